Context: an optimization exercise on an open-source flow, tuned for small area, a short achievable clock period and few clock cycles. The choices shown serve that exercise and are no tape-out recipe.
RTL that was checked went through simulation tests only; none was proved equivalent to the original.
Order is by start time. A run may have started before the one above it ended, and the first run may already hold edits.
Not every run is shown, and edits may drop behaviour that the tests do not exercise.
No functional check of the RTL was part of runs 2 and 3.

[flow/run.sh]
#!/bin/bash
# synth_recipe.tcl (not shown) runs the flow's synth.tcl, then flattens the netlist and writes it again
# the make line also repeats each setting of config.mk as NAME=value (left out here)
make -C /OpenROAD-flow-scripts/flow DESIGN_CONFIG=/design/flow/config.mk WORK_HOME=/design/flow/orfs CLKGATE_MAP_FILE= SYNTH_SCRIPT=/design/flow/synth_recipe.tcl finish
[flow/config.mk]
export PLATFORM = sky130hd
export DESIGN_NAME = mips
export DESIGN_NICKNAME = mips
export VERILOG_FILES = /design/flow/design.v
export SDC_FILE = /design/flow/constraint.sdc
export NUM_CORES = 4
export LEC_CHECK = 0
export CAP_MARGIN = 20
export CORE_MARGIN = 2
export CORE_UTILIZATION = 40
export SLEW_MARGIN = 20
[flow/constraint.sdc]
create_clock -name core_clock -period 10.0 [get_ports {clk}]
set_input_delay 2.0000 -clock core_clock [delete_from_list [all_inputs] [get_ports {clk}]]
set_output_delay 2.0000 -clock core_clock [all_outputs]
set_load 0.01 [all_outputs]
[flow/design.v]
module A(clk, reset, busA_in, busA);
    input clk, reset;
    input [31:0] busA_in;
    output reg [31:0]busA;
    always @(posedge clk or posedge reset)
        if (reset)
            busA <= 32'b0;
        else
            busA <= busA_in;
endmodule
module ALU( A_in,B_in,ALUOp,zero,OV,ALUOut,opcode);
  	input [31:0]A_in,B_in;
 	input [2:0]ALUOp;
 	input [5:0]opcode;
  	output [31:0]ALUOut;
  	output zero,OV;
	reg [31:0] ALUOut;
  	assign zero = (ALUOut==0)? 1:0;
  	assign OV = (opcode == 6'b001000)?((A_in[31]==0&&B_in[31]==0&&ALUOut[31]==1) || (A_in[31]==1&&B_in[31]==1&&ALUOut[31]==0)):0;  
	always@( ALUOp or A_in or B_in )
	begin
		case(ALUOp)
			3'b000: ALUOut = A_in + B_in;
			3'b001: ALUOut = A_in - B_in;
			3'b010: ALUOut = A_in | B_in;
			3'b011: ALUOut = A_in & B_in;
			3'b100: begin
            if (A_in[31]> B_in[31])
                ALUOut = 1;
            else
              	begin
                if(A_in[31] == B_in[31])
                 	begin
                    if(((A_in[31] == 0) && ( A_in < B_in )) ||(( A_in[31]==1) && (A_in < B_in)))
                      	ALUOut = 1;
                    else
                      	ALUOut = 0;
                  	end
                else
                  ALUOut = 0;
              	end
            end
          	default: ALUOut = 0;			
		endcase		
	end
endmodule
module ALUOut(clk,reset,ALUOut_in,ALUOut);
   input clk,reset;
   input [31:0] ALUOut_in;
   output reg [31:0]ALUOut;
   always @(posedge clk or posedge reset)
       if (reset)
           ALUOut <= 32'b0;
       else
           ALUOut <= ALUOut_in;
endmodule
module B(clk,reset,busB_in,busB);
    input clk,reset;
    input [31:0] busB_in;
    output reg [31:0]busB;
    always @(posedge clk or posedge reset)
        if (reset)
            busB <= 32'b0;
        else
            busB <= busB_in;
endmodule
module DR(clk,reset,dout_DM_in,dout_DM);
    input clk,reset;
    input [31:0]dout_DM_in;
    output [31:0]dout_DM;
    reg [31:0] dout_DM;
    always@(posedge clk or posedge reset)
        if (reset)
            dout_DM <= 32'b0;
        else
            dout_DM <= dout_DM_in;
endmodule
module EXT(imm, EXTop, imm_extend);
    input [1:0]EXTop;
    input [15:0]imm;
    output [31:0]imm_extend;
    assign imm_extend=(EXTop == 2'b00)? {16'h0000,imm[15:0]}:
           (EXTop == 2'b01)? {{16{imm[15]}},imm[15:0]}:
           (EXTop == 2'b10)? {imm[15:0],16'h0000}:{{14{imm[15]}},imm[15:0],2'b00};
endmodule
module GPR(clk ,reset, RegWr, rs, rt, rd, busW, busA, busB, OV);
    input clk , reset , RegWr , OV ; 
    input [4:0]rs,rt,rd;   
    input [31:0] busW; 
    output [31:0] busA ,busB;
    reg [31:0] Regs[31:0];
    assign busA = Regs[rs];
    assign busB = Regs[rt];
    always@( posedge clk or posedge reset) begin
       	if (reset) begin
            Regs [1]<=0; Regs [2]<=0; Regs [3]<=0; Regs [4]<=0;
            Regs [5]<=0; Regs [6]<=0; Regs [7]<=0; Regs [8]<=0;
            Regs [9]<=0; Regs [10]<=0; Regs [11]<=0; Regs [12]<=0;
            Regs [13]<=0; Regs [14]<=0; Regs [15]<=0; Regs [16]<=0;
         	Regs [17]<=0; Regs [18]<=0; Regs [19]<=0; Regs [20]<=0;
         	Regs [21]<=0; Regs [22]<=0; Regs [23]<=0; Regs [24]<=0;
         	Regs [25]<=0; Regs [26]<=0; Regs [27]<=0; Regs [28]<=32'h00001800;
         	Regs [29]<=32'h00002ffc; Regs [30]<=0; Regs [31]<=0; Regs [0]<=0;
       	end
		else if (RegWr) begin
            if (!OV) begin
                if (rd != 5'd0)
                    Regs[rd] <= busW;
            end
            else
                Regs[30] <= (Regs[30] & ~1) | (OV & 1);   
        end
   	end
endmodule
module IR(clk,reset,instruction_in,IRWr,instruction);
    input clk,reset,IRWr;
    input [31:0]instruction_in;
    output reg [31:0] instruction;
    always @(posedge clk or posedge reset)
        if (reset)
            instruction <= 32'b0;
        else if(IRWr)
            instruction <= instruction_in;
endmodule
module NPC(PC, imm, jr_PC, NPC, PC_Add4, zero, NPCOp);
    input zero;
    input [1:0]NPCOp;
    input [31:0] PC,jr_PC;
    input [25:0] imm;
    output [31:0] NPC, PC_Add4;
    wire [31:0] t0, t1, t2, t3, t1_temp;
    assign PC_Add4 = PC;
    assign NPC = (NPCOp == 2'b11)? t3:
           ((NPCOp == 2'b01) && zero)? t1:
           (NPCOp == 2'b10)? t2:t0;
    assign t0 = PC + 4;  
    assign t1_temp = {{14{imm[15]}},imm[15:0],2'b00};  
    assign t1 = PC + t1_temp;  
    assign t2 = {PC_Add4[31:28],imm[25:0],2'b00};  
    assign t3 = jr_PC;  
endmodule
module PC(clk,reset,npc,pc,PCwr);
    input clk,reset,PCwr;
    input [31:0]npc;
    output [31:0]pc;
    reg [31:0]pc;
    always@(posedge clk or posedge reset) begin
        if(reset)
            pc <= 32'h0000_3000;
        else
            if(PCwr)
                pc <= npc;
    end
endmodule
module lb(DMin,LBout);
    input [31:0]DMin;
    output [31:0]LBout;
    assign LBout = {{24{DMin[7]}},DMin[7:0]};
endmodule
module sb(busB,dout_DM,SBout);
    input [31:0]busB,dout_DM;
    output [31:0]SBout;
    assign SBout={dout_DM[31:8],busB[7:0]};
endmodule
module controller(clk,reset,opcode,funct,PCWr,IRWr,GPRWr,DMWr,Bsel,EXTop,ALUOp,NPCop,WDsel,GPRsel,zero,sb_sel,lb_sel);
    input clk,reset,zero;
    input [5:0]opcode,funct;
    output PCWr,IRWr,GPRWr,DMWr,Bsel,sb_sel,lb_sel;
    output [1:0] EXTop,NPCop,WDsel,GPRsel;
    output [2:0]ALUOp;
    reg [3:0]FSM;
    wire addu,subu,ori,lw,sw,beq,j,lui,addi,addiu,slt,jal,jr,sb,lb;
    wire t0,t1,t2,t3,t4,t5,t6,t7,t8,t9;
    parameter s0=4'b0000,s1=4'b0001,s2=4'b0010,s3=4'b0011,s4=4'b0100,s5=4'b0101,s6=4'b0110,s7=4'b0111,s8=4'b1000,s9=4'b1001;
    assign addu=(opcode==6'b000000&&funct==6'b100001)?1:0;
    assign subu=(opcode==6'b000000&&funct==6'b100011)?1:0;
    assign slt =(opcode==6'b000000&&funct==6'b101010)?1:0;
    assign jr = (opcode==6'b000000&&funct==6'b001000)?1:0;
    assign addiu=(opcode==6'b001001)?1:0;
    assign addi=(opcode==6'b001000)?1:0;
    assign ori=(opcode==6'b001101)?1:0;
    assign beq=(opcode==6'b000100)?1:0;
    assign lui=(opcode==6'b001111)?1:0;
    assign jal=(opcode==6'b000011)?1:0;
    assign lw=(opcode==6'b100011)?1:0;  
    assign sw=(opcode==6'b101011)?1:0;
    assign lb=(opcode==6'b100000)?1:0;
    assign sb=(opcode==6'b101000)?1:0;
    assign j=(opcode==6'b000010)?1:0;
    always @(posedge clk or posedge reset) begin
        if(reset) 
            FSM<=s0;
        else begin
            case(FSM)
                s0:
                    FSM<=s1;
                s1:
                case(opcode)
                    6'b100011:
                        FSM<=s2; 
                    6'b100000:
                        FSM<=s2; 
                    6'b101000:
                        FSM<=s2; 
                    6'b101011:
                        FSM<=s2; 
                    6'b000000:
                        FSM<=s6; 
                    6'b001101:
                        FSM<=s6; 
                    6'b001111:
                        FSM<=s6; 
                    6'b001000:
                        FSM<=s6; 
                    6'b001001:
                        FSM<=s6; 
                    6'b000100:
                        FSM<=s8; 
                    6'b000010:
                        FSM<=s9; 
                    6'b000011:
                        FSM<=s9; 
                endcase
                s2:
                case(opcode)
                    6'b100011:
                        FSM<=s3; 
                    6'b100000:
                        FSM<=s3; 
                    6'b101000:
                        FSM<=s5; 
                    6'b101011:
                        FSM<=s5; 
                endcase
                s3:
                    FSM<=s4; 
                s4:
                    FSM<=s0; 
                s5:
                    FSM<=s0; 
                s6:
                    FSM<=s7; 
                s7:
                    FSM<=s0; 
                s8:
                    FSM<=s0; 
                s9:
                    FSM<=s0; 
            endcase
        end
    end
    assign t0=(~FSM[3])&&(~FSM[2])&&(~FSM[1])&&(~FSM[0]);  
    assign t1=(~FSM[3])&&(~FSM[2])&&(~FSM[1])&&( FSM[0]);  
    assign t2=(~FSM[3])&&(~FSM[2])&&( FSM[1])&&(~FSM[0]);  
    assign t3=(~FSM[3])&&(~FSM[2])&&( FSM[1])&&( FSM[0]);  
    assign t4=(~FSM[3])&&( FSM[2])&&(~FSM[1])&&(~FSM[0]);  
    assign t5=(~FSM[3])&&( FSM[2])&&(~FSM[1])&&( FSM[0]);  
    assign t6=(~FSM[3])&&( FSM[2])&&( FSM[1])&&(~FSM[0]);  
    assign t7=(~FSM[3])&&( FSM[2])&&( FSM[1])&&( FSM[0]);  
    assign t8=( FSM[3])&&(~FSM[2])&&(~FSM[1])&&(~FSM[0]);  
    assign t9=( FSM[3])&&(~FSM[2])&&(~FSM[1])&&( FSM[0]);  
    assign PCWr=t0||(t8&&zero)||t9||(jr&&t7);
    assign IRWr=t0;
    assign GPRWr=((lw||lb)&&t4)||((addu||subu||ori||lui||addi||addiu||slt)&&t7)||(jal&&t9);
    assign DMWr=(sw||sb)&&t5;
    assign EXTop[0]=((sw||sb)&&(t1||t2||t5))||((lw||lb)&&(t1||t2||t3||t4))||((addi||addiu)&&(t1||t6||t7));
    assign EXTop[1]=(lui&&(t1||t6||t7));
    assign Bsel=((addi||addiu||ori||lui)&&(t1||t6||t7))||((sw||sb)&&(t1||t2||t5))||((lw||lb)&&(t1||t2||t3||t4));
    assign ALUOp[0]=(subu&&(t1||t6||t7))||(beq&&(t1||t8));
    assign ALUOp[1]=((ori||lui)&&(t1||t6||t7));
    assign ALUOp[2]=(slt&&(t1||t6||t7));
    assign WDsel[0]=((lw||lb)&&(t1||t2||t3||t4));
    assign WDsel[1]=(jal&&(t1||t9));
    assign GPRsel[0]=((ori||addi||addiu||lui)&&(t1||t6||t7))||((lw||lb)&&(t1||t2||t3||t4));
    assign GPRsel[1]=(jal&&(t1||t9));
    assign NPCop[0]=(beq&&(t1||t8))||(jr&&(t1||t6||t7));
    assign NPCop[1]=((j||jal)&&(t1||t9))||(jr&&(t1||t6||t7));
    assign lb_sel=(lb&&(t1||t2||t3||t4));
    assign sb_sel=(sb&&(t1||t2||t5));
endmodule
module mips(clk,reset,imem_addr,imem_rdata,dmem_addr,dmem_wdata,dmem_we,dmem_rdata);
    input clk;
    input reset;
    output [9:0] imem_addr;
    input [31:0] imem_rdata;
    output [9:0] dmem_addr;
    output [31:0] dmem_wdata;
    output dmem_we;
    input [31:0] dmem_rdata;
    wire [31:0] busA, busA_in;
    wire [31:0] busB, busB_in;
    wire [31:0] imm_extend;
    wire [31:0] ALUout,ALUout_in;
    wire [31:0] dout;
    wire [31:0] instruction;
    wire [31:0] busW;
    wire [31:0] PC;
    wire [31:0] NPC;
    wire [31:0] PC_add4;
    wire PCwr, IRwr, DMwr, GPRwr, Bsel, zero, ov, sb_sel, lb_sel;
    wire [2:0] ALUOp;
    wire [1:0] NPCop,EXTop,WDsel,GPRsel;
    wire [4:0] rd;
    wire [31:0] B;
    wire [31:0] DM_RD, SBout, LBout;
    wire [31:0] dout_DM, dout_DM_in;
    wire [31:0] din;
    assign rd=(GPRsel==2'b00)?instruction[15:11]:(GPRsel==2'b01)?instruction[20:16]:(GPRsel==2'b10)?31:0;
    assign busW=(WDsel==2'b00)?ALUout:(WDsel==2'b01)?dout_DM:(WDsel==2'b10)?PC_add4:0;
    assign B=(Bsel==0)?busB:imm_extend;
    assign din=(sb_sel)?SBout:busB;
    assign dout_DM_in=(lb_sel)?LBout:DM_RD;
    PC PC1(clk,reset,NPC,PC,PCwr);
    assign imem_addr = PC[9:0];
    assign dout = imem_rdata;
    IR IR1(clk,reset,dout,IRwr,instruction);
    controller controller1(clk,reset,instruction[31:26],instruction[5:0],PCwr,IRwr,GPRwr,DMwr,Bsel,EXTop,ALUOp,NPCop,WDsel,GPRsel,zero,sb_sel,lb_sel);
    NPC NPC1(PC,instruction[25:0],busA,NPC,PC_add4,zero,NPCop);
    GPR GPR1(clk,reset,GPRwr,instruction[25:21],instruction[20:16],rd,busW,busA_in,busB_in,ov);
    A A1(clk,reset,busA_in,busA);
    B B1(clk,reset,busB_in,busB);
    EXT EXT1(instruction[15:0],EXTop,imm_extend);
    ALU ALU1(busA,B,ALUOp,zero,ov,ALUout_in,instruction[31:26]);
    ALUOut ALUout1(clk,reset,ALUout_in,ALUout);
    assign dmem_addr = ALUout[9:0];
    assign dmem_wdata = din;
    assign dmem_we = DMwr;
    assign DM_RD = dmem_rdata;
    sb sb1(busB,DM_RD,SBout);
    lb lb1(DM_RD,LBout);
    DR DR1(clk,reset,dout_DM_in,dout_DM);
endmodule
==> results of run 1 <==
cells in the final DEF, fill, tap and decap left out, types with 22 or more instances in the layout:
cell type,Yosys,layout
inv_1,117,116
a21oi_1,920,888
nor2_4,0,67
mux2i_1,38,38
clkinv_2,0,22
clkbuf_8,0,22
a22o_1,353,353
xor2_1,27,27
mux2_2,70,70
a22oi_1,330,330
clkbuf_16,0,140
o21ai_0,346,346
nor3_1,38,37
clkdlybuf4s50_1,0,118
clkbuf_1,559,34
ha_1,126,126
dfrtp_1,1205,1205
nand2_1,505,504
nand3_1,119,119
o32a_1,64,64
a21o_1,30,30
o21ai_1,37,37
or2_2,26,25
buf_4,31,167
a21oi_2,1,29
o21a_1,25,25
xnor2_1,39,39
a221oi_1,323,323
nand4_1,156,156
nor4_1,26,25
nor2_1,942,874
worst max-delay path: cells and delay by family, from the launching register on:
kind | cells | cell delay, ps
AO/OA/AOI/OAI | 10 | 3050
AND/OR/NAND/NOR | 10 | 2690
buffers and inverters | 5 | 1340
adder cells (fa/ha/maj) | 1 | 580
multiplexers | 2 | 500
flip-flops | 1 | 350
state kept, by name (all words and copies together) (netlist names):
signal / cells
IR1.instruction: 32
A1.busA: 32
DR1.dout_DM: 32
GPR1.Regs: 1024
controller1.FSM: 4
ALUout1.ALUOut: 32
B1.busB: 32
PC1.pc: 32
final cells by class:
type | count | share of cell area
Multi-Input combinational cell | 4888 | 0.4276
Sequential cell | 1220 | 0.4263
Clock buffer | 196 | 0.05490
Timing Repair Buffer | 307 | 0.04044
Tap cell | 2072 | 0.03618
Clock inverter | 44 | 0.007945
Inverter | 118 | 0.006234
Antenna cell | 11 | 0.0003842
per-layer routing:
layer,track usage,wire length [µm],vias up
li1,-,-,24970
met1,0.4818,117000,29980
met2,0.5448,130000,5417
met3,0.1812,50490,1856
met4,0.2764,30210,34
met5,0.02468,494,-
cell families (layout without fill, tap and decap cells):
group	count (synthesis)	after routing	share of synthesized area
other cells	0	11	0
compound gates	2609	2609	0.2759
xor+xnor	66	66	0.009090
mux	112	112	0.01932
fa+ha+maj	129	129	0.02574
flops	1220	1220	0.4804
simple gates	1972	1972	0.1389
buf+inv	797	665	0.05065
worst min path at each step:
stage | from | end | slack (ps) | depth (start not counted)
after floorplan | GPR1.Regs[0][0] | GPR1.Regs[0][0] | 450 | 1
after global placement | GPR1.Regs[0][11] | GPR1.Regs[0][11] | 390 | 0
after detailed placement | GPR1.Regs[0][27] | GPR1.Regs[0][27] | 390 | 0
after CTS | GPR1.Regs[0][2] | GPR1.Regs[0][2] | 410 | 0
after global routing | GPR1.Regs[0][19] | GPR1.Regs[0][19] | 420 | 0
final | GPR1.Regs[0][27] | GPR1.Regs[0][27] | 410 | 0
through the flow:
stage | utilization | hold WS, ps | worst slack (ps)
after detailed placement | 0.4238 | 392.1 | 1757
after global routing | 0.4529 | 415.6 | 994.0
after floorplan | - | 452.2 | -8843
final | 0.4529 | 406.5 | 1311
after global placement | 0.4236 | 388.1 | 1897
after CTS | 0.4523 | 405.9 | 1728
==> results.yml, run 1 <==
detailed_routing:
  avgViaCountPerCell: 7.030
  ant_nets: 0
  route.detailed.drc: 0
  dr.pass1.iters: 12
  drtIter0Drc: 10480
  avgRoutedWirePerCell_um: 37.06
  vias: 62260
  drt_wl_total_um: 328200
critical_path:
  cp_slowest_cell: "a311oi_1"
  start_kind: "register"
  crit_type: "register to register"
  cp_data_required_time_ps: 10660
  r2r_cells: 28
  worst-path-max-fanout: 25
  reg2reg_slack_ps: 1310
  critPathArrivalTime_ps: 9350
  rr_startpoint: "IR1.instruction[27]"
  cpPeakStageDelay_ps: 840
  reg2reg_to: "PC1.pc[6]"
  worstSetupStartpoint: "IR1.instruction[27]"
  end_kind: "register"
  cp-endpoint: "PC1.pc[6]"
floorplanning:
  die-area_mm2: 0.1622
  num_rows: 146
  die_x_um: 402.7
  die_h_um: 402.7
  start_util: 0.4020
  core_area_mm2: 0.1582
  ioPinCount: 119
timing:
  fin_tns_setup_ps: 0
  rsz0062_at_grt: "false"
  skew_ps: 42.89
  fmax_mhz: 115.1
  drv_slew: 0
  maxSlewHeadroom: 0.1518
  finalHoldViolations: 0
  min_period_over_period: 0.8689
  fin_crit_ps: 8689
  worst_pin_slew_ps: 1269
  final-setup-viol-count: 0
logic_synthesis:
  synth_area_per_cell_um2: 9.209
  post-synth-top-area-fraction: 0.4742
  ys_warn_count: 10
  ys.flop_type: "dfrtp_1"
  synth.area.top_cells: "dfrtp_1 (47%), a21oi_1 (7.2%), nor2_1 (5.6%)"
  synth.net_count: 7100
  synth_common_cells: "dfrtp_1 (1205), nor2_1 (942), a21oi_1 (920), clkbuf_1 (559), nand2_1 (505)"
  synth-async-reset-ratio: 1.000
  synth_top_area_cell: "dfrtp_1"
  syn_inst: 6905
  synth_seq_cells: 1220
  syn_area_mm2: 0.06359
  ys_seq_area_frac: 0.4804
  synth_edf_count: 0
  synth.distinct_cells: 92
  yosysMostFrequentCell: "dfrtp_1"
placement:
  portBuffers: 118
  dp_hpwl_um: 185700
  placed_area_mm2: 0.06705
  dp_cells: 8602
  gp_congestion: 0.9823
grt:
  grt_util_all_layers: 0.3939
  grt_pass1_wl_um: 453400
  grt_max_degree: 188
  grt_pass1_vias: 57900
  grt_overflow: 0
  antenna_found_initial: 20
outcome:
  status: "complete, no violations"
min_path:
  hold_path.class: "register to register"
cells_and_area:
  final_cell_area_mm2: 0.07165
  multi_input_comb_area_mm2: 0.03064
  drive_above_1_share: 0.09966
  area_growth_pct: 12.68
  layout.cells.non_filler: 8856
  ff_latch_area_mm2: 0.03055
  layout.nets: 6863
  nFillCells: 15170
clock_tree:
  cts_root_buffer: "clkbuf_16"
  ctsHoldBuffers: 0
  path_clk_slew_ps: 60
  cts_buffers: 133
  cts_resized: 0
  clock_path_buffers: 3
  clkLatencyLatePin_ps: 810
  cts_tree: "yes"
  clkSinkCount: 1220
  h-tree-depth: 4
  post_cts_buffers: 0
flow_run:
  max_cap_violations: 0
Testbench counts, summed over its fixed seeds: cycles 140,804.
Power of run 1 is not shown: the default activity estimate is doubtful for this run.
==> inputs of run 2 (changes only) <==
==> flow/design.v (replaced) <==
module GPR(clk, reset, we, waddr, wdata, ov_set, rs, rt, busA, busB);
    input clk, reset, we, ov_set;
    input [4:0] waddr, rs, rt;
    input [31:0] wdata;
    output [31:0] busA, busB;
    wire [1023:0] q;      
    wire [31:0] v;        
    assign q[31:0] = 32'b0;
    assign v[0] = 1'b1;
    genvar i;
    generate
        for (i = 1; i < 32; i = i + 1) begin : r
            if (i == 30) begin : rst
                reg [31:0] d;
                always @(posedge clk or posedge reset) begin
                    if (reset)
                        d <= 32'b0;
                    else begin
                        if (we && waddr == 5'd30)
                            d[31:1] <= wdata[31:1];
                        if ((we && waddr == 5'd30) || ov_set)
                            d[0] <= wdata[0] | ov_set;
                    end
                end
                assign q[32*i +: 32] = d;
                assign v[i] = 1'b1;
            end else begin : plain
                reg [31:0] d;
                reg val;
                always @(posedge clk)
                    if (we && waddr == i)
                        d <= wdata;
                always @(posedge clk or posedge reset)
                    if (reset)
                        val <= 1'b0;
                    else if (we && waddr == i)
                        val <= 1'b1;
                assign q[32*i +: 32] = d;
                assign v[i] = val;
            end
        end
    endgenerate
    function [31:0] init_val;
        input [4:0] a;
        init_val = (a == 5'd28) ? 32'h00001800 :
                   (a == 5'd29) ? 32'h00002ffc : 32'b0;
    endfunction
    wire [31:0] qa = q[32*rs +: 32];
    wire [31:0] qb = q[32*rt +: 32];
    wire va = v[rs];
    wire vb = v[rt];
    assign busA = va ? qa : init_val(rs);
    assign busB = vb ? qb : init_val(rt);
endmodule
module mips(clk,reset,imem_addr,imem_rdata,dmem_addr,dmem_wdata,dmem_we,dmem_rdata);
    input clk;
    input reset;
    output [9:0] imem_addr;
    input [31:0] imem_rdata;
    output [9:0] dmem_addr;
    output [31:0] dmem_wdata;
    output dmem_we;
    input [31:0] dmem_rdata;
    reg [31:0] pc;
    reg [31:0] ir;
    wire [5:0] op = ir[31:26];
    wire [4:0] rs = ir[25:21];
    wire [4:0] rt = ir[20:16];
    wire [4:0] rd = ir[15:11];
    wire [5:0] fn = ir[5:0];
    wire [15:0] imm = ir[15:0];
    wire [31:0] se = {{16{imm[15]}}, imm};
    wire mem    = op[5];
    wire store  = op[5] & op[3];
    wire load   = op[5] & ~op[3];
    wire word   = op[0];                         
    wire itype  = ~op[5] & op[3];                
    wire logic_i = op[2];                        
    wire is_lui = op[1];                         
    wire addi   = itype & ~op[2] & ~op[0];
    wire rtype  = ~op[5] & ~op[3] & ~op[2] & ~op[1];
    wire alu_r  = rtype & fn[5];                 
    wire jr     = rtype & ~fn[5] & fn[3];
    wire beq    = ~op[5] & ~op[3] & op[2];
    wire jmp    = ~op[5] & ~op[3] & ~op[2] & op[1];   
    wire jal    = jmp & op[0];
    wire sub    = fn[1];                         
    wire slt    = fn[3];                         
    wire [31:0] a, b;
    wire we;
    wire [4:0] waddr;
    wire [31:0] wdata;
    wire ov_set;
    GPR GPR1(.clk(clk), .reset(reset), .we(we), .waddr(waddr), .wdata(wdata),
             .ov_set(ov_set), .rs(rs), .rt(rt), .busA(a), .busB(b));
    wire [31:0] bop = alu_r ? (sub ? ~b : b) : se;
    wire [31:0] sum = a + bop + {31'b0, alu_r & sub};
    wire ov = (a[31] == se[31]) & (sum[31] != a[31]);
    wire lt = (a[31] != b[31]) ? a[31] : sum[31];
    wire [31:0] pc4 = pc + 32'd4;
    wire [31:0] load_val = word ? dmem_rdata : {{24{dmem_rdata[7]}}, dmem_rdata[7:0]};
    wire [31:0] logic_val = is_lui ? {imm, 16'b0} : (a | {16'b0, imm});
    wire [31:0] add_val = (addi & ov) ? b : sum;
    assign wdata = load   ? load_val :
                   jal    ? pc4 :
                   (itype & logic_i) ? logic_val :
                   (alu_r & slt) ? {31'b0, lt} :
                   add_val;
    assign we = load | jal | itype | alu_r;
    assign waddr = jal ? 5'd31 : rtype ? rd : rt;
    assign ov_set = addi & ov;
    wire [9:0] maddr = a[9:0] + imm[9:0];
    assign dmem_addr = maddr;
    assign dmem_we = store;
    assign dmem_wdata = {word ? b[31:8] : dmem_rdata[31:8], b[7:0]};
    wire taken = beq & (a == b);
    wire [31:0] btarget = pc4 + {se[29:0], 2'b00};
    wire [31:0] jtarget = {pc4[31:28], ir[25:0], 2'b00};
    wire [31:0] npc = jr ? a : taken ? btarget : jmp ? jtarget : pc4;
    assign imem_addr = npc[9:0];
    always @(posedge clk or posedge reset) begin
        if (reset) begin
            pc <= 32'h00002ffc;
            ir <= 32'b0;
        end else begin
            pc <= npc;
            ir <= imem_rdata;
        end
    end
endmodule
==> run 2 against run 1 <==
Against the previous run: global-route usage fell by 10 points; critical path depth fell by 15; fmax fell by 7.2%; count of clock-buffer cells in the layout fell by 52; non-clock buffer count did not move; synthesized cell count fell by 43%; clock skew rose by 31 ps; die area fell by 8.1%; highest routed layer unchanged.
==> results.yml, run 2 <==
cells_and_area:
  final_cell_mix: "edfxtp_1 (960), mux4_2 (427), nand2_1 (204)"
  multi_input_comb_area_mm2: 0.02484
  drive_above_1_share: 0.2599
  area_growth_pct: 13.31
  nFillCells: 12820
  layout.nets: 4252
  layout.cells.non_filler: 6122
  regMostFlops: "GPR1.r.plain.d"
  final_common_cell: "edfxtp_1"
  reg.largest.list: "GPR1.r.plain.d: 960 flops, GPR1.r.rst.d: 32 flops, pc: 32 flops"
  ff_latch_area_mm2: 0.03200
  largest_reg_flops: 960
floorplanning:
  start_util: 0.4017
  ioPinCount: 119
  core_area_mm2: 0.1454
  die_x_um: 386.1
  num_rows: 140
  die-area_mm2: 0.1491
  die_h_um: 386.1
critical_path:
  critPathBufInv: 2
  worst-path-stages: 13
  crit_path_cell_trace: "buf_4 -> or3_1 -> a221o_1 -> o21ai_0 -> nor4_2 -> mux2_2 -> xnor2_1 -> nand3_1 -> or4_4 -> and4bb_4 -> nor3_1 -> o32ai_1 -> clkdlybuf4s50_1"
  critPathTopFamily: "simple AND/OR/NAND/NOR gates"
  start_kind: "register"
  reg2reg_slack_ps: 1560
  crit_type: "register to output port"
  r2r_cells: 20
  reg2reg_to: "GPR1.r[30].rst.d[14]"
  critPathArrivalTime_ps: 7360
  worst-path-max-fanout: 35
  cp_slowest_cell: "dfrtp_2"
  cp_data_required_time_ps: 8000
  cp-endpoint: "imem_addr[4]"
  rr_startpoint: "ir[20]"
  end_kind: "output port"
  worstSetupStartpoint: "ir[20]"
  cpPeakStageDelay_ps: 950
detailed_routing:
  route.detailed.drc: 0
  avgRoutedWirePerCell_um: 36.03
  vias: 40950
  ant_nets: 0
  drt_wl_total_um: 220600
  avgViaCountPerCell: 6.689
  dr.pass1.iters: 7
  drtIter0Drc: 6240
logic_synthesis:
  ys_seq_area_frac: 0.5473
  synth_edf_count: 960
  synth.area.top_cells: "edfxtp_1 (49%), mux4_2 (16%), dfrtp_1 (4.9%)"
  synth_area_per_cell_um2: 14.74
  yosysMostFrequentCell: "edfxtp_1"
  post-synth-top-area-fraction: 0.4935
  synth_seq_cells: 1085
  ys_warn_count: 2
  synth_common_cells: "edfxtp_1 (960), mux4_2 (427), nor2_1 (217), nand2_1 (204), mux2i_1 (164)"
  synth.distinct_cells: 96
  syn_area_mm2: 0.05841
  synth.net_count: 4112
  ys.flop_type: "edfxtp_1"
  synth-async-reset-ratio: 0.1152
  syn_inst: 3963
  synth_top_area_cell: "edfxtp_1"
flow_run:
  max_cap_violations: 0
clock_tree:
  h-tree-depth: 3
  cts_root_buffer: "clkbuf_16"
  ctsHoldBuffers: 0
  clkSinkCount: 1085
  clock_path_buffers: 3
  cts_buffers: 112
  cts_tree: "yes"
  post_cts_buffers: 0
  clkLatencyLatePin_ps: 770
  path_clk_slew_ps: 60
  cts_resized: 0
min_path:
  hold_path.class: "register to register"
  hold_depth: 1
timing:
  min_period_over_period: 0.9364
  maxSlewHeadroom: 0.1493
  fin_crit_ps: 9364
  fin_tns_setup_ps: 0
  rsz0062_at_grt: "false"
  fmax_mhz: 106.8
  worst_pin_slew_ps: 1275
  drv_slew: 0
  finalHoldViolations: 0
  skew_ps: 74.23
  final-setup-viol-count: 0
grt:
  antenna_found_initial: 10
  grt_util_all_layers: 0.2938
  grt_pass1_vias: 40160
  grt_overflow: 0
  grt_pass1_wl_um: 308000
  grt_max_degree: 93
placement:
  dp_cells: 5905
  dp_hpwl_um: 142200
  portBuffers: 117
  gp_congestion: 0.9446
outcome:
  status: "complete, no violations"
-- run 2: cell types whose count changed in the layout (fill, tap and decap cells not counted), moves of 300 or more --
cell / previous run / this run
mux4_2: 0 / 427
a21oi_1: 888 / 149
nand2_1: 504 / 204
dfrtp_1: 1205 / 102
nor2_1: 874 / 182
edfxtp_1: 0 / 960
a22o_1: 353 / 6
-- run 2: logic make-up after synthesis --
logic type,share of synthesized area
AO/OA/AOI/OAI,0.09331
XOR/XNOR,0.02039
adder cells (fa/ha/maj),0.01829
buffers and inverters,0.03507
flip-flops,0.5473
multiplexers,0.2183
AND/OR/NAND/NOR,0.06735
-- run 2: worst reg2reg max path, stage by stage, from the launching register on --
cell and delay [ps]:
dfrtp_2 950, buf_4 650, or2_2 710, o32ai_1 290, nor3_1 780, mux2i_1 450
xnor2_1 220, o21ai_0 200, ha_1 330, nand2_1 80, o21ai_0 160, a221oi_1 570
o22ai_1 160, or2_2 320, nor4_1 370, o31ai_4 230, buf_12 240, nor4b_1 340
nor4_1 140, o22ai_4 830, mux2_2 360
-- run 2: through the flow --
step	util	instance area, µm²	hold WS (ps)	setup slack (ps)
4_1_cts	0.4550	66150	487.0	847.1
6_report	0.4552	66190	485.5	636.4
3_3_place_gp	0.4280	62230	467.9	1742
5_1_grt	0.4552	66180	506.2	645.7
3_5_place_dp	0.4280	62230	472.6	1660
2_1_floorplan	-	58410	448.6	2186
-- run 2: area by class of cell --
| cell class | instances | share of cell area |
|---|---|---|
| Timing Repair Buffer | 307 | 0.04114 |
| Inverter | 79 | 0.004556 |
| Clock inverter | 69 | 0.01261 |
| Tap cell | 1917 | 0.03624 |
| Multi-Input combinational cell | 2518 | 0.3753 |
| Sequential cell | 1085 | 0.4835 |
| Antenna cell | 3 | 0.0001134 |
| Clock buffer | 144 | 0.04662 |
-- run 2: routing by layer --
metal,track usage,up-vias,part of all wire
met5,0,-,0.00040
met4,0.1352,8,0.055
met3,0.08939,609,0.13
met2,0.4406,2758,0.44
met1,0.3921,21220,0.38
li1,-,16360,-
-- run 2: worst min-delay path by stage --
stage,start,end,slack [ps]
after CTS,GPR1.r[17].plain.val,GPR1.r[17].plain.val,490
after global routing,GPR1.r[7].plain.val,GPR1.r[7].plain.val,510
after floorplan,GPR1.r[20].plain.val,GPR1.r[20].plain.val,450
after detailed placement,GPR1.r[17].plain.val,GPR1.r[17].plain.val,470
final,GPR1.r[17].plain.val,GPR1.r[17].plain.val,490
after global placement,GPR1.r[19].plain.val,GPR1.r[19].plain.val,470
Power of run 2 is not shown: the default activity estimate is doubtful for this run.
==> inputs of run 3 (changes only) <==
==> flow/design.v (replaced) <==
module GPR(clk, reset, we, waddr, wdata, ov_set,
           sa, fa, ia28, ia29, sb, fb, ib28, ib29, fwd, busA, busB, valid);
    input clk, reset, we, ov_set;
    input [4:0] waddr;
    input [31:0] wdata;
    input [31:1] sa, sb;           
    input fa, fb;                  
    input ia28, ia29, ib28, ib29;  
    input [31:0] fwd;
    output [31:0] busA, busB;
    output [31:1] valid;           
    wire [31:0] q [1:31];
    genvar i;
    generate
        for (i = 1; i < 32; i = i + 1) begin : r
            if (i == 30) begin : rst
                reg [31:0] d;
                always @(posedge clk or posedge reset) begin
                    if (reset)
                        d <= 32'b0;
                    else begin
                        if (we && waddr == 5'd30)
                            d[31:1] <= wdata[31:1];
                        if ((we && waddr == 5'd30) || ov_set)
                            d[0] <= wdata[0] | ov_set;
                    end
                end
                assign q[i] = d;
                assign valid[i] = 1'b1;
            end else begin : plain
                reg [31:0] d;
                reg val;
                always @(posedge clk)
                    if (we && waddr == i)
                        d <= wdata;
                always @(posedge clk or posedge reset)
                    if (reset)
                        val <= 1'b0;
                    else if (we && waddr == i)
                        val <= 1'b1;
                assign q[i] = d;
                assign valid[i] = val;
            end
        end
    endgenerate
    reg [31:0] ra, rb;
    integer k;
    always @* begin
        ra = ({32{fa}} & fwd) | ({32{ia28}} & 32'h00001800) | ({32{ia29}} & 32'h00002ffc);
        rb = ({32{fb}} & fwd) | ({32{ib28}} & 32'h00001800) | ({32{ib29}} & 32'h00002ffc);
        for (k = 1; k < 32; k = k + 1) begin
            ra = ra | ({32{sa[k]}} & q[k]);
            rb = rb | ({32{sb[k]}} & q[k]);
        end
    end
    assign busA = ra;
    assign busB = rb;
endmodule
module mips(clk,reset,imem_addr,imem_rdata,dmem_addr,dmem_wdata,dmem_we,dmem_rdata);
    input clk;
    input reset;
    output [9:0] imem_addr;
    input [31:0] imem_rdata;
    output [9:0] dmem_addr;
    output [31:0] dmem_wdata;
    output dmem_we;
    input [31:0] dmem_rdata;
    reg [9:0]  fpc;            
    reg [9:0]  ras;            
    reg [31:0] ir;             
    reg        ir_v;           
    reg [31:0] pc_x;           
    reg [31:1] sa, sb;         
    reg        fa, fb;         
    reg        ia28, ia29, ib28, ib29;   
    reg        ldu;            
    reg        r30dep;         
    reg [9:0]  m_addr;
    reg [31:0] m_res;          
    reg        m_we;           
    reg        m_sb1;          
    reg        m_load, m_word, m_rwe, m_ov;
    reg [4:0]  m_waddr;
    wire [5:0] op = ir[31:26];
    wire [4:0] rs = ir[25:21];
    wire [4:0] rt = ir[20:16];
    wire [4:0] rd = ir[15:11];
    wire [5:0] fn = ir[5:0];
    wire [15:0] imm = ir[15:0];
    wire [31:0] se = {{16{imm[15]}}, imm};
    wire store  = op[5] & op[3];
    wire load   = op[5] & ~op[3];
    wire word   = op[0];                         
    wire itype  = ~op[5] & op[3];                
    wire logic_i = itype & op[2];                
    wire is_lui = op[1];
    wire addi   = itype & ~op[2] & ~op[0];
    wire rtype  = ~op[5] & ~op[3] & ~op[2] & ~op[1];
    wire alu_r  = rtype & fn[5];                 
    wire jr     = rtype & ~fn[5] & fn[3];
    wire beq    = ~op[5] & ~op[3] & op[2];
    wire jmp    = ~op[5] & ~op[3] & ~op[2] & op[1];   
    wire jal    = jmp & op[0];
    wire sub    = fn[1];                         
    wire slt    = fn[3];
    wire same   = (rs == rt);
    wire stall  = ldu | m_sb1 | (r30dep & m_ov);
    wire commit = ir_v & ~stall;
    wire x_rwe  = load | jal | itype | alu_r;
    wire [4:0] x_waddr = jal ? 5'd31 : rtype ? rd : rt;
    wire [31:0] a, b;
    wire [31:1] valid;
    wire [31:0] wdata;
    GPR GPR1(.clk(clk), .reset(reset), .we(m_rwe), .waddr(m_waddr), .wdata(wdata),
             .ov_set(m_ov), .sa(sa), .fa(fa), .ia28(ia28), .ia29(ia29),
             .sb(sb), .fb(fb), .ib28(ib28), .ib29(ib29), .fwd(m_res),
             .busA(a), .busB(b), .valid(valid));
    wire [31:0] bop = alu_r ? (sub ? ~b : b) : se;
    wire [31:0] sum = a + bop + {31'b0, alu_r & sub};
    wire ov = (a[31] == se[31]) & (sum[31] != a[31]);
    wire lt = (a[31] != b[31]) ? a[31] : sum[31];
    wire [31:0] pc4 = pc_x + 32'd4;
    wire [31:0] res = jal     ? pc4 :
                      logic_i ? (is_lui ? {imm, 16'b0} : (a | {16'b0, imm})) :
                      (alu_r & slt) ? {31'b0, lt} :
                      store   ? b :
                      (addi & ov) ? b : sum;
    wire [9:0] maddr = a[9:0] + imm[9:0];
    wire eq = (a == b);
    wire [31:0] btarget = pc4 + {se[29:0], 2'b00};
    wire [31:0] jtarget = {pc4[31:28], ir[25:0], 2'b00};
    wire [31:0] npc = jr ? a : (beq & eq) ? btarget : jmp ? jtarget : pc4;
    wire redirect = commit & ((jr & (a[9:0] != fpc)) | (beq & ~same & eq));
    wire [9:0] rtarget = jr ? a[9:0] : btarget[9:0];
    wire [5:0] f_op = imem_rdata[31:26];
    wire [4:0] f_rs = imem_rdata[25:21];
    wire [4:0] f_rt = imem_rdata[20:16];
    wire f_j    = ~f_op[5] & ~f_op[3] & ~f_op[2] & f_op[1];
    wire f_jal  = f_j & f_op[0];
    wire f_beqs = ~f_op[5] & ~f_op[3] & f_op[2] & (f_rs == f_rt);
    wire f_jr   = ~f_op[5] & ~f_op[3] & ~f_op[2] & ~f_op[1] & ~imem_rdata[5] & imem_rdata[3];
    wire [9:0] fpc4 = fpc + 10'd4;
    wire [9:0] fpred = f_j    ? {imem_rdata[7:0], 2'b00} :
                       f_beqs ? fpc4 + {imem_rdata[7:0], 2'b00} :
                       f_jr   ? ras : fpc4;
    wire [4:0] n_rs = stall ? rs : f_rs;
    wire [4:0] n_rt = stall ? rt : f_rt;
    wire x_fwd = commit & x_rwe & ~load & (x_waddr != 5'd0);
    wire n_fa = x_fwd & (x_waddr == n_rs);
    wire n_fb = x_fwd & (x_waddr == n_rt);
    wire n_ldu = commit & load & (rt != 5'd0) & ((rt == n_rs) | (rt == n_rt));
    wire n_r30 = commit & addi & ((n_rs == 5'd30) | (n_rt == 5'd30));
    wire [31:1] n_valid;
    wire [31:1] n_sa, n_sb;
    genvar i;
    generate
        for (i = 1; i < 32; i = i + 1) begin : sel
            assign n_valid[i] = valid[i] | (m_rwe & (m_waddr == i));
            assign n_sa[i] = (n_rs == i) & n_valid[i] & ~n_fa;
            assign n_sb[i] = (n_rt == i) & n_valid[i] & ~n_fb;
        end
    endgenerate
    assign wdata = m_load ? (m_word ? dmem_rdata : {{24{dmem_rdata[7]}}, dmem_rdata[7:0]}) : m_res;
    assign dmem_addr = m_addr;
    assign dmem_wdata = m_res;
    assign dmem_we = m_we;
    assign imem_addr = fpc;
    always @(posedge clk or posedge reset) begin
        if (reset) begin
            fpc <= 10'h000;
            ras <= 10'h000;
            ir <= 32'b0;
            ir_v <= 1'b0;
            pc_x <= 32'h00003000;
            sa <= 31'b0; sb <= 31'b0;
            fa <= 1'b0; fb <= 1'b0;
            ia28 <= 1'b0; ia29 <= 1'b0; ib28 <= 1'b0; ib29 <= 1'b0;
            ldu <= 1'b0; r30dep <= 1'b0;
        end else begin
            sa <= n_sa; sb <= n_sb;
            fa <= n_fa; fb <= n_fb;
            ia28 <= (n_rs == 5'd28) & ~n_valid[28] & ~n_fa;
            ia29 <= (n_rs == 5'd29) & ~n_valid[29] & ~n_fa;
            ib28 <= (n_rt == 5'd28) & ~n_valid[28] & ~n_fb;
            ib29 <= (n_rt == 5'd29) & ~n_valid[29] & ~n_fb;
            ldu <= n_ldu;
            r30dep <= n_r30;
            if (commit)
                pc_x <= npc;
            if (!stall) begin
                if (redirect) begin
                    fpc <= rtarget;
                    ir_v <= 1'b0;
                end else begin
                    fpc <= fpred;
                    ir_v <= 1'b1;
                    if (f_jal)
                        ras <= fpc4;
                end
                ir <= imem_rdata;
            end
        end
    end
    always @(posedge clk or posedge reset) begin
        if (reset) begin
            m_addr <= 10'b0;
            m_res <= 32'b0;
            m_we <= 1'b0;
            m_sb1 <= 1'b0;
            m_load <= 1'b0;
            m_word <= 1'b0;
            m_rwe <= 1'b0;
            m_ov <= 1'b0;
            m_waddr <= 5'b0;
        end else if (m_sb1) begin
            m_sb1 <= 1'b0;
            m_we <= 1'b1;
            m_res[31:8] <= dmem_rdata[31:8];
        end else if (commit) begin
            m_addr <= maddr;
            m_res <= res;
            m_we <= store & word;
            m_sb1 <= store & ~word;
            m_load <= load;
            m_word <= word;
            m_rwe <= x_rwe;
            m_ov <= addi & ov;
            m_waddr <= x_waddr;
        end else begin
            m_we <= 1'b0;
            m_sb1 <= 1'b0;
            m_load <= 1'b0;
            m_rwe <= 1'b0;
            m_ov <= 1'b0;
        end
    end
endmodule
--- a/flow/config.mk
+++ b/flow/config.mk
@@ -8,4 +8,5 @@
 export CAP_MARGIN = 20
 export CORE_MARGIN = 2
 export CORE_UTILIZATION = 40
+export SETUP_SLACK_MARGIN = 5
 export SLEW_MARGIN = 20
==> run 3 against run 2 <==
Against the previous run: still clean on timing, DRC and antenna; global-route usage is 9.4 points higher; cell area is 5.9% higher; cell count is 14% higher; sequential share of layout area is 2.7 points higher; routed wire length is 35% higher; critical endpoint is now m_res[19].
==> results.yml, run 3 <==
outcome:
  status: "complete, no violations"
logic_synthesis:
  synth_top_area_cell: "edfxtp_1"
  synth_common_cells: "edfxtp_1 (960), a22oi_1 (731), dfrtp_1 (267), nand2_1 (252), nor2_1 (221)"
  syn_area_mm2: 0.05814
  synth_xor_area_frac: 0.03164
  ys.flop_type: "edfxtp_1"
  synth_top_family_by_area: "compound AO/OA/AOI/OAI gates"
  syn_inst: 4692
  synth-async-reset-ratio: 0.2189
  synth.distinct_cells: 74
  synth_seq_cells: 1229
  ys_seq_area_frac: 0.6117
  synth_fa_ha_area_frac: 0.02045
  yosysMostFrequentCell: "edfxtp_1"
  synth_compound_area_frac: 0.2012
  synth.net_count: 4850
  synth.area.top_cells: "edfxtp_1 (50%), dfrtp_1 (11%), a22oi_1 (9.4%)"
  post-synth-top-area-fraction: 0.4959
  synthSimpleGateAreaFrac: 0.08775
  synth_area_per_cell_um2: 12.39
  synth_edf_count: 960
  synthMuxAreaShare: 0.01539
  ys_warn_count: 2
detailed_routing:
  route.detailed.drc: 0
  dr.pass1.iters: 13
  vias: 52520
  drtIter0Drc: 10850
  ant_nets: 0
  avgViaCountPerCell: 7.522
  avgRoutedWirePerCell_um: 42.54
  drt_wl_total_um: 297000
timing:
  drv_slew: 0
  rsz0062_at_grt: "true"
  min_period_over_period: 0.5249
  maxSlewHeadroom: 0.1896
  final-setup-viol-count: 0
  finalHoldViolations: 0
  skew_ps: 41.45
  fin_tns_setup_ps: 0
  fmax_mhz: 190.5
  fin_crit_ps: 5249
  worst_pin_slew_ps: 1216
min_path:
  hold_depth: 2
  hold_path.class: "register to register"
floorplanning:
  ioPinCount: 119
  die_x_um: 385.2
  core_area_mm2: 0.1440
  num_rows: 139
  start_util: 0.4037
  die_h_um: 385.2
  die-area_mm2: 0.1484
critical_path:
  worst-path-stages: 25
  worst_path_most_repeated_cell: "buf_4"
  end_kind: "register"
  r2r_cells: 25
  crit_type: "register to register"
  cp_data_required_time_ps: 10720
  cpPeakStageDelay_ps: 540
  critPathBufInv: 8
  start_kind: "register"
  critPathTopFamily: "compound AO/OA/AOI/OAI gates"
  critPathArrivalTime_ps: 5960
  cp_slowest_cell: "or3_4"
  worst-path-max-fanout: 32
clock_tree:
  cts_tree: "yes"
  path_clk_slew_ps: 60
  clkLatencyLatePin_ps: 810
  clkSinkCount: 1229
  h-tree-depth: 4
  clock_path_buffers: 3
  ctsHoldBuffers: 0
  cts_buffers: 135
  cts_root_buffer: "clkbuf_16"
cells_and_area:
  area_growth_pct: 20.51
  regMostFlops: "GPR1.r.plain.d"
  nFillCells: 12560
  drive_above_1_share: 0.1733
  ff_latch_area_mm2: 0.03576
  final_cell_mix: "edfxtp_1 (960), a22oi_1 (725), nand2_1 (242)"
  final_common_cell: "edfxtp_1"
  largest_reg_flops: 960
  multi_input_comb_area_mm2: 0.02202
  layout.nets: 5113
grt:
  grt_util_all_layers: 0.3880
  grt_pass1_vias: 48300
  grt_pass1_wl_um: 396300
  antenna_found_initial: 14
  grt_overflow: 0
  grt_max_degree: 159
placement:
  gp_congestion: 0.9644
  dp_hpwl_um: 160600
  portBuffers: 117
flow_run:
  max_cap_violations: 0
-- run 3: cell count changes after synthesis, sizes merged, moves of 57 or more --
cell and change:
a221oi +87, a22o +122, a22oi +687, buf -57, clkbuf +105, dfrtp +153
mux2 -70, mux2i -138, mux4 -431, nand4 +190, o21ai +64
-- run 3: cell families after synthesis --
kind of cell | count (synthesis)
simple gates | 1022
mux | 79
fa+ha+maj | 92
buf+inv | 434
flops | 1229
xor+xnor | 210
compound gates | 1626
-- run 3: tightest hold or removal path: stages (launching register included) --
cell	delay (ps)
dfrtp_1	330
nor2_1	60
inv_1	50
-- run 3: metrics by stage --
stage | utilization | instances | setup slack [ps] | hold WS [ps] | cell area (µm²)
6_report | 0.4865 | 6982 | 4751 | 459.6 | 70060
4_1_cts | 0.4786 | 6931 | 4983 | 455.8 | 68920
3_3_place_gp | 0.4303 | 6547 | 3248 | 436.9 | 61970
3_5_place_dp | 0.4304 | 6547 | 3249 | 442.1 | 61980
2_1_floorplan | - | 4692 | 4448 | 426.8 | 58140
5_1_grt | 0.4863 | 6972 | 4572 | 478.8 | 70030
-- run 3: worst paths after layout --
path                                         to                  from  slack (ps)
setup / recovery                      m_res[19]                sb[25]        4750
hold / removal             GPR1.r[19].plain.val  GPR1.r[19].plain.val         460
setup reg to reg                      m_res[19]                sb[25]        4750
hold reg to reg            GPR1.r[19].plain.val  GPR1.r[19].plain.val         460
max in group asynchronous  GPR1.r[30].rst.d[30]                 reset        7130
min in group asynchronous                ras[2]                 reset        1520
-- run 3: final cells by class --
| cell class | instances | area share |
|---|---|---|
| sequential | 1229 | 0.5104 |
| multi-input combinational | 3030 | 0.3142 |
| timing repair buffer | 454 | 0.06874 |
| clock buffer | 191 | 0.05724 |
| tap | 1903 | 0.03399 |
| clock inverter | 58 | 0.009233 |
| inverter | 105 | 0.005679 |
| antenna | 12 | 0.0004286 |
-- run 3: routing by layer --
layer  vias up  GRT usage  wire [µm]
met4        20     0.2897      30120
met3      1891     0.2053      55580
li1      19350          -          -
met1     25290     0.4583      95170
met5         -    0.01787        542
met2      5970     0.5288     115600
-- run 3: timing repair --
action	CTS	global route
buffers inserted	131	35
pin swaps	40	70
cloned	4	2
endpoints found under the setup margin	55	44
gates resized for setup	245	138
endpoints found under the hold margin	0	0
Power of run 3 is not shown: the default activity estimate is doubtful for this run.
==> inputs of run 4 (changes only) <==
==> flow/design.v (replaced) <==
module ALU(a, b, cin, sum);
    input [31:0] a, b;
    input cin;
    output [31:0] sum;
    wire [31:0] g0 = a & b;
    wire [31:0] p0 = a ^ b;
    wire [31:0] g1, p1, g2, p2, g3, p3, g4, p4, g5;
    wire [31:0] gi = {g0[31:1], g0[0] | (p0[0] & cin)};
    genvar i;
    generate
        for (i = 0; i < 32; i = i + 1) begin : l1
            if (i >= 1) begin : c
                assign g1[i] = gi[i] | (p0[i] & gi[i-1]);
                assign p1[i] = p0[i] & p0[i-1];
            end else begin : n
                assign g1[i] = gi[i];
                assign p1[i] = p0[i];
            end
        end
        for (i = 0; i < 32; i = i + 1) begin : l2
            if (i >= 2) begin : c
                assign g2[i] = g1[i] | (p1[i] & g1[i-2]);
                assign p2[i] = p1[i] & p1[i-2];
            end else begin : n
                assign g2[i] = g1[i];
                assign p2[i] = p1[i];
            end
        end
        for (i = 0; i < 32; i = i + 1) begin : l3
            if (i >= 4) begin : c
                assign g3[i] = g2[i] | (p2[i] & g2[i-4]);
                assign p3[i] = p2[i] & p2[i-4];
            end else begin : n
                assign g3[i] = g2[i];
                assign p3[i] = p2[i];
            end
        end
        for (i = 0; i < 32; i = i + 1) begin : l4
            if (i >= 8) begin : c
                assign g4[i] = g3[i] | (p3[i] & g3[i-8]);
                assign p4[i] = p3[i] & p3[i-8];
            end else begin : n
                assign g4[i] = g3[i];
                assign p4[i] = p3[i];
            end
        end
        for (i = 0; i < 32; i = i + 1) begin : l5
            if (i >= 16) begin : c
                assign g5[i] = g4[i] | (p4[i] & g4[i-16]);
            end else begin : n
                assign g5[i] = g4[i];
            end
        end
    endgenerate
    assign sum = p0 ^ {g5[30:0], cin};
endmodule
module GPR(clk, reset, we, waddr, wdata, ov_set,
           sa, fa, ia28, ia29, sb, fb, ib28, ib29, fwd, busA, busB, valid);
    input clk, reset, we, ov_set;
    input [4:0] waddr;
    input [31:0] wdata;
    input [31:1] sa, sb;           
    input fa, fb;                  
    input ia28, ia29, ib28, ib29;  
    input [31:0] fwd;
    output [31:0] busA, busB;
    output [31:1] valid;           
    wire [31:0] q [1:31];
    genvar i;
    generate
        for (i = 1; i < 32; i = i + 1) begin : r
            if (i == 30) begin : rst
                reg [31:0] d;
                always @(posedge clk or posedge reset) begin
                    if (reset)
                        d <= 32'b0;
                    else begin
                        if (we && waddr == 5'd30)
                            d[31:1] <= wdata[31:1];
                        if ((we && waddr == 5'd30) || ov_set)
                            d[0] <= wdata[0] | ov_set;
                    end
                end
                assign q[i] = d;
                assign valid[i] = 1'b1;
            end else begin : plain
                reg [31:0] d;
                reg val;
                always @(posedge clk)
                    if (we && waddr == i)
                        d <= wdata;
                always @(posedge clk or posedge reset)
                    if (reset)
                        val <= 1'b0;
                    else if (we && waddr == i)
                        val <= 1'b1;
                assign q[i] = d;
                assign valid[i] = val;
            end
        end
    endgenerate
    reg [31:0] ra, rb;
    integer k;
    always @* begin
        ra = ({32{fa}} & fwd) | ({32{ia28}} & 32'h00001800) | ({32{ia29}} & 32'h00002ffc);
        rb = ({32{fb}} & fwd) | ({32{ib28}} & 32'h00001800) | ({32{ib29}} & 32'h00002ffc);
        for (k = 1; k < 32; k = k + 1) begin
            ra = ra | ({32{sa[k]}} & q[k]);
            rb = rb | ({32{sb[k]}} & q[k]);
        end
    end
    assign busA = ra;
    assign busB = rb;
endmodule
module mips(clk,reset,imem_addr,imem_rdata,dmem_addr,dmem_wdata,dmem_we,dmem_rdata);
    input clk;
    input reset;
    output [9:0] imem_addr;
    input [31:0] imem_rdata;
    output [9:0] dmem_addr;
    output [31:0] dmem_wdata;
    output dmem_we;
    input [31:0] dmem_rdata;
    reg [9:0]  fpc;            
    reg [9:0]  ras;            
    reg        r_v;            
    reg [31:0] r_ir;
    reg [9:0]  r_pc;           
    reg [31:1] sa, sb;         
    reg        fa, fb;         
    reg        ia28, ia29, ib28, ib29;   
    reg        x_v;            
    reg [31:0] x_ir;
    reg [31:0] xa, xb;         
    reg [31:0] xbop;           
    reg        xfa, xfb;       
    reg        xfbop;          
    reg [31:0] pc_x;
    reg [9:0]  m_addr;
    reg [31:0] m_res;          
    reg        m_we;           
    reg        m_sb1;          
    reg        m_load, m_word, m_rwe, m_ov;
    reg [4:0]  m_waddr;
    function [22:0] decode;
        input [31:0] w;
        reg [5:0] op, fn;
        reg store, load, itype, logic_i, addi, rtype, alur, jr, beq, same, j, jal, sub, slt, rwe;
        reg [4:0] waddr;
        begin
            op = w[31:26];
            fn = w[5:0];
            store = op[5] & op[3];
            load = op[5] & ~op[3];
            itype = ~op[5] & op[3];
            logic_i = itype & op[2];
            addi = itype & ~op[2] & ~op[0];
            rtype = ~op[5] & ~op[3] & ~op[2] & ~op[1];
            alur = rtype & fn[5];
            jr = rtype & ~fn[5] & fn[3];
            beq = ~op[5] & ~op[3] & op[2];
            same = (w[25:21] == w[20:16]);
            j = ~op[5] & ~op[3] & ~op[2] & op[1];
            jal = j & op[0];
            sub = fn[1];
            slt = alur & fn[3];
            rwe = load | jal | itype | alur;
            waddr = jal ? 5'd31 : rtype ? w[15:11] : w[20:16];
            decode = {store, load, op[0], addi, jr, beq, beq & ~same, j,
                      rwe & (waddr != 5'd0), alur & ~sub, alur & sub, ~alur,
                      jal, logic_i, op[1], slt, store,
                      ~(jal | logic_i | slt | store), waddr};
        end
    endfunction
    reg [22:0] r_c, x_c;
    wire x_store  = x_c[22];
    wire x_load   = x_c[21];
    wire x_word   = x_c[20];
    wire x_addi   = x_c[19];
    wire x_jr     = x_c[18];
    wire x_beq    = x_c[17];
    wire x_beqd   = x_c[16];
    wire x_jmp    = x_c[15];
    wire x_rwe    = x_c[14];
    wire x_bb     = x_c[13];
    wire x_bnb    = x_c[12];
    wire x_bse    = x_c[11];
    wire x_rpc4   = x_c[10];
    wire x_rlogic = x_c[9];
    wire x_rlui   = x_c[8];
    wire x_rslt   = x_c[7];
    wire x_rb     = x_c[6];
    wire x_rsum   = x_c[5];
    wire [4:0] x_waddr = x_c[4:0];
    wire r_rwe    = r_c[14];
    wire r_load   = r_c[21];
    wire [4:0] r_waddr = r_c[4:0];
    wire [4:0] r_rs = r_ir[25:21];
    wire [4:0] r_rt = r_ir[20:16];
    wire ldu = r_v & x_v & x_load & x_rwe & ((x_waddr == r_rs) | (x_waddr == r_rt));
    wire flush = m_ov;                        
    wire x_commit = x_v & ~m_sb1 & ~flush;
    wire hold_r = m_sb1 | ldu;                
    wire [31:0] wdata = m_load ? (m_word ? dmem_rdata : {{24{dmem_rdata[7]}}, dmem_rdata[7:0]}) : m_res;
    wire m_wen = m_rwe & ~m_ov;
    wire [31:0] ra, rb;
    wire [31:1] valid;
    GPR GPR1(.clk(clk), .reset(reset), .we(m_wen), .waddr(m_waddr), .wdata(wdata),
             .ov_set(m_ov), .sa(sa), .fa(fa), .ia28(ia28), .ia29(ia29),
             .sb(sb), .fb(fb), .ib28(ib28), .ib29(ib29), .fwd(wdata),
             .busA(ra), .busB(rb), .valid(valid));
    wire x_byp = x_v & x_rwe & ~x_load;
    wire n_xfa = x_byp & (x_waddr == r_rs);
    wire n_xfb = x_byp & (x_waddr == r_rt);
    wire r_bb  = r_c[13];
    wire r_bnb = r_c[12];
    wire [31:0] r_se = {{16{r_ir[15]}}, r_ir[15:0]};
    wire [31:0] n_bop = r_bb ? rb : r_bnb ? ~rb : r_se;
    wire [31:0] a = xfa ? m_res : xa;
    wire [31:0] b = xfb ? m_res : xb;
    wire [15:0] imm = x_ir[15:0];
    wire [31:0] se = {{16{imm[15]}}, imm};
    wire [31:0] bop = xfbop ? (m_res ^ {32{x_bnb}}) : xbop;
    wire [31:0] sum;
    ALU ALU1(.a(a), .b(bop), .cin(x_bnb), .sum(sum));
    wire ov = (a[31] == se[31]) & (sum[31] != a[31]);
    wire lt = (a[31] != b[31]) ? a[31] : sum[31];
    wire [31:0] pc4 = pc_x + 32'd4;
    wire [31:0] logic_val = x_rlui ? {imm, 16'b0} : (a | {16'b0, imm});
    wire [31:0] res = ({32{x_rpc4}} & pc4) | ({32{x_rlogic}} & logic_val) |
                      {31'b0, x_rslt & lt} | ({32{x_rb}} & b) | ({32{x_rsum}} & sum);
    wire [9:0] maddr = a[9:0] + imm[9:0];
    wire eq = (a == b);
    wire [31:0] btarget = pc4 + {se[29:0], 2'b00};
    wire [31:0] jtarget = {pc4[31:28], x_ir[25:0], 2'b00};
    wire [31:0] npc = x_jr ? a : (x_beq & eq) ? btarget : x_jmp ? jtarget : pc4;
    wire redirect = x_commit & ((x_jr & (~r_v | (a[9:0] != r_pc))) | (x_beqd & eq));
    wire [9:0] rtarget = x_jr ? a[9:0] : btarget[9:0];
    wire [31:0] w = imem_rdata;
    wire f_j    = ~w[31] & ~w[29] & ~w[28] & w[27];
    wire f_jal  = f_j & w[26];
    wire f_beqs = ~w[31] & ~w[29] & w[28] & (w[25:21] == w[20:16]);
    wire f_jr   = ~w[31] & ~w[29] & ~w[28] & ~w[27] & ~w[5] & w[3];
    wire [9:0] fpc4 = fpc + 10'd4;
    wire [9:0] fpred = f_j  ? {w[7:0], 2'b00} :
                       f_beqs ? fpc4 + {w[7:0], 2'b00} :
                       f_jr ? ras : fpc4;
    wire [4:0] n_rs = hold_r ? r_rs : w[25:21];
    wire [4:0] n_rt = hold_r ? r_rt : w[20:16];
    wire n_mw = x_commit & x_rwe;
    wire n_fa = n_mw & (x_waddr == n_rs);
    wire n_fb = n_mw & (x_waddr == n_rt);
    wire [31:1] n_valid;
    wire [31:1] n_sa, n_sb;
    genvar i;
    generate
        for (i = 1; i < 32; i = i + 1) begin : sel
            assign n_valid[i] = valid[i] | (m_wen & (m_waddr == i));
            assign n_sa[i] = (n_rs == i) & n_valid[i] & ~n_fa;
            assign n_sb[i] = (n_rt == i) & n_valid[i] & ~n_fb;
        end
    endgenerate
    assign dmem_addr = m_addr;
    assign dmem_wdata = m_res;
    assign dmem_we = m_we;
    assign imem_addr = fpc;
    always @(posedge clk or posedge reset) begin
        if (reset) begin
            fpc <= 10'h000;
            r_v <= 1'b0;
            x_v <= 1'b0;
            pc_x <= 32'h00003000;
        end else begin
            if (x_commit)
                pc_x <= npc;
            if (flush) begin
                fpc <= pc_x[9:0];
                r_v <= 1'b0;
                x_v <= 1'b0;
            end else if (m_sb1) begin
            end else if (redirect) begin
                fpc <= rtarget;
                r_v <= 1'b0;
                x_v <= 1'b0;
            end else if (ldu) begin
                x_v <= 1'b0;
            end else begin
                fpc <= fpred;
                r_v <= 1'b1;
                x_v <= r_v;
            end
        end
    end
    always @(posedge clk) begin
        sa <= n_sa; sb <= n_sb;
        fa <= n_fa; fb <= n_fb;
        ia28 <= (n_rs == 5'd28) & ~n_valid[28] & ~n_fa;
        ia29 <= (n_rs == 5'd29) & ~n_valid[29] & ~n_fa;
        ib28 <= (n_rt == 5'd28) & ~n_valid[28] & ~n_fb;
        ib29 <= (n_rt == 5'd29) & ~n_valid[29] & ~n_fb;
        if (!hold_r) begin
            r_ir <= w;
            r_c <= decode(w);
            r_pc <= fpc;
            if (!redirect && !flush && f_jal)
                ras <= fpc4;
        end
        if (!m_sb1) begin
            x_ir <= r_ir;
            x_c <= r_c;
            xa <= ra;
            xb <= rb;
            xbop <= n_bop;
            xfa <= n_xfa;
            xfb <= n_xfb;
            xfbop <= n_xfb & (r_bb | r_bnb);
        end
    end
    always @(posedge clk or posedge reset) begin
        if (reset) begin
            m_we <= 1'b0;
            m_sb1 <= 1'b0;
            m_rwe <= 1'b0;
            m_ov <= 1'b0;
        end else if (m_sb1) begin
            m_sb1 <= 1'b0;
            m_we <= 1'b1;
        end else if (x_commit) begin
            m_we <= x_store & x_word;
            m_sb1 <= x_store & ~x_word;
            m_rwe <= x_rwe;
            m_ov <= x_addi & ov;
        end else begin
            m_we <= 1'b0;
            m_sb1 <= 1'b0;
            m_rwe <= 1'b0;
            m_ov <= 1'b0;
        end
    end
    always @(posedge clk) begin
        if (m_sb1)
            m_res[31:8] <= dmem_rdata[31:8];
        else begin
            m_addr <= maddr;
            m_res <= res;
            m_load <= x_load;
            m_word <= x_word;
            m_waddr <= x_waddr;
        end
    end
endmodule
==> flow/flow/run.sh (new file) <==
#!/bin/bash
set -euo pipefail
bash standard.sh SETUP_SLACK_MARGIN=6.5 "BUFFER_PORTS_ARGS=-buffer_cell sky130_fd_sc_hd__buf_4" finish > standard_flow.log 2>&1
==> flow/standard.sh (new file) <==
#!/bin/bash
# synth_recipe.tcl (not shown) runs the flow's synth.tcl, then flattens the netlist and writes it again
# the make line also repeats each setting of config.mk as NAME=value (left out here)
make -C /OpenROAD-flow-scripts/flow DESIGN_CONFIG=/design/flow/config.mk WORK_HOME=/design/flow/orfs CLKGATE_MAP_FILE= SYNTH_SCRIPT=/design/flow/synth_recipe.tcl "${@:-finish}"
--- a/flow/config.mk
+++ b/flow/config.mk
@@ -8,5 +8,4 @@
 export CAP_MARGIN = 20
 export CORE_MARGIN = 2
 export CORE_UTILIZATION = 40
-export SETUP_SLACK_MARGIN = 5
 export SLEW_MARGIN = 20
removed: flow/run.sh
==> run 4 against run 3 <==
Against the previous run: register-to-register slack better by 1300 ps; worst hold slack worse by 41 ps; critical endpoint is now m_res[0]; still clean on timing, DRC and antenna; utilization about the same; setup slack gained 1300 ps.
==> results.yml, run 4 <==
grt:
  antenna_found_initial: 11
  grt_util_all_layers: 0.3672
  grt_pass1_vias: 51050
  grt_overflow: 0
  grt_pass1_wl_um: 416900
  grt_max_degree: 91
clock_tree:
  path_clk_slew_ps: 60
  cts_tree: "yes"
  clkSinkCount: 1399
  ctsHoldBuffers: 0
  clock_path_buffers: 3
  h-tree-depth: 4
  cts_buffers: 149
  cts_root_buffer: "clkbuf_16"
  clkLatencyLatePin_ps: 830
critical_path:
  critPathArrivalTime_ps: 4560
  start_kind: "register"
  end_kind: "register"
  crit_type: "register to register"
  cp_data_required_time_ps: 10660
  worst-path-max-fanout: 8
logic_synthesis:
  synth_area_per_cell_um2: 13.21
  ys_warn_count: 2
  synth_edf_count: 1197
  synth_seq_cells: 1399
  synth.distinct_cells: 87
  synth_fa_ha_area_frac: 0.01854
  ys_seq_area_frac: 0.6271
  synth-async-reset-ratio: 0.07863
  syn_area_mm2: 0.06465
  yosysMostFrequentCell: "edfxtp_1"
  synth_common_cells: "edfxtp_1 (1197), a221oi_1 (401), a22o_1 (377), clkbuf_1 (263), a21oi_1 (229)"
  synth_xor_area_frac: 0.02682
  post-synth-top-area-fraction: 0.5560
  synth_compound_area_frac: 0.2062
  ys.flop_type: "edfxtp_1"
  synth.net_count: 5053
  synth_top_area_cell: "edfxtp_1"
  synthSimpleGateAreaFrac: 0.06644
  syn_inst: 4895
  synth.area.top_cells: "edfxtp_1 (56%), a221oi_1 (5.4%), a22o_1 (5.1%)"
  synthMuxAreaShare: 0.02590
  synth_top_family_by_area: "compound AO/OA/AOI/OAI gates"
detailed_routing:
  drtIter0Drc: 11220
  ant_nets: 0
  avgViaCountPerCell: 7.393
  vias: 55390
  route.detailed.drc: 0
  dr.pass1.iters: 12
  drt_wl_total_um: 314100
  avgRoutedWirePerCell_um: 41.92
timing:
  final-setup-viol-count: 0
  fin_crit_ps: 3905
  finalHoldViolations: 0
  min_period_over_period: 0.3905
  maxSlewHeadroom: 0.1812
  drv_slew: 0
  rsz0062_at_grt: "true"
  worst_pin_slew_ps: 1228
  setup_slack_ps: 6095
  fin_tns_setup_ps: 0
  skew_ps: 31.06
  fmax_mhz: 256.1
floorplanning:
  die_h_um: 406.0
  core_area_mm2: 0.1606
  die-area_mm2: 0.1649
  num_rows: 147
  die_x_um: 406.0
  start_util: 0.4026
  ioPinCount: 119
placement:
  portBuffers: 117
  dp_hpwl_um: 159100
  gp_congestion: 0.9277
  post-place-ws_ps: 4792
min_path:
  hold_path.class: "register to register"
cells_and_area:
  regMostFlops: "GPR1.r.plain.d"
  final_common_cell: "edfxtp_1"
  final_util: 0.4863
  largest_reg_flops: 960
  area_growth_pct: 20.78
  drive_above_1_share: 0.2308
  final_cell_mix: "edfxtp_1 (1197), a221oi_1 (390), buf_4 (378)"
  layout.nets: 5353
outcome:
  status: "complete, no violations"
flow_run:
  max_cap_violations: 0
## run 4: changes by cell type in the layout (fill, tap and decap cells not counted), sizes merged, moves of 92 or more
| cell | change |
|---|---|
| clkdlybuf4s50 | -117 |
| dfrtp | -159 |
| a22o | +249 |
| a221oi | +254 |
| a22oi | -543 |
| edfxtp | +237 |
| dfxtp | +92 |
| buf | +111 |
## run 4: worst paths after layout
check | start | to | slack [ps] | depth (start not counted)
min reg2reg | r_c[2] | x_c[2] | 420 | 0
max | xfa | m_res[0] | 6100 | 15
max reg2reg | xfa | m_res[0] | 6100 | 15
min in group asynchronous | reset | GPR1.r[30].rst.d[4] | 1350 | 2
max in group asynchronous | reset | pc_x[14] | 6780 | 4
min | r_c[2] | x_c[2] | 420 | 0
## run 4: metal layers
layer / global-route usage / vias up / share of wire / wire length [µm]
met5: 0.02557 / - / 0.0016 / 506
met4: 0.2538 / 26 / 0.095 / 29710
met3: 0.1813 / 1811 / 0.18 / 55260
met2: 0.5090 / 5883 / 0.40 / 124400
met1: 0.4418 / 26890 / 0.33 / 104300
li1: - / 20790 / - / -
## run 4: repair_timing
| item | in CTS | in global routing |
|---|---|---|
| gates resized for setup | 260 | 166 |
| setup endpoints to repair | 198 | 212 |
| buffers inserted | 136 | 74 |
| gates cloned | 25 | 9 |
| pin swaps | 111 | 118 |
## run 4: kinds of logic (layout without fill, tap and decap cells)
group / Yosys count / in the layout
xor+xnor: 198 / 198
mux: 157 / 157
flops: 1399 / 1399
simple gates: 856 / 857
other cells: 0 / 12
fa+ha+maj: 93 / 93
buf+inv: 484 / 885
compound gates: 1708 / 1732
## run 4: critical path, cell delays in order, from the launching register on
cell and delay [ps]:
edfxtp_1 490, buf_6 210, buf_16 160, nand2_2 60, a21boi_4 230, inv_2 80, ha_4 160, or3_4 380
o221a_4 240, o311a_4 350, o31ai_4 310, a21oi_4 120, a31oi_4 230, xnor2_2 120, maj3_2 410, o21ai_2 190
## run 4: layout make-up
type                       instances  area [µm²]
antenna                           12       30.03
clock buffer                     198        4078
clock inverter                    79       920.9
fill                           13710       82490
inverter                         158       616.8
multi-input combinational       3037       25010
sequential                      1399       40750
tap                             2160        2703
timing repair buffer             450        3974
## run 4: metrics by stage
stage,instance area (µm²),hold slack (ps),instances
floorplan,65500,400.3,4895
global placement,68920,401.1,6958
detailed placement,68990,404.5,6960
CTS,76580,418.7,7398
global route,78060,423.7,7486
finish,78080,418.2,7493
Testbench counts for the RTL of run 4, summed over its fixed seeds: cycles 40,750.
Power of run 4 is not shown: the default activity estimate is doubtful for this run.
==> inputs of run 5 (changes only) <==
==> flow/design.v (replaced) <==
module ALU(a, b, cin, sum);
    input [31:0] a, b;
    input cin;
    output [31:0] sum;
    wire [31:0] g0 = a & b;
    wire [31:0] p0 = a ^ b;
    wire [31:0] g1, p1, g2, p2, g3, p3, g4, p4, g5;
    wire [31:0] gi = {g0[31:1], g0[0] | (p0[0] & cin)};
    genvar i;
    generate
        for (i = 0; i < 32; i = i + 1) begin : l1
            if (i >= 1) begin : c
                assign g1[i] = gi[i] | (p0[i] & gi[i-1]);
                assign p1[i] = p0[i] & p0[i-1];
            end else begin : n
                assign g1[i] = gi[i];
                assign p1[i] = p0[i];
            end
        end
        for (i = 0; i < 32; i = i + 1) begin : l2
            if (i >= 2) begin : c
                assign g2[i] = g1[i] | (p1[i] & g1[i-2]);
                assign p2[i] = p1[i] & p1[i-2];
            end else begin : n
                assign g2[i] = g1[i];
                assign p2[i] = p1[i];
            end
        end
        for (i = 0; i < 32; i = i + 1) begin : l3
            if (i >= 4) begin : c
                assign g3[i] = g2[i] | (p2[i] & g2[i-4]);
                assign p3[i] = p2[i] & p2[i-4];
            end else begin : n
                assign g3[i] = g2[i];
                assign p3[i] = p2[i];
            end
        end
        for (i = 0; i < 32; i = i + 1) begin : l4
            if (i >= 8) begin : c
                assign g4[i] = g3[i] | (p3[i] & g3[i-8]);
                assign p4[i] = p3[i] & p3[i-8];
            end else begin : n
                assign g4[i] = g3[i];
                assign p4[i] = p3[i];
            end
        end
        for (i = 0; i < 32; i = i + 1) begin : l5
            if (i >= 16) begin : c
                assign g5[i] = g4[i] | (p4[i] & g4[i-16]);
            end else begin : n
                assign g5[i] = g4[i];
            end
        end
    endgenerate
    assign sum = p0 ^ {g5[30:0], cin};
endmodule
module GPR(clk, reset, we, waddr, wdata, ov_set,
           sa, fa, ia28, ia29, sb, fb, ib28, ib29, fwd, busA, busB, valid);
    input clk, reset, we, ov_set;
    input [4:0] waddr;
    input [31:0] wdata;
    input [31:1] sa, sb;           
    input fa, fb;                  
    input ia28, ia29, ib28, ib29;  
    input [31:0] fwd;
    output [31:0] busA, busB;
    output [31:1] valid;           
    wire [31:0] q [1:31];
    genvar i;
    generate
        for (i = 1; i < 32; i = i + 1) begin : r
            if (i == 30) begin : rst
                reg [31:0] d;
                always @(posedge clk or posedge reset) begin
                    if (reset)
                        d <= 32'b0;
                    else begin
                        if (we && waddr == 5'd30)
                            d[31:1] <= wdata[31:1];
                        if ((we && waddr == 5'd30) || ov_set)
                            d[0] <= wdata[0] | ov_set;
                    end
                end
                assign q[i] = d;
                assign valid[i] = 1'b1;
            end else begin : plain
                reg [31:0] d;
                reg val;
                always @(posedge clk)
                    if (we && waddr == i)
                        d <= wdata;
                always @(posedge clk or posedge reset)
                    if (reset)
                        val <= 1'b0;
                    else if (we && waddr == i)
                        val <= 1'b1;
                assign q[i] = d;
                assign valid[i] = val;
            end
        end
    endgenerate
    reg [31:0] ra, rb;
    integer k;
    always @* begin
        ra = ({32{fa}} & fwd) | ({32{ia28}} & 32'h00001800) | ({32{ia29}} & 32'h00002ffc);
        rb = ({32{fb}} & fwd) | ({32{ib28}} & 32'h00001800) | ({32{ib29}} & 32'h00002ffc);
        for (k = 1; k < 32; k = k + 1) begin
            ra = ra | ({32{sa[k]}} & q[k]);
            rb = rb | ({32{sb[k]}} & q[k]);
        end
    end
    assign busA = ra;
    assign busB = rb;
endmodule
module mips(clk,reset,imem_addr,imem_rdata,dmem_addr,dmem_wdata,dmem_we,dmem_rdata);
    input clk;
    input reset;
    output [9:0] imem_addr;
    input [31:0] imem_rdata;
    output [9:0] dmem_addr;
    output [31:0] dmem_wdata;
    output dmem_we;
    input [31:0] dmem_rdata;
    reg [9:0]  fpc;            
    reg [9:0]  ras;            
    reg [31:0] ir;             
    reg        ir_v;           
    reg [31:0] pc_x;           
    reg [31:1] sa, sb;         
    reg        fa, fb;         
    reg        ia28, ia29, ib28, ib29;   
    reg        ldu;            
    reg        adep;           
    reg [9:0]  m_addr;
    reg [31:0] m_res;          
    reg        m_we;           
    reg        m_sb1;          
    reg        m_load, m_word, m_rwe, m_ov;
    reg [4:0]  m_waddr;
    wire [5:0] f_op = imem_rdata[31:26];
    wire [4:0] f_rs = imem_rdata[25:21];
    wire [4:0] f_rt = imem_rdata[20:16];
    wire [4:0] f_rd = imem_rdata[15:11];
    wire [5:0] f_fn = imem_rdata[5:0];
    wire f_store  = f_op[5] & f_op[3];
    wire f_load   = f_op[5] & ~f_op[3];
    wire f_itype  = ~f_op[5] & f_op[3];                  
    wire f_logic  = f_itype & f_op[2];                   
    wire f_addi   = f_itype & ~f_op[2] & ~f_op[0];
    wire f_rtype  = ~f_op[5] & ~f_op[3] & ~f_op[2] & ~f_op[1];
    wire f_alur   = f_rtype & f_fn[5];                   
    wire f_jr     = f_rtype & ~f_fn[5] & f_fn[3];
    wire f_beq    = ~f_op[5] & ~f_op[3] & f_op[2];
    wire f_same   = (f_rs == f_rt);
    wire f_j      = ~f_op[5] & ~f_op[3] & ~f_op[2] & f_op[1];   
    wire f_jal    = f_j & f_op[0];
    wire f_sub    = f_fn[1];                             
    wire f_slt    = f_alur & f_fn[3];
    wire f_rwe    = f_load | f_jal | f_itype | f_alur;
    wire [4:0] f_waddr = f_jal ? 5'd31 : f_rtype ? f_rd : f_rt;
    reg c_store, c_load, c_word, c_addi, c_jr, c_beq, c_beqd, c_jmp;
    reg c_rwe, c_fwd, c_ldu;
    reg [4:0] c_waddr;
    reg c_bb, c_bnb, c_bse;                  
    reg c_rpc4, c_rlogic, c_rlui, c_rslt, c_rb, c_rsum;   
    always @(posedge clk) begin
        if (!stall) begin
            c_store <= f_store;
            c_load <= f_load;
            c_word <= f_op[0];
            c_addi <= f_addi;
            c_jr <= f_jr;
            c_beq <= f_beq;
            c_beqd <= f_beq & ~f_same;
            c_jmp <= f_j;
            c_rwe <= f_rwe;
            c_fwd <= f_rwe & ~f_load & (f_waddr != 5'd0);
            c_ldu <= f_load & (f_rt != 5'd0);
            c_waddr <= f_waddr;
            c_bb <= f_alur & ~f_sub;
            c_bnb <= f_alur & f_sub;
            c_bse <= ~f_alur;
            c_rpc4 <= f_jal;
            c_rlogic <= f_logic;
            c_rlui <= f_op[1];
            c_rslt <= f_slt;
            c_rb <= f_store;
            c_rsum <= ~(f_jal | f_logic | f_slt | f_store);
        end
    end
    wire [4:0] rs = ir[25:21];
    wire [4:0] rt = ir[20:16];
    wire [15:0] imm = ir[15:0];
    wire [31:0] se = {{16{imm[15]}}, imm};
    wire stall  = ldu | m_sb1 | (adep & m_ov);
    wire commit = ir_v & ~stall;
    wire [31:0] a, b;
    wire [31:1] valid;
    wire [31:0] wdata;
    wire m_wen = m_rwe & ~m_ov;
    GPR GPR1(.clk(clk), .reset(reset), .we(m_wen), .waddr(m_waddr), .wdata(wdata),
             .ov_set(m_ov), .sa(sa), .fa(fa), .ia28(ia28), .ia29(ia29),
             .sb(sb), .fb(fb), .ib28(ib28), .ib29(ib29), .fwd(m_res),
             .busA(a), .busB(b), .valid(valid));
    wire [31:0] bop = ({32{c_bb}} & b) | ({32{c_bnb}} & ~b) | ({32{c_bse}} & se);
    wire [31:0] sum;
    ALU ALU1(.a(a), .b(bop), .cin(c_bnb), .sum(sum));
    wire ov = (a[31] == se[31]) & (sum[31] != a[31]);
    wire lt = (a[31] != b[31]) ? a[31] : sum[31];
    wire [31:0] pc4 = pc_x + 32'd4;
    wire [31:0] logic_val = c_rlui ? {imm, 16'b0} : (a | {16'b0, imm});
    wire [31:0] res = ({32{c_rpc4}} & pc4) | ({32{c_rlogic}} & logic_val) |
                      {31'b0, c_rslt & lt} | ({32{c_rb}} & b) | ({32{c_rsum}} & sum);
    wire [9:0] maddr = a[9:0] + imm[9:0];
    wire eq = (a == b);
    wire [31:0] btarget = pc4 + {se[29:0], 2'b00};
    wire [31:0] jtarget = {pc4[31:28], ir[25:0], 2'b00};
    wire [31:0] npc = c_jr ? a : (c_beq & eq) ? btarget : c_jmp ? jtarget : pc4;
    wire redirect = commit & ((c_jr & (a[9:0] != fpc)) | (c_beqd & eq));
    wire [9:0] rtarget = c_jr ? a[9:0] : btarget[9:0];
    wire [9:0] fpc4 = fpc + 10'd4;
    wire [9:0] fpred = f_j                ? {imem_rdata[7:0], 2'b00} :
                       (f_beq & f_same)   ? fpc4 + {imem_rdata[7:0], 2'b00} :
                       f_jr               ? ras : fpc4;
    wire [4:0] n_rs = stall ? rs : f_rs;
    wire [4:0] n_rt = stall ? rt : f_rt;
    wire x_fwd = commit & c_fwd;
    wire n_fa = x_fwd & (c_waddr == n_rs);
    wire n_fb = x_fwd & (c_waddr == n_rt);
    wire n_ldu = commit & c_ldu & ((c_waddr == n_rs) | (c_waddr == n_rt));
    wire n_adep = commit & c_addi & ((n_rs == 5'd30) | (n_rt == 5'd30) |
                                     (c_waddr == n_rs) | (c_waddr == n_rt));
    wire [31:1] n_valid;
    wire [31:1] n_sa, n_sb;
    genvar i;
    generate
        for (i = 1; i < 32; i = i + 1) begin : sel
            assign n_valid[i] = valid[i] | (m_wen & (m_waddr == i));
            assign n_sa[i] = (n_rs == i) & n_valid[i] & ~n_fa;
            assign n_sb[i] = (n_rt == i) & n_valid[i] & ~n_fb;
        end
    endgenerate
    assign wdata = m_load ? (m_word ? dmem_rdata : {{24{dmem_rdata[7]}}, dmem_rdata[7:0]}) : m_res;
    assign dmem_addr = m_addr;
    assign dmem_wdata = m_res;
    assign dmem_we = m_we;
    assign imem_addr = fpc;
    always @(posedge clk or posedge reset) begin
        if (reset) begin
            fpc <= 10'h000;
            ir_v <= 1'b0;
            pc_x <= 32'h00003000;
            ldu <= 1'b0;
            adep <= 1'b0;
        end else begin
            ldu <= n_ldu;
            adep <= n_adep;
            if (commit)
                pc_x <= npc;
            if (!stall) begin
                if (redirect) begin
                    fpc <= rtarget;
                    ir_v <= 1'b0;
                end else begin
                    fpc <= fpred;
                    ir_v <= 1'b1;
                end
            end
        end
    end
    always @(posedge clk) begin
        sa <= n_sa; sb <= n_sb;
        fa <= n_fa; fb <= n_fb;
        ia28 <= (n_rs == 5'd28) & ~n_valid[28] & ~n_fa;
        ia29 <= (n_rs == 5'd29) & ~n_valid[29] & ~n_fa;
        ib28 <= (n_rt == 5'd28) & ~n_valid[28] & ~n_fb;
        ib29 <= (n_rt == 5'd29) & ~n_valid[29] & ~n_fb;
        if (!stall) begin
            ir <= imem_rdata;
            if (!redirect && f_jal)
                ras <= fpc4;
        end
    end
    always @(posedge clk or posedge reset) begin
        if (reset) begin
            m_we <= 1'b0;
            m_sb1 <= 1'b0;
            m_rwe <= 1'b0;
            m_ov <= 1'b0;
        end else if (m_sb1) begin
            m_sb1 <= 1'b0;
            m_we <= 1'b1;
        end else if (commit) begin
            m_we <= c_store & c_word;
            m_sb1 <= c_store & ~c_word;
            m_rwe <= c_rwe;
            m_ov <= c_addi & ov;
        end else begin
            m_we <= 1'b0;
            m_sb1 <= 1'b0;
            m_rwe <= 1'b0;
            m_ov <= 1'b0;
        end
    end
    always @(posedge clk) begin
        if (m_sb1)
            m_res[31:8] <= dmem_rdata[31:8];
        else begin
            m_addr <= maddr;
            m_res <= res;
            m_load <= c_load;
            m_word <= c_word;
            m_waddr <= c_waddr;
        end
    end
endmodule
==> flow/run.sh (new file) <==
#!/bin/bash
# synth_recipe.tcl (not shown) runs the flow's synth.tcl, then flattens the netlist and writes it again
# the make line also repeats each setting of config.mk as NAME=value (left out here)
make -C /OpenROAD-flow-scripts/flow DESIGN_CONFIG=/design/flow/config.mk WORK_HOME=/design/flow/orfs CLKGATE_MAP_FILE= SYNTH_SCRIPT=/design/flow/synth_recipe.tcl finish
--- a/flow/config.mk
+++ b/flow/config.mk
@@ -8,4 +8,5 @@
 export CAP_MARGIN = 20
 export CORE_MARGIN = 2
 export CORE_UTILIZATION = 40
+export SETUP_SLACK_MARGIN = 5
 export SLEW_MARGIN = 20
removed: flow/flow/run.sh
removed: flow/standard.sh
==> run 5 against run 4 <==
Against the previous run: via count shrank 8.3%; utilization shrank 0.53 points; first-iteration DRC count is essentially flat; register-to-register slack lost 1200 ps; synthesized cell count shrank 8.5%; non-clock buffer count shrank 54; setup slack lost 1200 ps; highest routed layer unchanged.
==> results.yml, run 5 <==
logic_synthesis:
  synth_seq_cells: 1248
  syn_area_mm2: 0.05754
  synth.distinct_cells: 85
  synth_edf_count: 1045
  syn_inst: 4478
  synth.area.top_cells: "edfxtp_1 (55%), a22oi_1 (10%), dfrtp_1 (4.7%)"
  synth.net_count: 4636
  synth_area_per_cell_um2: 12.85
  ys.flop_type: "edfxtp_1"
  yosysMostFrequentCell: "edfxtp_1"
  ys_seq_area_frac: 0.6256
  post-synth-top-area-fraction: 0.5453
  synth_common_cells: "edfxtp_1 (1045), a22oi_1 (797), nand4_1 (225), nand2_1 (218), a21oi_1 (181)"
  ys_warn_count: 2
  synth_top_area_cell: "edfxtp_1"
  synth-async-reset-ratio: 0.08894
timing:
  final-setup-viol-count: 0
  fmax_mhz: 197.0
  fin_crit_ps: 5076
  fin_tns_setup_ps: 0
  finalHoldViolations: 0
  min_period_over_period: 0.5076
  maxSlewHeadroom: 0.1694
  rsz0062_at_grt: "true"
  fin_hold_ws_ps: 446.2
  drv_slew: 0
  skew_ps: 49.45
  worst_pin_slew_ps: 1243
cells_and_area:
  layout.nets: 4877
  nFillCells: 12480
  ff_latch_area_mm2: 0.03619
  final_common_cell: "edfxtp_1"
  largest_reg_flops: 960
  regMostFlops: "GPR1.r.plain.d"
  final_cell_mix: "edfxtp_1 (1045), a22oi_1 (789), nand4_1 (225)"
  area_growth_pct: 19.65
  drive_above_1_share: 0.1660
  multi_input_comb_area_mm2: 0.02109
grt:
  antenna_found_initial: 12
  grt_max_degree: 76
  grt_pass1_wl_um: 389400
  grt_overflow: 0
  grt_pass1_vias: 46420
  grt_util_all_layers: 0.3872
clock_tree:
  path_clk_slew_ps: 60
  h-tree-depth: 4
  cts_tree: "yes"
  cts_buffers: 133
  clkLatencyLatePin_ps: 820
  clkSinkCount: 1248
  cts_root_buffer: "clkbuf_16"
  clock_path_buffers: 3
critical_path:
  end_kind: "register"
  critPathArrivalTime_ps: 5620
  reg2reg_to: "m_res[0]"
  worst-path-max-fanout: 27
  r2r_cells: 20
  rr_startpoint: "sb[11]"
  crit_type: "register to register"
  start_kind: "register"
  reg2reg_slack_ps: 4920
  cp_data_required_time_ps: 10540
floorplanning:
  num_rows: 139
  ioPinCount: 119
  die_h_um: 383.3
  start_util: 0.4020
  die-area_mm2: 0.1469
  core_area_mm2: 0.1431
  die_x_um: 383.3
placement:
  gp_congestion: 0.9900
  portBuffers: 117
  dp_hpwl_um: 166600
min_path:
  hold_start: "c_load"
  holdPathEnd: "m_load"
  hold_depth: 0
  hold_path.class: "register to register"
detailed_routing:
  drt_wl_total_um: 294600
  avgViaCountPerCell: 7.527
  dr.pass1.iters: 13
  vias: 50780
  ant_nets: 0
  drtIter0Drc: 11230
  avgRoutedWirePerCell_um: 43.67
  route.detailed.drc: 0
outcome:
  status: "complete, no violations"
flow_run:
  max_cap_violations: 0
[run 5: stage by stage]
step	instance area, µm²	utilization	cells	setup slack (ps)
after detailed placement	61720	0.4312	6384	3695
after global placement	61710	0.4311	6383	3702
after floorplan	57540	-	4478	5073
after CTS	67380	0.4707	6676	4931
after global routing	68830	0.4809	6736	4919
final	68850	0.4810	6746	4924
[run 5: logic make-up (layout without fill, tap and decap cells)]
logic type | after synthesis | in the layout | share of synthesized area
flip-flops | 1248 | 1248 | 0.6256
buffers and inverters | 420 | 773 | 0.03116
multiplexers | 126 | 126 | 0.02285
adder cells (fa/ha/maj) | 92 | 92 | 0.02066
AO/OA/AOI/OAI | 1495 | 1495 | 0.1909
other | 0 | 12 | 0
AND/OR/NAND/NOR | 942 | 942 | 0.08523
XOR/XNOR | 155 | 155 | 0.02359
[run 5: layout make-up]
type | instances | area share
Multi-Input combinational cell | 2810 | 0.3062
Clock inverter | 65 | 0.01069
Tap cell | 1903 | 0.03458
Timing Repair Buffer | 396 | 0.06030
Antenna cell | 12 | 0.0004361
Clock buffer | 182 | 0.05501
Inverter | 130 | 0.007160
Sequential cell | 1248 | 0.5256
[run 5: what timing repair did]
item | CTS | global route
buffers inserted | 44 | 54
gates resized for setup | 173 | 163
pin swaps | 21 | 54
endpoints found under the setup margin | 28 | 30
cloned | 1 | 3
hold buffers | 0 | 0
[run 5: worst max path at each step]
stage / to / from / depth (start not counted) / slack [ps]
floorplan: GPR1.r[10].plain.val / reset / 1 / 5070
global placement: m_res[0] / sb[25] / 19 / 3700
detailed placement: m_res[0] / sb[25] / 19 / 3690
CTS: m_res[0] / sb[5] / 21 / 4930
global route: m_res[0] / sb[13] / 21 / 4920
finish: m_res[0] / sb[11] / 20 / 4920
[run 5: metal layers]
metal,wire length (µm),part of all wire,up-vias,global-route usage
li1,-,-,18680,-
met4,29240,0.099,16,0.2724
met3,54460,0.18,1704,0.1914
met5,415,0.0014,-,0.007937
met1,97670,0.33,24600,0.4789
met2,112800,0.38,5770,0.5211
[run 5: worst max-delay path, cell delays in order, from the launching register on]
cell and delay (ps):
dfxtp_2 520, buf_12 300, a22oi_1 290, nand4_1 130, nor4_1 360, buf_4 240
nor2b_1 50, a221o_1 260, ha_1 430, o211ai_1 130, nor2_1 120, o21a_1 230
o221ai_2 180, o21ai_2 170, a21oi_2 80, buf_6 140, o311a_4 380, a211oi_4 210
buf_6 170, nor2_1 50, a311o_1 300
Testbench counts for the RTL of run 5, summed over its fixed seeds: cycles 39,464.
Power of run 5 is not shown: the default activity estimate is doubtful for this run.
==> inputs of run 6 (changes only) <==
==> flow/design.v (replaced) <==
module ALU(a, b, cin, sum);
    input [31:0] a, b;
    input cin;
    output [31:0] sum;
    wire [31:0] g0 = a & b;
    wire [31:0] p0 = a ^ b;
    wire [31:0] g1, p1, g2, p2, g3, p3, g4, p4, g5;
    wire [31:0] gi = {g0[31:1], g0[0] | (p0[0] & cin)};
    genvar i;
    generate
        for (i = 0; i < 32; i = i + 1) begin : l1
            if (i >= 1) begin : c
                assign g1[i] = gi[i] | (p0[i] & gi[i-1]);
                assign p1[i] = p0[i] & p0[i-1];
            end else begin : n
                assign g1[i] = gi[i];
                assign p1[i] = p0[i];
            end
        end
        for (i = 0; i < 32; i = i + 1) begin : l2
            if (i >= 2) begin : c
                assign g2[i] = g1[i] | (p1[i] & g1[i-2]);
                assign p2[i] = p1[i] & p1[i-2];
            end else begin : n
                assign g2[i] = g1[i];
                assign p2[i] = p1[i];
            end
        end
        for (i = 0; i < 32; i = i + 1) begin : l3
            if (i >= 4) begin : c
                assign g3[i] = g2[i] | (p2[i] & g2[i-4]);
                assign p3[i] = p2[i] & p2[i-4];
            end else begin : n
                assign g3[i] = g2[i];
                assign p3[i] = p2[i];
            end
        end
        for (i = 0; i < 32; i = i + 1) begin : l4
            if (i >= 8) begin : c
                assign g4[i] = g3[i] | (p3[i] & g3[i-8]);
                assign p4[i] = p3[i] & p3[i-8];
            end else begin : n
                assign g4[i] = g3[i];
                assign p4[i] = p3[i];
            end
        end
        for (i = 0; i < 32; i = i + 1) begin : l5
            if (i >= 16) begin : c
                assign g5[i] = g4[i] | (p4[i] & g4[i-16]);
            end else begin : n
                assign g5[i] = g4[i];
            end
        end
    endgenerate
    assign sum = p0 ^ {g5[30:0], cin};
endmodule
module GPR(clk, reset, we, waddr, wdata, ov_set,
           sa, fa, ia28, ia29, sb, fb, ib28, ib29, fwd, busA, busB, valid);
    input clk, reset, we, ov_set;
    input [4:0] waddr;
    input [31:0] wdata;
    input [31:1] sa, sb;           
    input fa, fb;                  
    input ia28, ia29, ib28, ib29;  
    input [31:0] fwd;
    output [31:0] busA, busB;
    output [31:1] valid;           
    wire [31:0] q [1:31];
    genvar i;
    generate
        for (i = 1; i < 32; i = i + 1) begin : r
            if (i == 30) begin : rst
                reg [31:0] d;
                always @(posedge clk or posedge reset) begin
                    if (reset)
                        d <= 32'b0;
                    else begin
                        if (we && waddr == 5'd30)
                            d[31:1] <= wdata[31:1];
                        if ((we && waddr == 5'd30) || ov_set)
                            d[0] <= wdata[0] | ov_set;
                    end
                end
                assign q[i] = d;
                assign valid[i] = 1'b1;
            end else begin : plain
                reg [31:0] d;
                reg val;
                always @(posedge clk)
                    if (we && waddr == i)
                        d <= wdata;
                always @(posedge clk or posedge reset)
                    if (reset)
                        val <= 1'b0;
                    else if (we && waddr == i)
                        val <= 1'b1;
                assign q[i] = d;
                assign valid[i] = val;
            end
        end
    endgenerate
    reg [31:0] ra, rb;
    integer k;
    always @* begin
        ra = ({32{fa}} & fwd) | ({32{ia28}} & 32'h00001800) | ({32{ia29}} & 32'h00002ffc);
        rb = ({32{fb}} & fwd) | ({32{ib28}} & 32'h00001800) | ({32{ib29}} & 32'h00002ffc);
        for (k = 1; k < 32; k = k + 1) begin
            ra = ra | ({32{sa[k]}} & q[k]);
            rb = rb | ({32{sb[k]}} & q[k]);
        end
    end
    assign busA = ra;
    assign busB = rb;
endmodule
module mips(clk,reset,imem_addr,imem_rdata,dmem_addr,dmem_wdata,dmem_we,dmem_rdata);
    input clk;
    input reset;
    output [9:0] imem_addr;
    input [31:0] imem_rdata;
    output [9:0] dmem_addr;
    output [31:0] dmem_wdata;
    output dmem_we;
    input [31:0] dmem_rdata;
    reg [9:0]  fpc;            
    reg [9:0]  ras;            
    reg        r_v;            
    reg [31:0] r_ir;
    reg [9:0]  r_pc;           
    reg [31:1] sa, sb;         
    reg        fa, fb;         
    reg        ia28, ia29, ib28, ib29;   
    reg        x_v;            
    reg [31:0] x_ir;
    reg [31:0] xa;             
    reg [31:0] xbop;           
    reg        xfa;            
    reg        xfbop;          
    reg [31:0] pc_x;
    reg [9:0]  m_addr;
    reg [31:0] m_res;          
    reg        m_we;           
    reg        m_sb1;          
    reg        m_load, m_word, m_rwe, m_ov;
    reg [4:0]  m_waddr;
    function [22:0] decode;
        input [31:0] w;
        reg [5:0] op, fn;
        reg store, load, itype, logic_i, addi, rtype, alur, jr, beq, same, j, jal, sub, slt, rwe, bb, bnb;
        reg [4:0] waddr;
        begin
            op = w[31:26];
            fn = w[5:0];
            store = op[5] & op[3];
            load = op[5] & ~op[3];
            itype = ~op[5] & op[3];
            logic_i = itype & op[2];
            addi = itype & ~op[2] & ~op[0];
            rtype = ~op[5] & ~op[3] & ~op[2] & ~op[1];
            alur = rtype & fn[5];
            jr = rtype & ~fn[5] & fn[3];
            beq = ~op[5] & ~op[3] & op[2];
            same = (w[25:21] == w[20:16]);
            j = ~op[5] & ~op[3] & ~op[2] & op[1];
            jal = j & op[0];
            sub = fn[1];
            slt = alur & fn[3];
            bb = (alur & ~sub) | store;
            bnb = (alur & sub) | beq;
            rwe = load | jal | itype | alur;
            waddr = jal ? 5'd31 : rtype ? w[15:11] : w[20:16];
            decode = {store, load, op[0], addi, jr, beq, beq & ~same, j,
                      rwe & (waddr != 5'd0), bb, bnb, ~(bb | bnb),
                      jal, logic_i, op[1], slt, store,
                      ~(jal | logic_i | slt | store), waddr};
        end
    endfunction
    reg [22:0] r_c, x_c;
    wire x_store  = x_c[22];
    wire x_load   = x_c[21];
    wire x_word   = x_c[20];
    wire x_addi   = x_c[19];
    wire x_jr     = x_c[18];
    wire x_beq    = x_c[17];
    wire x_beqd   = x_c[16];
    wire x_jmp    = x_c[15];
    wire x_rwe    = x_c[14];
    wire x_bb     = x_c[13];
    wire x_bnb    = x_c[12];
    wire x_bse    = x_c[11];
    wire x_rpc4   = x_c[10];
    wire x_rlogic = x_c[9];
    wire x_rlui   = x_c[8];
    wire x_rslt   = x_c[7];
    wire x_rb     = x_c[6];
    wire x_rsum   = x_c[5];
    wire [4:0] x_waddr = x_c[4:0];
    wire r_rwe    = r_c[14];
    wire r_load   = r_c[21];
    wire [4:0] r_waddr = r_c[4:0];
    wire [4:0] r_rs = r_ir[25:21];
    wire [4:0] r_rt = r_ir[20:16];
    wire ldu = r_v & x_v & x_load & x_rwe & ((x_waddr == r_rs) | (x_waddr == r_rt));
    wire flush = m_ov;                        
    wire x_commit = x_v & ~m_sb1 & ~flush;
    wire hold_r = m_sb1 | ldu;                
    wire [31:0] wdata = m_load ? (m_word ? dmem_rdata : {{24{dmem_rdata[7]}}, dmem_rdata[7:0]}) : m_res;
    wire m_wen = m_rwe & ~m_ov;
    wire [31:0] ra, rb;
    wire [31:1] valid;
    GPR GPR1(.clk(clk), .reset(reset), .we(m_wen), .waddr(m_waddr), .wdata(wdata),
             .ov_set(m_ov), .sa(sa), .fa(fa), .ia28(ia28), .ia29(ia29),
             .sb(sb), .fb(fb), .ib28(ib28), .ib29(ib29), .fwd(wdata),
             .busA(ra), .busB(rb), .valid(valid));
    wire x_byp = x_v & x_rwe & ~x_load;
    wire n_xfa = x_byp & (x_waddr == r_rs);
    wire n_xfb = x_byp & (x_waddr == r_rt);
    wire r_bb  = r_c[13];
    wire r_bnb = r_c[12];
    wire [31:0] r_se = {{16{r_ir[15]}}, r_ir[15:0]};
    wire [31:0] n_bop = r_bb ? rb : r_bnb ? ~rb : r_se;
    wire [31:0] a = xfa ? m_res : xa;
    wire [15:0] imm = x_ir[15:0];
    wire [31:0] se = {{16{imm[15]}}, imm};
    wire [31:0] bop = xfbop ? (m_res ^ {32{x_bnb}}) : xbop;
    wire [31:0] b = bop ^ {32{x_bnb}};     
    wire [31:0] sum;
    ALU ALU1(.a(a), .b(bop), .cin(x_bnb), .sum(sum));
    wire ov = (a[31] == se[31]) & (sum[31] != a[31]);
    wire lt = (a[31] != b[31]) ? a[31] : sum[31];
    wire [31:0] pc4 = pc_x + 32'd4;
    wire [31:0] logic_val = x_rlui ? {imm, 16'b0} : (a | {16'b0, imm});
    wire [31:0] res = ({32{x_rpc4}} & pc4) | ({32{x_rlogic}} & logic_val) |
                      {31'b0, x_rslt & lt} | ({32{x_rb}} & b) | ({32{x_rsum}} & sum);
    wire [9:0] maddr = a[9:0] + imm[9:0];
    wire eq = (a == b);
    wire [31:0] btarget = pc4 + {se[29:0], 2'b00};
    wire [31:0] jtarget = {pc4[31:28], x_ir[25:0], 2'b00};
    wire [31:0] npc = x_jr ? a : (x_beq & eq) ? btarget : x_jmp ? jtarget : pc4;
    wire redirect = x_commit & ((x_jr & (~r_v | (a[9:0] != r_pc))) | (x_beqd & eq));
    wire [9:0] rtarget = x_jr ? a[9:0] : btarget[9:0];
    wire [31:0] w = imem_rdata;
    wire f_j    = ~w[31] & ~w[29] & ~w[28] & w[27];
    wire f_jal  = f_j & w[26];
    wire f_beqs = ~w[31] & ~w[29] & w[28] & (w[25:21] == w[20:16]);
    wire f_jr   = ~w[31] & ~w[29] & ~w[28] & ~w[27] & ~w[5] & w[3];
    wire [9:0] fpc4 = fpc + 10'd4;
    wire [9:0] fpred = f_j  ? {w[7:0], 2'b00} :
                       f_beqs ? fpc4 + {w[7:0], 2'b00} :
                       f_jr ? ras : fpc4;
    wire [4:0] n_rs = hold_r ? r_rs : w[25:21];
    wire [4:0] n_rt = hold_r ? r_rt : w[20:16];
    wire n_mw = x_commit & x_rwe;
    wire n_fa = n_mw & (x_waddr == n_rs);
    wire n_fb = n_mw & (x_waddr == n_rt);
    wire [31:1] n_valid;
    wire [31:1] n_sa, n_sb;
    genvar i;
    generate
        for (i = 1; i < 32; i = i + 1) begin : sel
            assign n_valid[i] = valid[i] | (m_wen & (m_waddr == i));
            assign n_sa[i] = (n_rs == i) & n_valid[i] & ~n_fa;
            assign n_sb[i] = (n_rt == i) & n_valid[i] & ~n_fb;
        end
    endgenerate
    assign dmem_addr = m_addr;
    assign dmem_wdata = m_res;
    assign dmem_we = m_we;
    assign imem_addr = fpc;
    always @(posedge clk or posedge reset) begin
        if (reset) begin
            fpc <= 10'h000;
            r_v <= 1'b0;
            x_v <= 1'b0;
            pc_x <= 32'h00003000;
        end else begin
            if (x_commit)
                pc_x <= npc;
            if (flush) begin
                fpc <= pc_x[9:0];
                r_v <= 1'b0;
                x_v <= 1'b0;
            end else if (m_sb1) begin
            end else if (redirect) begin
                fpc <= rtarget;
                r_v <= 1'b0;
                x_v <= 1'b0;
            end else if (ldu) begin
                x_v <= 1'b0;
            end else begin
                fpc <= fpred;
                r_v <= 1'b1;
                x_v <= r_v;
            end
        end
    end
    always @(posedge clk) begin
        sa <= n_sa; sb <= n_sb;
        fa <= n_fa; fb <= n_fb;
        ia28 <= (n_rs == 5'd28) & ~n_valid[28] & ~n_fa;
        ia29 <= (n_rs == 5'd29) & ~n_valid[29] & ~n_fa;
        ib28 <= (n_rt == 5'd28) & ~n_valid[28] & ~n_fb;
        ib29 <= (n_rt == 5'd29) & ~n_valid[29] & ~n_fb;
        if (!hold_r) begin
            r_ir <= w;
            r_c <= decode(w);
            r_pc <= fpc;
            if (!redirect && !flush && f_jal)
                ras <= fpc4;
        end
        if (!m_sb1) begin
            x_ir <= r_ir;
            x_c <= r_c;
            xa <= ra;
            xbop <= n_bop;
            xfa <= n_xfa;
            xfbop <= n_xfb & (r_bb | r_bnb);
        end
    end
    always @(posedge clk or posedge reset) begin
        if (reset) begin
            m_we <= 1'b0;
            m_sb1 <= 1'b0;
            m_rwe <= 1'b0;
            m_ov <= 1'b0;
        end else if (m_sb1) begin
            m_sb1 <= 1'b0;
            m_we <= 1'b1;
        end else if (x_commit) begin
            m_we <= x_store & x_word;
            m_sb1 <= x_store & ~x_word;
            m_rwe <= x_rwe;
            m_ov <= x_addi & ov;
        end else begin
            m_we <= 1'b0;
            m_sb1 <= 1'b0;
            m_rwe <= 1'b0;
            m_ov <= 1'b0;
        end
    end
    always @(posedge clk) begin
        if (m_sb1)
            m_res[31:8] <= dmem_rdata[31:8];
        else begin
            m_addr <= maddr;
            m_res <= res;
            m_load <= x_load;
            m_word <= x_word;
            m_waddr <= x_waddr;
        end
    end
endmodule
==> flow/flow/run.sh (new file) <==
#!/bin/bash
set -euo pipefail
bash standard.sh SETUP_SLACK_MARGIN=6.5 "BUFFER_PORTS_ARGS=-buffer_cell sky130_fd_sc_hd__buf_4" finish > standard_flow.log 2>&1
==> flow/standard.sh (new file) <==
#!/bin/bash
# synth_recipe.tcl (not shown) runs the flow's synth.tcl, then flattens the netlist and writes it again
# the make line also repeats each setting of config.mk as NAME=value (left out here)
make -C /OpenROAD-flow-scripts/flow DESIGN_CONFIG=/design/flow/config.mk WORK_HOME=/design/flow/orfs CLKGATE_MAP_FILE= SYNTH_SCRIPT=/design/flow/synth_recipe.tcl "${@:-finish}"
--- a/flow/config.mk
+++ b/flow/config.mk
@@ -8,5 +8,4 @@
 export CAP_MARGIN = 20
 export CORE_MARGIN = 2
 export CORE_UTILIZATION = 40
-export SETUP_SLACK_MARGIN = 5
 export SLEW_MARGIN = 20
removed: flow/run.sh
==> run 6 against run 5 <==
Against the previous run: worst hold slack got worse by 29 ps; clock skew fell by 3.2 ps; cell count is 9.4% higher; setup slack improved by 1300 ps; still clean; non-clock buffer count up 37; routed wire length up 4.2%; first-iteration DRC count grew 0.90%; die area rose by 11%; synthesized area up 11%.
==> results.yml, run 6 <==
critical_path:
  r2r_cells: 18
  start_kind: "register"
  rr_startpoint: "x_c[12]"
  critPathTopFamily: "compound AO/OA/AOI/OAI gates"
  cp_data_required_time_ps: 10680
  critPathBufInv: 2
  cp_slowest_cell: "edfxtp_1"
  reg2reg_slack_ps: 6180
  crit_path_cell_trace: "buf_12 -> xnor2_4 -> nor2_2 -> a21oi_2 -> fa_2 -> inv_2 -> fa_2 -> a21o_1 -> a21oi_2 -> o21bai_2 -> a41o_4 -> a21oi_4 -> nor3_4 -> o31a_1 -> or4_4 -> a21o_1 -> nand3_1 -> a2bb2oi_1"
  worst-path-max-fanout: 4
  cpPeakStageDelay_ps: 440
  reg2reg_to: "m_res[30]"
  critPathArrivalTime_ps: 4500
  crit_type: "register to register"
  worst-path-stages: 18
  end_kind: "register"
placement:
  dp_cells: 6857
  gp_congestion: 0.9396
  portBuffers: 117
  dp_hpwl_um: 151700
  placed_area_mm2: 0.06764
cells_and_area:
  final_cell_mix: "edfxtp_1 (1164), a221oi_1 (394), a22o_1 (384)"
  largest_reg_flops: 960
  final_common_cell: "edfxtp_1"
  area_growth_pct: 20.70
  layout.nets: 5329
  multi_input_comb_area_mm2: 0.02537
  final_util: 0.4860
  regMostFlops: "GPR1.r.plain.d"
  final_cell_area_mm2: 0.07698
  nFillCells: 13490
  layout.cells.non_filler: 7382
  drive_above_1_share: 0.2286
  ff_latch_area_mm2: 0.03974
clock_tree:
  cts_buffers: 142
  path_clk_slew_ps: 60
  cts_root_buffer: "clkbuf_16"
  cts_tree: "yes"
  h-tree-depth: 4
  clkLatencyLatePin_ps: 830
  clock_path_buffers: 3
  clkSinkCount: 1366
logic_synthesis:
  synth_top_area_cell: "edfxtp_1"
  synth-async-reset-ratio: 0.08053
  yosysMostFrequentCell: "edfxtp_1"
  synth_common_cells: "edfxtp_1 (1164), a221oi_1 (407), a22o_1 (384), clkbuf_1 (265), a21oi_1 (248)"
  ys_seq_area_frac: 0.6201
  synth_seq_cells: 1366
  synth_area_per_cell_um2: 13.01
  post-synth-top-area-fraction: 0.5480
  syn_inst: 4901
  synth.area.top_cells: "edfxtp_1 (55%), a221oi_1 (5.6%), a22o_1 (5.3%)"
  ys.flop_type: "edfxtp_1"
  synth_edf_count: 1164
  ys_warn_count: 2
  syn_area_mm2: 0.06378
  synth.distinct_cells: 100
  synth.net_count: 5059
detailed_routing:
  avgViaCountPerCell: 7.444
  avgRoutedWirePerCell_um: 41.58
  top_layer_used: "met5"
  wl_met3_um: 52090
  vias: 54950
  drtIter0Drc: 11330
  m1WireLength_um: 103500
  ant_nets: 0
  met2_length_um: 124800
  dr.pass1.iters: 11
  drt_wl_total_um: 306900
  route.detailed.drc: 0
timing:
  final-setup-viol-count: 0
  drv_slew: 0
  fin_crit_ps: 3820
  rsz0062_at_grt: "true"
  finalHoldViolations: 0
  skew_ps: 46.26
  fmax_mhz: 261.8
  min_period_over_period: 0.3820
  maxSlewHeadroom: 0.1408
  worst_pin_slew_ps: 1289
  fin_tns_setup_ps: 0
flow_run:
  max_cap_violations: 0
outcome:
  status: "complete, no violations"
grt:
  grt_pass1_vias: 50220
  grt_max_degree: 111
  grt_pass1_wl_um: 407400
  grt_overflow: 0
  antenna_found_initial: 9
  grt_util_all_layers: 0.3605
floorplanning:
  start_util: 0.4027
  num_rows: 146
  die_x_um: 403.3
  ioPinCount: 119
  die_h_um: 403.3
  core_area_mm2: 0.1584
  die-area_mm2: 0.1627
min_path:
  hold_path.class: "register to register"
  holdPathEnd: "x_c[3]"
  hold_depth: 0
  hold_start: "r_c[3]"
[run 6: changes by cell type after synthesis, moves of 67 or more]
cell | previous run | this run
a22oi_1 | 797 | 159
a221oi_1 | 108 | 407
a22o_1 | 96 | 384
clkbuf_1 | 140 | 265
edfxtp_1 | 1045 | 1164
nand4_1 | 225 | 146
xnor2_1 | 87 | 159
buf_2 | 92 | 24
a21oi_1 | 181 | 248
[run 6: per-layer routing]
metal	up-vias	GRT usage
li1	20660	-
met1	26960	0.4373
met2	5660	0.5119
met3	1654	0.1743
met4	17	0.2249
met5	-	0.007136
[run 6: through the flow]
stage / setup slack [ps] / hold slack (ps)
floorplan: 6061 / 400.3
global placement: 4242 / 403.1
detailed placement: 4238 / 405.4
CTS: 6157 / 417.1
global route: 6017 / 423.5
finish: 6180 / 416.9
[run 6: worst max path at each step]
stage / to / slack (ps) / from
floorplan: fpc[8] / 6060 / imem_rdata[0]
global placement: m_res[31] / 4240 / xfa
detailed placement: m_res[31] / 4240 / xfa
CTS: m_res[30] / 6160 / x_c[12]
global route: pc_x[30] / 6020 / pc_x[3]
finish: m_res[30] / 6180 / x_c[12]
[run 6: cell type report]
class / count / share of cell area
Antenna cell: 17 / 0.0005526
Clock buffer: 181 / 0.04912
Clock inverter: 85 / 0.01408
Inverter: 142 / 0.007590
Multi-Input combinational cell: 3085 / 0.3296
Sequential cell: 1366 / 0.5163
Tap cell: 2072 / 0.03368
Timing Repair Buffer: 433 / 0.04899
Timing Repair inverter: 1 / 0.0001138
[run 6: timing repair]
item / 4_1_cts / 5_1_grt
hold buffers: 0 / 0
hold endpoints to repair: 0 / 0
resized for setup: 252 / 225
gates cloned: 27 / 8
pin swaps: 107 / 138
endpoints found under the setup margin: 261 / 177
buffers inserted: 106 / 100
[run 6: logic make-up after synthesis]
family / Yosys count / share of synthesized area
muxes: 115 / 0.01923
DFF: 1366 / 0.6201
buffers and inverters: 475 / 0.03033
and+or+nand+nor: 881 / 0.06892
AOI/OAI and AO/OA: 1746 / 0.2115
xor gates and xnor gates: 226 / 0.03125
adders and majority gates: 92 / 0.01864
Testbench counts for the RTL of run 6, summed over its fixed seeds: cycles 40,750.
Power of run 6 is not shown: the default activity estimate is doubtful for this run.
==> inputs of run 7 (changes only) <==
--- a/flow/design.v
+++ b/flow/design.v
@@ -128,6 +128,7 @@
     reg [9:0]  r_pc;           
     reg [31:1] sa, sb;         
     reg        fa, fb;         
+    reg        ldm;            
     reg        ia28, ia29, ib28, ib29;   
     reg        x_v;            
     reg [31:0] x_ir;
@@ -202,14 +203,15 @@
     wire ldu = r_v & x_v & x_load & x_rwe & ((x_waddr == r_rs) | (x_waddr == r_rt));
     wire flush = m_ov;                        
     wire x_commit = x_v & ~m_sb1 & ~flush;
-    wire hold_r = m_sb1 | ldu;                
+    wire hold_r = m_sb1 | ldu | (ldm & r_v);  
+    wire r_wait = ldu | (ldm & r_v);
     wire [31:0] wdata = m_load ? (m_word ? dmem_rdata : {{24{dmem_rdata[7]}}, dmem_rdata[7:0]}) : m_res;
     wire m_wen = m_rwe & ~m_ov;
     wire [31:0] ra, rb;
     wire [31:1] valid;
     GPR GPR1(.clk(clk), .reset(reset), .we(m_wen), .waddr(m_waddr), .wdata(wdata),
              .ov_set(m_ov), .sa(sa), .fa(fa), .ia28(ia28), .ia29(ia29),
-             .sb(sb), .fb(fb), .ib28(ib28), .ib29(ib29), .fwd(wdata),
+             .sb(sb), .fb(fb), .ib28(ib28), .ib29(ib29), .fwd(m_res),
              .busA(ra), .busB(rb), .valid(valid));
     wire x_byp = x_v & x_rwe & ~x_load;
     wire n_xfa = x_byp & (x_waddr == r_rs);
@@ -249,7 +251,8 @@
                        f_jr ? ras : fpc4;
     wire [4:0] n_rs = hold_r ? r_rs : w[25:21];
     wire [4:0] n_rt = hold_r ? r_rt : w[20:16];
-    wire n_mw = x_commit & x_rwe;
+    wire n_mw = x_commit & x_rwe & ~x_load;
+    wire n_ldm = x_commit & x_rwe & x_load & ((x_waddr == n_rs) | (x_waddr == n_rt));
     wire n_fa = n_mw & (x_waddr == n_rs);
     wire n_fb = n_mw & (x_waddr == n_rt);
     wire [31:1] n_valid;
@@ -284,7 +287,7 @@
                 fpc <= rtarget;
                 r_v <= 1'b0;
                 x_v <= 1'b0;
-            end else if (ldu) begin
+            end else if (r_wait) begin
                 x_v <= 1'b0;
             end else begin
                 fpc <= fpred;
@@ -296,6 +299,7 @@
     always @(posedge clk) begin
         sa <= n_sa; sb <= n_sb;
         fa <= n_fa; fb <= n_fb;
+        ldm <= n_ldm;
         ia28 <= (n_rs == 5'd28) & ~n_valid[28] & ~n_fa;
         ia29 <= (n_rs == 5'd29) & ~n_valid[29] & ~n_fa;
         ib28 <= (n_rt == 5'd28) & ~n_valid[28] & ~n_fb;
==> run 7 against run 6 <==
Against the previous run: critical path depth unchanged; sequential share of layout area down 0.37 points; clock skew down 17 ps; global-route usage up 2.0 points; register-to-register slack worse by 90 ps; routed wire length up 4.9%; synthesized cell count up 4.2%; setup slack worse by 86 ps; via count up 2.7%; cell count up 3.9%; count of clock-buffer cells in the layout up 7; critical path type unchanged.
==> results.yml, run 7 <==
outcome:
  status: "complete, no violations"
detailed_routing:
  avgViaCountPerCell: 7.362
  dr.pass1.iters: 9
  route.detailed.drc: 0
  drtIter0Drc: 10710
  m1WireLength_um: 104600
  top_layer_used: "met5"
  met2_length_um: 130300
  wl_met3_um: 54660
  avgRoutedWirePerCell_um: 41.99
  vias: 56450
  drt_wl_total_um: 321900
  ant_nets: 0
timing:
  maxSlewHeadroom: 0.09507
  fin_hold_ws_ps: 413.7
  rsz0062_at_grt: "true"
  drv_slew: 0
  min_period_over_period: 0.3906
  finalHoldViolations: 0
  fmax_mhz: 256.0
  worst_pin_slew_ps: 1347
  skew_ps: 28.81
  final-setup-viol-count: 0
  fin_crit_ps: 3906
  fin_tns_setup_ps: 0
floorplanning:
  start_util: 0.4015
  num_rows: 147
  die_h_um: 405.0
  die_x_um: 405.0
  die-area_mm2: 0.1640
  ioPinCount: 119
  core_area_mm2: 0.1602
critical_path:
  crit_type: "register to register"
  end_kind: "register"
  worst-path-max-fanout: 5
  cp_data_required_time_ps: 10560
  start_kind: "register"
  reg2reg_slack_ps: 6090
  critPathArrivalTime_ps: 4470
  rr_startpoint: "xfa"
  reg2reg_to: "m_res[0]"
  r2r_cells: 18
logic_synthesis:
  synth_seq_cells: 1367
  ys_warn_count: 2
  syn_area_mm2: 0.06433
  ys_seq_area_frac: 0.6152
  synth.distinct_cells: 89
  yosysMostFrequentCell: "edfxtp_1"
  synth.area.top_cells: "edfxtp_1 (54%), a22oi_1 (6.7%), dfrtp_1 (4.2%)"
  post-synth-top-area-fraction: 0.5434
  synth.net_count: 5264
  syn_inst: 5106
  synth_area_per_cell_um2: 12.60
  synth_common_cells: "edfxtp_1 (1164), a22oi_1 (574), clkbuf_1 (289), nor2_1 (237), a21oi_1 (229)"
  synth_edf_count: 1164
  ys.flop_type: "edfxtp_1"
  synth_top_area_cell: "edfxtp_1"
  synth-async-reset-ratio: 0.08047
grt:
  grt_util_all_layers: 0.3806
  antenna_found_initial: 7
  grt_overflow: 0
  grt_max_degree: 98
  grt_pass1_vias: 52140
  grt_pass1_wl_um: 429400
placement:
  dp_cells: 7181
  dp_hpwl_um: 177800
  gp_congestion: 0.9762
  portBuffers: 117
clock_tree:
  cts_buffers: 144
  path_clk_slew_ps: 60
  cts_root_buffer: "clkbuf_16"
  clkSinkCount: 1367
  clock_path_buffers: 3
  clkLatencyLatePin_ps: 820
  ctsHoldBuffers: 0
  h-tree-depth: 4
  cts_tree: "yes"
cells_and_area:
  final_util: 0.4843
  layout.cells.non_filler: 7667
  regMostFlops: "GPR1.r.plain.d"
  final_common_cell: "edfxtp_1"
  nFillCells: 13990
  drive_above_1_share: 0.2210
  final_cell_mix: "edfxtp_1 (1164), a22oi_1 (573), buf_4 (418)"
  largest_reg_flops: 960
  area_growth_pct: 20.60
  layout.nets: 5533
flow_run:
  max_cap_violations: 0
min_path:
  hold_start: "r_c[7]"
  hold_path.class: "register to register"
  hold_depth: 0
  holdPathEnd: "x_c[7]"
[run 7: cell types whose count changed after synthesis, moves of 25 or more]
cell	previous run	this run
a211o_1	44	1
a221oi_1	407	225
a22o_1	384	213
a22oi_1	159	574
nand3_1	76	158
nor3_1	35	60
nor4_1	46	74
o211ai_1	41	73
or4_1	9	40
[run 7: through the flow]
| step | setup WS, ps | cell area [µm²] |
|---|---|---|
| 6_report | 6094 | 77580 |
| 4_1_cts | 6113 | 76130 |
| 3_5_place_dp | 3996 | 68550 |
| 5_1_grt | 6031 | 77560 |
| 2_1_floorplan | 5887 | 65010 |
| 3_3_place_gp | 4013 | 68530 |
[run 7: worst max-delay path, cell delays in order, from the launching register on]
cell        delay [ps]
edfxtp_1           420
buf_12             180
buf_12             120
buf_16             140
nand2_4             70
a21boi_4           170
buf_6              120
clkinvlp_4         100
ha_4               220
o211a_1            210
o31a_1             130
o41a_1             400
o211ai_1           200
buf_4              190
a31o_4             180
a31oi_4            120
xnor2_2            190
mux2i_2            200
a221o_1            300
[run 7: per-layer routing]
layer / up-vias / track usage
li1: 21250 / -
met1: 27540 / 0.4505
met2: 5849 / 0.5391
met3: 1807 / 0.1759
met4: 4 / 0.2821
met5: - / 0
[run 7: timing repair]
action / 4_1_cts / 5_1_grt
buffers inserted: 136 / 56
cloned: 11 / 5
pin swaps: 84 / 81
resized for setup: 289 / 165
endpoints found under the setup margin: 131 / 194
[run 7: cells by family (layout without fill, tap and decap cells)]
family | Yosys count | in the layout | synth area share
compound gates | 1762 | 1764 | 0.2034
simple gates | 1058 | 1059 | 0.08403
other cells | 0 | 9 | 0
mux | 111 | 111 | 0.01844
fa+ha+maj | 92 | 92 | 0.01848
buf+inv | 500 | 889 | 0.03104
flops | 1367 | 1367 | 0.6152
xor+xnor | 216 | 216 | 0.02941
[run 7: final cells by class]
type / count / area, µm² / share of cell area
Tap cell: 2160 / 2703 / 0.03484
Antenna cell: 9 / 22.52 / 0.0002903
Clock buffer: 188 / 3974 / 0.05122
Sequential cell: 1367 / 39760 / 0.5125
Multi-Input combinational cell: 3242 / 25400 / 0.3274
Timing Repair Buffer: 482 / 4284 / 0.05522
Inverter: 138 / 548.0 / 0.007064
Clock inverter: 81 / 888.4 / 0.01145
[run 7: worst max path at each step]
stage | startpoint | end | slack [ps]
floorplan | xfbop | m_res[0] | 5890
global placement | xfa | m_res[0] | 4010
detailed placement | xfa | m_res[0] | 4000
CTS | xfa | m_res[0] | 6110
global route | xfa | m_res[24] | 6030
finish | xfa | m_res[0] | 6090
Testbench counts for the RTL of run 7, summed over its fixed seeds: cycles 40,879.
Power of run 7 is not shown: the default activity estimate is doubtful for this run.

-- what the ideal ports hide --
No port has a modelled driver above. Below, the same layouts with a new extraction and two added sets of constraints.
Step 1 sets driving cells, clkbuf_16 on the clock port and buf_2 on the other inputs (assumed; they add their load-dependent delay and slew).
Step 2 also shifts input and output timing later by t, the mid clock arrival at the registers, as if the neighbouring blocks saw the same clock.
a / b / c = ideal / step 1 / step 2; a / b = the first two.
| run | t, ns | slack for setup (ns) | hold WS [ns] | worst data-port slew with drivers (ns) | cell pins on the clock port's net |
|---|---|---|---|---|---|
| run 1 | 0.869 | 1.311 / 1.311 / 1.311 | 0.406 / 0.406 / 0.406 | 0.08 | 1 |
| run 2 | 0.822 | 0.636 / 0.552 / 1.374 | 0.485 / 0.485 / 0.485 | 0.07 | 1 |
| run 3 | 0.867 | 4.751 / 4.751 / 4.751 | 0.460 / 0.460 / 0.460 | 0.10 | 1 |
| run 4 | 0.900 | 6.095 / 6.095 / 5.364 | 0.418 / 0.418 / 0.418 | 0.07 | 1 |
| run 5 | 0.875 | 4.924 / 4.924 / 4.844 | 0.446 / 0.446 / 0.446 | 0.14 | 1 |
| run 6 | 0.891 | 6.180 / 6.180 / 5.482 | 0.417 / 0.417 / 0.417 | 0.09 | 1 |
| run 7 | 0.887 | 6.094 / 6.094 / 5.695 | 0.414 / 0.414 / 0.414 | 0.08 | 1 |
After both steps setup and hold are still met in every run listed. The setup slack of run 4, which loses most, moves by 0.000 ns with the drivers and by -0.731 ns with both steps.
